This design comes from an exercise in tuning for small area on the open sky130 flow, not from production work. RTL that was checked went through simulation tests only; none was proved equivalent to the original. Order is by start time. A run may have started before the one above it ended, and the first run may already hold edits. The series may have gaps, and a smaller design here may also do less where the tests do not look. Only the layout flow was run in run 1; the RTL was not checked for function there. No activity file was given, so power comes from the tool's default toggle rates.

==> design.v <==
`timescale 1ns / 1ps
module dff(      
    input clk,  
    input rst,
    input D,     
    output reg Q
);
    always @(posedge clk) begin
        if (rst)
            Q <= 1'b0;
        else
            Q <= D;
    end
endmodule
module debouncer(
    input clk,  
    input rst,
    input btn_in, 
    output btn_out
    );
    wire Q1, Q2, Q2_bar;
    dff dff1(
        .clk (clk),
        .rst (rst),
        .D (btn_in),
        .Q (Q1)
    );
    dff dff2 (
        .clk (clk),
        .rst (rst),
        .D (Q1),
        .Q (Q2)
    );
    assign Q2_bar  = ~Q2;
    assign btn_out = Q2_bar & Q1;
endmodule
`timescale 1ns / 1ps
module select_phase(
    input clk,       
    input rst,
    input sel,       
    input [7: 0] seg,	 
    input [3: 0] an,		 
    output phase,	 
    output reg [27: 0] pships
    );
    reg [2: 0] sel_count;
    assign phase = (sel_count < 3'd4) ? 0: 1;
    reg [27: 0] guess_bit;
    always @* begin
        guess_bit = 28'd0;
        case (an)
            4'b1110: begin
                case (seg)
                    8'b11111110: guess_bit = 28'd1 << 1;
                    8'b11111101: guess_bit = 28'd1 << 0;
                    8'b11111011: guess_bit = 28'd1 << 4;
                    8'b11110111: guess_bit = 28'd1 << 3;
                    8'b11101111: guess_bit = 28'd1 << 2;
                    8'b11011111: guess_bit = 28'd1 << 6;
                    8'b10111111: guess_bit = 28'd1 << 5;
                    default: ;
                endcase
            end
            4'b1101: begin
                case (seg)
                    8'b11111110: guess_bit = 28'd1 << 8;
                    8'b11111101: guess_bit = 28'd1 << 7;
                    8'b11111011: guess_bit = 28'd1 << 11;
                    8'b11110111: guess_bit = 28'd1 << 10;
                    8'b11101111: guess_bit = 28'd1 << 9;
                    8'b11011111: guess_bit = 28'd1 << 13;
                    8'b10111111: guess_bit = 28'd1 << 12;
                    default: ;
                endcase
            end
            4'b1011: begin
                case (seg)
                    8'b11111110: guess_bit = 28'd1 << 15;
                    8'b11111101: guess_bit = 28'd1 << 14;
                    8'b11111011: guess_bit = 28'd1 << 18;
                    8'b11110111: guess_bit = 28'd1 << 17;
                    8'b11101111: guess_bit = 28'd1 << 16;
                    8'b11011111: guess_bit = 28'd1 << 20;
                    8'b10111111: guess_bit = 28'd1 << 19;
                    default: ;
                endcase
            end
            4'b0111: begin
                case (seg)
                    8'b11111110: guess_bit = 28'd1 << 22;
                    8'b11111101: guess_bit = 28'd1 << 21;
                    8'b11111011: guess_bit = 28'd1 << 25;
                    8'b11110111: guess_bit = 28'd1 << 24;
                    8'b11101111: guess_bit = 28'd1 << 23;
                    8'b11011111: guess_bit = 28'd1 << 27;
                    8'b10111111: guess_bit = 28'd1 << 26;
                    default: ;
                endcase
            end
            default: ;
        endcase      
    end
    always @ (posedge clk) begin
        if (rst) begin
            pships <= 0;
            sel_count <= 0;
        end
        else if(sel && sel_count < 4 && phase == 0) begin
            sel_count <= sel_count + 1'b1;     
            pships <= pships + guess_bit;
        end      
    end      
endmodule
`timescale 1ns / 1ps
module select(
    input clk,
    input rst,
    input phase,      
    input sel,       
    input btnU,      
    input btnD,      
    input btnR,      
    input btnL,      
    output reg [3: 0] an,
    output reg [7: 0] seg,
    output [27:0] pships,
    output [27:0] cships
    );
    always @ (posedge clk) begin
            if (rst) begin
                an <= 4'b1110;
                seg <= 8'b11111110;
            end
            else if (seg == 8'b11111110) begin
                if (btnR) begin
                    an <= (an == 4'b1110) ? 
                        4'b0111: (an >> 1'b1) | 4'd8;     
                end
                else begin
                    seg <= 
                    (btnL ? 8'b11111011:
                    btnU ? 8'b11111101: seg);
                end
            end
            else if (seg == 8'b11111101) begin
                if (btnR) begin
                    an <= (an == 4'b1110) ? 
                        4'b0111: (an >> 1'b1) | 4'd8;     
                end
                else begin
                    seg <= 
                    (btnL ? 8'b11110111:
                    btnD ? 8'b11111110: seg);
                end
            end
            else if (seg == 8'b11111011) begin
                seg <= 
                    (btnR ? 8'b11111110:
                    btnL? 8'b11011111:
                    btnU ? 8'b11110111: seg); 
            end
            else if(seg == 8'b11110111) begin
                seg <= 
                    (btnR ? 8'b11111101:
                    btnL ? 8'b10111111:
                    btnD ? 8'b11111011:
                    btnU ? 8'b11101111: seg); 
            end
            else if (seg == 8'b11101111) begin
                seg <= 
                    (btnR ? 8'b11111101:
                    btnL ? 8'b10111111:
                    btnD ? 8'b11110111: seg);
            end
            else if (seg == 8'b11011111) begin
                if (btnL) begin
                    an <= (an == 4'b0111) ?
                        4'b1110: ((an << 1) | 1'b1);     
                end
                else begin
                    seg <= 
                        (btnR ? 8'b11111011:    
                        btnU ? 8'b10111111: seg);
                end
            end
            else if (8'b10111111) begin
                if (btnL) begin 
                    an <= (an == 4'b0111) ?
                        4'b1110: ((an << 1) | 1'b1);     
                end
                else begin
                    seg <= 
                        (btnR ? 8'b11110111:
                        btnD ? 8'b11011111: seg);
                end
            end
            else begin
                seg <= seg;
            end
    end
endmodule
`timescale 1ns / 1ps
module game_phase(
    input clk,
    input sel,       
	 input sw,
	input rst,
	input phase,		 
    input [7: 0] seg,	 
    input [3: 0] an,		 
    output reg [27: 0] pships,  
    output reg [27: 0] sing_guess
    );
    reg [4: 0] sel_count;
    reg [27: 0] guess_bit;
    reg [27: 0] sing_bit;
    always @* begin
        guess_bit = 28'd0;
        sing_bit = 28'd0;
        case (an)
            4'b1110: begin
                case (seg)
                    8'b11111110: begin guess_bit = 28'd1 << 1; sing_bit = 28'd1 << 1; end
                    8'b11111101: begin guess_bit = 28'd1 << 0; sing_bit = 28'd1 << 0; end
                    8'b11111011: begin guess_bit = 28'd1 << 4; sing_bit = 28'd1 << 4; end
                    8'b11110111: begin guess_bit = 28'd1 << 3; sing_bit = 28'd1 << 3; end
                    8'b11101111: begin guess_bit = 28'd1 << 2; sing_bit = 28'd1 << 2; end
                    8'b11011111: begin guess_bit = 28'd1 << 6; sing_bit = 28'd1 << 6; end
                    8'b10111111: begin guess_bit = 28'd1 << 5; sing_bit = 28'd1 << 5; end
                    default: ;
                endcase
            end
            4'b1101: begin
                case (seg)
                    8'b11111110: begin guess_bit = 28'd1 << 8; sing_bit = 28'd1 << 5; end
                    8'b11111101: begin guess_bit = 28'd1 << 7; sing_bit = 28'd1 << 7; end
                    8'b11111011: begin guess_bit = 28'd1 << 11; sing_bit = 28'd1 << 11; end
                    8'b11110111: begin guess_bit = 28'd1 << 10; sing_bit = 28'd1 << 10; end
                    8'b11101111: begin guess_bit = 28'd1 << 9; sing_bit = 28'd1 << 9; end
                    8'b11011111: begin guess_bit = 28'd1 << 13; sing_bit = 28'd1 << 13; end
                    8'b10111111: begin guess_bit = 28'd1 << 12; sing_bit = 28'd1 << 12; end
                    default: ;
                endcase
            end
            4'b1011: begin
                case (seg)
                    8'b11111110: begin guess_bit = 28'd1 << 15; sing_bit = 28'd1 << 15; end
                    8'b11111101: begin guess_bit = 28'd1 << 14; sing_bit = 28'd1 << 14; end
                    8'b11111011: begin guess_bit = 28'd1 << 18; sing_bit = 28'd1 << 18; end
                    8'b11110111: begin guess_bit = 28'd1 << 17; sing_bit = 28'd1 << 17; end
                    8'b11101111: begin guess_bit = 28'd1 << 16; sing_bit = 28'd1 << 16; end
                    8'b11011111: begin guess_bit = 28'd1 << 20; sing_bit = 28'd1 << 20; end
                    8'b10111111: begin guess_bit = 28'd1 << 19; sing_bit = 28'd1 << 19; end
                    default: ;
                endcase
            end
            4'b0111: begin
                case (seg)
                    8'b11111110: begin guess_bit = 28'd1 << 22; sing_bit = 28'd1 << 22; end
                    8'b11111101: begin guess_bit = 28'd1 << 21; sing_bit = 28'd1 << 21; end
                    8'b11111011: begin guess_bit = 28'd1 << 25; sing_bit = 28'd1 << 25; end
                    8'b11110111: begin guess_bit = 28'd1 << 24; sing_bit = 28'd1 << 24; end
                    8'b11101111: begin guess_bit = 28'd1 << 23; sing_bit = 28'd1 << 23; end
                    8'b11011111: begin guess_bit = 28'd1 << 27; sing_bit = 28'd1 << 27; end
                    8'b10111111: begin guess_bit = 28'd1 << 26; sing_bit = 28'd1 << 26; end
                    default: ;
                endcase
            end
            default: ;
        endcase      
    end
    always @ (posedge clk) begin
		if (rst) begin
				sel_count <= 0;
				pships <= 0;
				sing_guess <= 0;
        end else if(!sw && sel && phase) begin
            sel_count <= sel_count + 1'b1;     
            if (guess_bit != 28'd0) begin
                pships <= pships | guess_bit;
                sing_guess <= sing_bit;
            end
        end      
    end      
endmodule
`timescale 1ns / 1ps
module correct_guess_counter(
    input clk,      
    input rst,
    input sel,
    input phase,
    input sw,
    input [27: 0] c_curr_guess,
    input [27: 0] p_curr_guess,
    input [27: 0] cships,
    input [27: 0] pships,
    output finish
    );
    reg [2: 0] c_correct;
    reg [2: 0] p_correct;
    assign finish = (c_correct >= 4 || p_correct >= 4);
    always @(posedge clk) begin
        if (rst) begin
            c_correct <= 0;
            p_correct <= 0;
        end
        else if(phase && sw && sel) begin 
            c_correct <= c_correct + |(pships & c_curr_guess);
        end
        else if(phase && sel && !sw) begin      
            p_correct <= p_correct + |(cships & p_curr_guess);
        end
    end
endmodule
`timescale 1ns / 1ps
module c_guess_generator
(
    input clk,       
    input rst,
	input sel,
    input sw,        
	input phase,
    output reg [27: 0] comp_guess,
    output reg [27: 0] sing_guess
);
    reg [4:0] counter;
    reg [27: 0] guess;
    always @* begin
        case (counter)
            5'd0: guess = 28'h0000020;    
            5'd1: guess = 28'h0000040;    
            5'd2: guess = 28'h0010000;    
            5'd3: guess = 28'h0400000;    
            5'd4: guess = 28'h0000004;    
            5'd5: guess = 28'h0000080;    
            5'd6: guess = 28'h0000400;    
            5'd7: guess = 28'h0000200;    
            5'd8: guess = 28'h2000000;    
            5'd9: guess = 28'h0080000;    
            5'd10: guess = 28'h4000000;    
            5'd11: guess = 28'h0004000;    
            5'd12: guess = 28'h0000010;    
            5'd13: guess = 28'h0000800;    
            5'd14: guess = 28'h0000100;    
            5'd15: guess = 28'h0000008;    
            5'd16: guess = 28'h0040000;    
            5'd17: guess = 28'h0000001;    
            5'd18: guess = 28'h0002000;    
            5'd19: guess = 28'h0001000;    
            5'd20: guess = 28'h0800000;    
            5'd21: guess = 28'h0100000;    
            5'd22: guess = 28'h0200000;    
            5'd23: guess = 28'h1000000;    
            5'd24: guess = 28'h8000000;    
            5'd25: guess = 28'h0000002;    
            5'd26: guess = 28'h0008000;    
            5'd27: guess = 28'h0020000;    
            default: guess = 28'h0000000;
        endcase
    end
    always @ (posedge clk) begin
		if (rst) begin
			  counter <= 0;
			  comp_guess <= 0;
			  sing_guess <= 0;
        end else if (sw && sel && phase && counter < 5'd28) begin         
            comp_guess <= comp_guess | guess;
            sing_guess <= guess;
            counter <= counter + 1;
        end      
    end      
endmodule
`timescale 1ns / 1ps
module vga640x480(
	input clk,		 
	input phase,			 
    input finish,
	input rst,			 
	input [27: 0] pships,		 
	input [27: 0] cships,		 
	input [27: 0] pguess,		 
	input [27: 0] cguess,		 
	output hsync,		 
	output vsync,		 
	output reg [2:0] red,	 
	output reg [2:0] green,  
	output reg [1:0] blue	 
	);
    reg [27: 0] p_guess_res;
    reg [27: 0] c_guess_res;
    parameter hpixels = 800; 
    parameter vlines = 521;  
    parameter hpulse = 96; 	 
    parameter vpulse = 2; 	 
    parameter hbp = 144; 	 
    parameter hfp = 784; 	 
    parameter vbp = 31; 		 
    parameter vfp = 511; 	 
    parameter mid_v = 271 ;	 
    parameter ship_len = 70;	 
    parameter ship_w = 20; 	 
    parameter in_ship_sep = 10;  
    parameter vf_off = 60;	 
    parameter vb_off = 60;	 
    parameter vm_off = 30;   
    parameter horiz_sep = 24 ; 	 
    parameter c_sh1_x = hfp - horiz_sep - ship_w;
    parameter c_sh1_y = vbp + vb_off;
    parameter c_sh2_x = c_sh1_x;
    parameter c_sh2_y = c_sh1_y + ship_len + in_ship_sep;
    parameter c_sh3_x = c_sh1_x - ship_len - in_ship_sep;
    parameter c_sh3_y = c_sh1_y;
    parameter c_sh4_x = c_sh3_x;
    parameter c_sh4_y = c_sh3_y + ship_len;
    parameter c_sh5_x = c_sh4_x;
    parameter c_sh5_y = c_sh4_y + (in_ship_sep + ship_len - ship_w);
    parameter c_sh6_x = c_sh3_x - ship_w - in_ship_sep;
    parameter c_sh6_y = c_sh1_y;
    parameter c_sh7_x = c_sh6_x;
    parameter c_sh7_y = c_sh6_y + ship_len + in_ship_sep;
    parameter c_sh8_x = c_sh6_x - horiz_sep - ship_w;
    parameter c_sh8_y = vbp + vb_off;
    parameter c_sh9_x = c_sh8_x;
    parameter c_sh9_y = c_sh8_y + ship_len + in_ship_sep;
    parameter c_sh10_x = c_sh8_x - ship_len - in_ship_sep;
    parameter c_sh10_y = c_sh8_y;
    parameter c_sh11_x = c_sh10_x;
    parameter c_sh11_y = c_sh10_y + ship_len;
    parameter c_sh12_x = c_sh10_x;
    parameter c_sh12_y = c_sh11_y + (in_ship_sep + ship_len - ship_w);
    parameter c_sh13_x = c_sh10_x - ship_w - in_ship_sep;
    parameter c_sh13_y = c_sh8_y;
    parameter c_sh14_x = c_sh13_x;
    parameter c_sh14_y = c_sh13_y + ship_len + in_ship_sep;
    parameter c_sh15_x = c_sh13_x - horiz_sep - ship_w;
    parameter c_sh15_y = vbp + vb_off;
    parameter c_sh16_x = c_sh15_x;
    parameter c_sh16_y = c_sh15_y + ship_len + in_ship_sep;
    parameter c_sh17_x = c_sh15_x - ship_len - in_ship_sep;
    parameter c_sh17_y = c_sh15_y;
    parameter c_sh18_x = c_sh17_x;
    parameter c_sh18_y = c_sh17_y + ship_len;
    parameter c_sh19_x = c_sh17_x;
    parameter c_sh19_y = c_sh18_y + (in_ship_sep + ship_len - ship_w);
    parameter c_sh20_x = c_sh17_x - ship_w - in_ship_sep;
    parameter c_sh20_y = c_sh15_y;
    parameter c_sh21_x = c_sh20_x;
    parameter c_sh21_y = c_sh20_y + ship_len + in_ship_sep;
    parameter c_sh22_x = c_sh20_x - horiz_sep - ship_w;
    parameter c_sh22_y = vbp + vb_off;
    parameter c_sh23_x = c_sh22_x;
    parameter c_sh23_y = c_sh22_y + ship_len + in_ship_sep;
    parameter c_sh24_x = c_sh22_x - ship_len - in_ship_sep;
    parameter c_sh24_y = c_sh22_y;
    parameter c_sh25_x = c_sh24_x;
    parameter c_sh25_y = c_sh24_y + ship_len;
    parameter c_sh26_x = c_sh24_x;
    parameter c_sh26_y = c_sh25_y + (in_ship_sep + ship_len - ship_w);
    parameter c_sh27_x = c_sh24_x - ship_w - in_ship_sep;
    parameter c_sh27_y = c_sh22_y;
    parameter c_sh28_x = c_sh27_x;
    parameter c_sh28_y = c_sh27_y + ship_len + in_ship_sep;
	parameter p_sh1_x = hfp - horiz_sep - ship_w;
	parameter p_sh1_y = mid_v + vm_off;
	parameter p_sh2_x = p_sh1_x;
	parameter p_sh2_y = p_sh1_y + ship_len + in_ship_sep;
	parameter p_sh3_x = p_sh1_x - ship_len - in_ship_sep;
	parameter p_sh3_y = p_sh1_y;
	parameter p_sh4_x = p_sh3_x;
	parameter p_sh4_y = p_sh3_y + ship_len;
	parameter p_sh5_x = p_sh4_x;
	parameter p_sh5_y = p_sh4_y + (in_ship_sep + ship_len - ship_w);
	parameter p_sh6_x = p_sh3_x - ship_w - in_ship_sep;
	parameter p_sh6_y = p_sh1_y;
	parameter p_sh7_x = p_sh6_x;
	parameter p_sh7_y = p_sh6_y + ship_len + in_ship_sep;
	parameter p_sh8_x = p_sh6_x - horiz_sep - ship_w;
	parameter p_sh8_y = mid_v + vm_off;
	parameter p_sh9_x = p_sh8_x;
	parameter p_sh9_y = p_sh8_y + ship_len + in_ship_sep;
	parameter p_sh10_x = p_sh8_x - ship_len - in_ship_sep;
	parameter p_sh10_y = p_sh8_y;
	parameter p_sh11_x = p_sh10_x;
	parameter p_sh11_y = p_sh10_y + ship_len;
	parameter p_sh12_x = p_sh10_x;
	parameter p_sh12_y = p_sh11_y + (in_ship_sep + ship_len - ship_w);
	parameter p_sh13_x = p_sh10_x - ship_w - in_ship_sep;
	parameter p_sh13_y = p_sh8_y;
	parameter p_sh14_x = p_sh13_x;
	parameter p_sh14_y = p_sh13_y + ship_len + in_ship_sep;
	parameter p_sh15_x = p_sh13_x - horiz_sep - ship_w;
	parameter p_sh15_y = mid_v + vm_off;
	parameter p_sh16_x = p_sh15_x;
	parameter p_sh16_y = p_sh15_y + ship_len + in_ship_sep;
	parameter p_sh17_x = p_sh15_x - ship_len - in_ship_sep;
	parameter p_sh17_y = p_sh15_y;
	parameter p_sh18_x = p_sh17_x;
	parameter p_sh18_y = p_sh17_y + ship_len;
	parameter p_sh19_x = p_sh17_x;
	parameter p_sh19_y = p_sh18_y + (in_ship_sep + ship_len - ship_w);
	parameter p_sh20_x = p_sh17_x - ship_w - in_ship_sep;
	parameter p_sh20_y = p_sh15_y;
	parameter p_sh21_x = p_sh20_x;
	parameter p_sh21_y = p_sh20_y + ship_len + in_ship_sep;
	parameter p_sh22_x = p_sh20_x - horiz_sep - ship_w;
	parameter p_sh22_y = mid_v + vm_off;
	parameter p_sh23_x = p_sh22_x;
	parameter p_sh23_y = p_sh22_y + ship_len + in_ship_sep;
	parameter p_sh24_x = p_sh22_x - ship_len - in_ship_sep;
	parameter p_sh24_y = p_sh22_y;
	parameter p_sh25_x = p_sh24_x;
	parameter p_sh25_y = p_sh24_y + ship_len;
	parameter p_sh26_x = p_sh24_x;
	parameter p_sh26_y = p_sh25_y + (in_ship_sep + ship_len - ship_w);
	parameter p_sh27_x = p_sh24_x - ship_w - in_ship_sep;
	parameter p_sh27_y = p_sh22_y;
	parameter p_sh28_x = p_sh27_x;
	parameter p_sh28_y = p_sh27_y + ship_len + in_ship_sep;
    reg [9:0] hc;
    reg [9:0] vc;
    always @(posedge clk)
    begin
        if (rst) begin
            hc <= 0;
            vc <= 0;
        end
        else if (hc < hpixels - 1)
            hc <= hc + 1;
        else
        begin
            hc <= 0;
            if (vc < vlines - 1)
                vc <= vc + 1;
            else
                vc <= 0;
        end
    end
    assign hsync = (hc < hpulse) ? 0:1;
    assign vsync = (vc < vpulse) ? 0:1;
    always @(posedge clk) begin
      if (rst) begin
        p_guess_res = 0;
        c_guess_res = 0;
        green = 3'b000;
        red = 3'b000;
        blue = 2'b00;
      end
      else begin
        if(phase) begin
            p_guess_res = p_guess_res | (cships & pguess);   
            c_guess_res = c_guess_res | (pships & cguess);   
        end
        if (vc >= c_sh1_y && vc < c_sh1_y + ship_len && hc >= c_sh1_x && hc < c_sh1_x + ship_w) begin
            if (phase && p_guess_res[0] && pguess[0] && !finish) begin
                green = 3'b000;
                red = 3'b111;
                blue = 2'b00;
            end
            else if (phase && !p_guess_res[0] && pguess[0] && !finish) begin
                green = 3'b000;
                red = 3'b000;
                blue = 2'b11;
            end
            else begin
                green = 3'b101;
                red = 3'b101;
                blue = 2'b10;
            end
        end
        else if (vc >= c_sh2_y && vc < c_sh2_y + ship_len && hc >= c_sh2_x && hc < c_sh2_x  + ship_w) begin
            if (phase && p_guess_res[1] && pguess[1] && !finish) begin
                green = 3'b000;
                red = 3'b111;
                blue = 2'b00;
            end
            else if (phase && !p_guess_res[1] && pguess[1] && !finish) begin
                green = 3'b000;
                red = 3'b000;
                blue = 2'b11;
            end
            else begin
                green = 3'b101;
                red = 3'b101;
                blue = 2'b10;
            end
        end
        else if (vc >= c_sh3_y && vc < c_sh3_y + ship_w && hc >= c_sh3_x && hc < c_sh3_x + ship_len) begin
            if (phase && p_guess_res[2] && pguess[2] && !finish) begin
                green = 3'b000;
                red = 3'b111;
                blue = 2'b00;
            end
            else if (phase && !p_guess_res[2] && pguess[2] && !finish) begin
                green = 3'b000;
                red = 3'b000;
                blue = 2'b11;
            end
            else begin
                green = 3'b101;
                red = 3'b101;
                blue = 2'b10;
            end
        end
        else if (vc >= c_sh4_y && vc < c_sh4_y + ship_w && hc >= c_sh4_x && hc < c_sh4_x + ship_len) begin
            if (phase && p_guess_res[3] && pguess[3] && !finish) begin
                green = 3'b000;
                red = 3'b111;
                blue = 2'b00;
            end
            else if (phase && !p_guess_res[3] && pguess[3] && !finish) begin
                green = 3'b000;
                red = 3'b000;
                blue = 2'b11;
            end
            else begin
                green = 3'b101;
                red = 3'b101;
                blue = 2'b10;
            end
        end
        else if (vc >= c_sh5_y && vc < c_sh5_y + ship_w && hc >= c_sh5_x && hc < c_sh5_x + ship_len) begin
            if (phase && p_guess_res[4] && pguess[4] && !finish) begin
                green = 3'b000;
                red = 3'b111;
                blue = 2'b00;
            end
            else if (phase && !p_guess_res[4] && pguess[4] && !finish) begin
                green = 3'b000;
                red = 3'b000;
                blue = 2'b11;
            end
            else begin
                green = 3'b101;
                red = 3'b101;
                blue = 2'b10;
            end
        end
        else if (vc >= c_sh6_y && vc < c_sh6_y + ship_len && hc >= c_sh6_x && hc < c_sh6_x + ship_w) begin
            if (phase && p_guess_res[5] && pguess[5] && !finish) begin
                green = 3'b000;
                red = 3'b111;
                blue = 2'b00;
            end
            else if (phase && !p_guess_res[5] && pguess[5] && !finish) begin
                green = 3'b000;
                red = 3'b000;
                blue = 2'b11;
            end
            else begin
                green = 3'b101;
                red = 3'b101;
                blue = 2'b10;
            end
        end
        else if (vc >= c_sh7_y && vc < c_sh7_y + ship_len && hc >= c_sh7_x && hc < c_sh7_x + ship_w) begin
            if (phase && p_guess_res[6] && pguess[6] && !finish) begin
                green = 3'b000;
                red = 3'b111;
                blue = 2'b00;
            end
            else if (phase && !p_guess_res[6] && pguess[6] && !finish) begin
                green = 3'b000;
                red = 3'b000;
                blue = 2'b11;
            end
            else begin
                green = 3'b101;
                red = 3'b101;
                blue = 2'b10;
            end
        end
        else if (vc >= c_sh8_y && vc < c_sh8_y + ship_len && hc >= c_sh8_x && hc < c_sh8_x + ship_w) begin
            if (phase && p_guess_res && pguess[7] && !finish) begin
                green = 3'b000;
                red = 3'b111;
                blue = 2'b00;
            end
            else if (phase && !p_guess_res && pguess[7] && !finish) begin
                green = 3'b000;
                red = 3'b000;
                blue = 2'b11;
            end
            else begin
                green = 3'b101;
                red = 3'b101;
                blue = 2'b10;
            end
        end
        else if (vc >= c_sh9_y && vc < c_sh9_y + ship_len && hc >= c_sh9_x && hc < c_sh9_x + ship_w) begin
            if (phase && p_guess_res[8] && pguess[8] && !finish) begin
                green = 3'b000;
                red = 3'b111;
                blue = 2'b00;
            end
            else if (phase && !p_guess_res[8] && pguess[8] && !finish) begin
                green = 3'b000;
                red = 3'b000;
                blue = 2'b11;
            end
            else begin
                green = 3'b101;
                red = 3'b101;
                blue = 2'b10;
            end
        end
        else if (vc >= c_sh10_y && vc < c_sh10_y + ship_w && hc >= c_sh10_x && hc < c_sh10_x + ship_len) begin
            if (phase && p_guess_res[9] && pguess[9] && !finish) begin
                green = 3'b000;
                red = 3'b111;
                blue = 2'b00;
            end
            else if (phase && !p_guess_res[9] && pguess[9] && !finish) begin
                green = 3'b000;
                red = 3'b000;
                blue = 2'b11;
            end
            else begin
                green = 3'b101;
                red = 3'b101;
                blue = 2'b10;
            end
        end
        else if (vc >= c_sh11_y && vc < c_sh11_y + ship_w && hc >= c_sh11_x && hc < c_sh11_x + ship_len) begin
            if (phase && p_guess_res[10] && pguess[10] && !finish) begin
                green = 3'b000;
                red = 3'b111;
                blue = 2'b00;
            end
            else if (phase && !p_guess_res[10] && pguess[10] && !finish) begin
                green = 3'b000;
                red = 3'b000;
                blue = 2'b11;
            end
            else begin
                green = 3'b101;
                red = 3'b101;
                blue = 2'b10;
            end
        end
        else if (vc >= c_sh12_y && vc < c_sh12_y + ship_w && hc >= c_sh12_x && hc < c_sh12_x + ship_len) begin
            if (phase && p_guess_res[11] && pguess[11] && !finish) begin
                green = 3'b000;
                red = 3'b111;
                blue = 2'b00;
            end
            else if (phase && !p_guess_res[11] && pguess[11] && !finish) begin
                green = 3'b000;
                red = 3'b000;
                blue = 2'b11;
            end
            else begin
                green = 3'b101;
                red = 3'b101;
                blue = 2'b10;
            end
        end
        else if (vc >= c_sh13_y && vc < c_sh13_y + ship_len && hc >= c_sh13_x && hc < c_sh13_x + ship_w) begin
            if (phase && p_guess_res[12] && pguess[12] && !finish) begin
                green = 3'b000;
                red = 3'b111;
                blue = 2'b00;
            end
            else if (phase && !p_guess_res[12] && pguess[12] && !finish) begin
                green = 3'b000;
                red = 3'b000;
                blue = 2'b11;
            end
            else begin
                green = 3'b101;
                red = 3'b101;
                blue = 2'b10;
            end
        end
        else if (vc >= c_sh14_y && vc < c_sh14_y + ship_len && hc >= c_sh14_x && hc < c_sh14_x + ship_w) begin
            if (phase && p_guess_res[13] && pguess[13] && !finish) begin
                green = 3'b000;
                red = 3'b111;
                blue = 2'b00;
            end
            else if (phase && !p_guess_res[13] && pguess[13] && !finish) begin
                green = 3'b000;
                red = 3'b000;
                blue = 2'b11;
            end
            else begin
                green = 3'b101;
                red = 3'b101;
                blue = 2'b10;
            end
        end
        else if (vc >= c_sh15_y && vc < c_sh15_y + ship_len && hc >= c_sh15_x && hc < c_sh15_x + ship_w) begin
            if (phase && p_guess_res[14] && pguess[14] && !finish) begin
                green = 3'b000;
                red = 3'b111;
                blue = 2'b00;
            end
            else if (phase && !p_guess_res[14] && pguess[14] && !finish) begin
                green = 3'b000;
                red = 3'b000;
                blue = 2'b11;
            end
            else begin
                green = 3'b101;
                red = 3'b101;
                blue = 2'b10;
            end
        end
        else if (vc >= c_sh16_y && vc < c_sh16_y + ship_len && hc >= c_sh16_x && hc < c_sh16_x + ship_w) begin
            if (phase && p_guess_res[15] && pguess[15] && !finish) begin
                green = 3'b000;
                red = 3'b111;
                blue = 2'b00;
            end
            else if (phase && !p_guess_res[15] && pguess[15] && !finish) begin
                green = 3'b000;
                red = 3'b000;
                blue = 2'b11;
            end
            else begin
                green = 3'b101;
                red = 3'b101;
                blue = 2'b10;
            end
        end
        else if (vc >= c_sh17_y && vc < c_sh17_y + ship_w && hc >= c_sh17_x && hc < c_sh17_x + ship_len) begin
            if (phase && p_guess_res[16] && pguess[16] && !finish) begin
                green = 3'b000;
                red = 3'b111;
                blue = 2'b00;
            end
            else if (phase && !p_guess_res[16] && pguess[16] && !finish) begin
                green = 3'b000;
                red = 3'b000;
                blue = 2'b11;
            end
            else begin
                green = 3'b101;
                red = 3'b101;
                blue = 2'b10;
            end
        end
        else if (vc >= c_sh18_y && vc < c_sh18_y + ship_w && hc >= c_sh18_x && hc < c_sh18_x + ship_len) begin
            if (phase && p_guess_res[17] && pguess[17] && !finish) begin
                green = 3'b000;
                red = 3'b111;
                blue = 2'b00;
            end
            else if (phase && !p_guess_res[17] && pguess[17] && !finish) begin
                green = 3'b000;
                red = 3'b000;
                blue = 2'b11;
            end
            else begin
                green = 3'b101;
                red = 3'b101;
                blue = 2'b10;
            end
        end
        else if (vc >= c_sh19_y && vc < c_sh19_y + ship_w && hc >= c_sh19_x && hc < c_sh19_x + ship_len) begin
            if (phase && p_guess_res[18] && pguess[18] && !finish) begin
                green = 3'b000;
                red = 3'b111;
                blue = 2'b00;
            end
            else if (phase && !p_guess_res[18] && pguess[18] && !finish) begin
                green = 3'b000;
                red = 3'b000;
                blue = 2'b11;
            end
            else begin
                green = 3'b101;
                red = 3'b101;
                blue = 2'b10;
            end
        end
        else if (vc >= c_sh20_y && vc < c_sh20_y + ship_len && hc >= c_sh20_x && hc < c_sh20_x + ship_w) begin
            if (phase && p_guess_res[19] && pguess[19] && !finish) begin
                green = 3'b000;
                red = 3'b111;
                blue = 2'b00;
            end
            else if (phase && !p_guess_res[19] && pguess[19] && !finish) begin
                green = 3'b000;
                red = 3'b000;
                blue = 2'b11;
            end
            else begin
                green = 3'b101;
                red = 3'b101;
                blue = 2'b10;
            end
        end
        else if (vc >= c_sh21_y && vc < c_sh21_y + ship_len && hc >= c_sh21_x && hc < c_sh21_x + ship_w) begin
            if (phase && p_guess_res[20] && pguess[20] && !finish) begin
                green = 3'b000;
                red = 3'b111;
                blue = 2'b00;
            end
            else if (phase && !p_guess_res[20] && pguess[20] && !finish) begin
                green = 3'b000;
                red = 3'b000;
                blue = 2'b11;
            end
            else begin
                green = 3'b101;
                red = 3'b101;
                blue = 2'b10;
            end
        end
        else if (vc >= c_sh22_y && vc < c_sh15_y + ship_len && hc >= c_sh22_x && hc < c_sh22_x + ship_w) begin
            if (phase && p_guess_res[21] && pguess[21] && !finish) begin
                green = 3'b000;
                red = 3'b111;
                blue = 2'b00;
            end
            else if (phase && !p_guess_res[21] && pguess[21] && !finish) begin
                green = 3'b000;
                red = 3'b000;
                blue = 2'b11;
            end
            else begin
                green = 3'b101;
                red = 3'b101;
                blue = 2'b10;
            end
        end
        else if (vc >= c_sh23_y && vc < c_sh23_y + ship_len && hc >= c_sh23_x && hc < c_sh23_x + ship_w) begin
            if (phase && p_guess_res[22] && pguess[22] && !finish) begin
                green = 3'b000;
                red = 3'b111;
                blue = 2'b00;
            end
            else if (phase && !p_guess_res[22] && pguess[22] && !finish) begin
                green = 3'b000;
                red = 3'b000;
                blue = 2'b11;
            end
            else begin
                green = 3'b101;
                red = 3'b101;
                blue = 2'b10;
            end
        end
        else if (vc >= c_sh24_y && vc < c_sh24_y + ship_w && hc >= c_sh24_x && hc < c_sh24_x + ship_len) begin
            if (phase && p_guess_res[23] && pguess[23] && !finish) begin
                green = 3'b000;
                red = 3'b111;
                blue = 2'b00;
            end
            else if (phase && !p_guess_res[23] && pguess[23] && !finish) begin
                green = 3'b000;
                red = 3'b000;
                blue = 2'b11;
            end
            else begin
                green = 3'b101;
                red = 3'b101;
                blue = 2'b10;
            end
        end
        else if (vc >= c_sh25_y && vc < c_sh25_y + ship_w && hc >= c_sh26_x && hc < c_sh26_x + ship_len) begin
            if (phase && p_guess_res[24] && pguess[24] && !finish) begin
                green = 3'b000;
                red = 3'b111;
                blue = 2'b00;
            end
            else if (phase && !p_guess_res[24] && pguess[24] && !finish) begin
                green = 3'b000;
                red = 3'b000;
                blue = 2'b11;
            end
            else begin
                green = 3'b101;
                red = 3'b101;
                blue = 2'b10;
            end
        end
        else if (vc >= c_sh26_y && vc < c_sh26_y + ship_w && hc >= c_sh26_x && hc < c_sh26_x + ship_len) begin
            if (phase && p_guess_res[25] && pguess[25] && !finish) begin
                green = 3'b000;
                red = 3'b111;
                blue = 2'b00;
            end
            else if (phase && !p_guess_res[25] && pguess[25] && !finish) begin
                green = 3'b000;
                red = 3'b000;
                blue = 2'b11;
            end
            else begin
                green = 3'b101;
                red = 3'b101;
                blue = 2'b10;
            end
        end
        else if (vc >= c_sh27_y && vc < c_sh27_y + ship_len && hc >= c_sh27_x && hc < c_sh27_x + ship_w) begin
            if (phase && p_guess_res[26] && pguess[26] && !finish) begin
                green = 3'b000;
                red = 3'b111;
                blue = 2'b00;
            end
            else if (phase && !p_guess_res[26] && pguess[26] && !finish) begin
                green = 3'b000;
                red = 3'b000;
                blue = 2'b11;
            end
            else begin
                green = 3'b101;
                red = 3'b101;
                blue = 2'b10;
            end
        end
        else if (vc >= c_sh28_y && vc < c_sh28_y + ship_len && hc >= c_sh28_x && hc < c_sh28_x + ship_w) begin
            if (phase && p_guess_res[27] && pguess[27] && !finish) begin
                green = 3'b000;
                red = 3'b111;
                blue = 2'b00;
            end
            else if (phase && !p_guess_res[27] && pguess[27] && !finish) begin
                green = 3'b000;
                red = 3'b000;
                blue = 2'b11;
            end
            else begin
                green = 3'b101;
                red = 3'b101;
                blue = 2'b10;
            end
        end
		else if (vc >= p_sh1_y && vc < p_sh1_y + ship_len && hc >= p_sh1_x && hc < p_sh1_x + ship_w) begin
				if (phase && c_guess_res[0] && cguess[0] && !finish) begin
					green = 3'b000;
					red = 3'b111;
					blue = 2'b00;
				end
				else if (pships[0] && !finish) begin
					green = 3'b111;
					red = 3'b111;
					blue = 2'b11;
				end
				else if (phase && !c_guess_res[0] && cguess[0] && !finish) begin
					green = 3'b000;
					red = 3'b000;
					blue = 2'b11;
				end
				else begin
					green = 3'b101;
					red = 3'b101;
					blue = 2'b10;
				end
		end
		else if (vc >= p_sh2_y && vc < p_sh2_y + ship_len && hc >= p_sh2_x && hc < p_sh2_x  + ship_w) begin
				if (phase && c_guess_res[1] && cguess[1] && !finish) begin
					green = 3'b000;
					red = 3'b111;
					blue = 2'b00;
				end
				else if (pships[1] && !finish) begin
					green = 3'b111;
					red = 3'b111;
					blue = 2'b11;
				end
				else if (phase && !c_guess_res[1] && cguess[1] && !finish) begin
					green = 3'b000;
					red = 3'b000;
					blue = 2'b11;
				end
				else begin
					green = 3'b101;
					red = 3'b101;
					blue = 2'b10;
				end
		end
		else if (vc >= p_sh3_y && vc < p_sh3_y + ship_w && hc >= p_sh3_x && hc < p_sh3_x + ship_len) begin
				if (phase && c_guess_res[2] && cguess[2] && !finish) begin
					green = 3'b000;
					red = 3'b111;
					blue = 2'b00;
				end
				else if (pships[2] && !finish) begin
					green = 3'b111;
					red = 3'b111;
					blue = 2'b11;
				end
				else if (phase && !c_guess_res[2] && cguess[2] && !finish) begin
					green = 3'b000;
					red = 3'b000;
					blue = 2'b11;
				end
				else begin
					green = 3'b101;
					red = 3'b101;
					blue = 2'b10;
				end
		end
		else if (vc >= p_sh4_y && vc < p_sh4_y + ship_w && hc >= p_sh4_x && hc < p_sh4_x + ship_len) begin
				if (phase && c_guess_res[3] && cguess[3] && !finish) begin
					green = 3'b000;
					red = 3'b111;
					blue = 2'b00;
				end
				else if (pships[3] && !finish) begin
					green = 3'b111;
					red = 3'b111;
					blue = 2'b11;
				end
				else if (phase && !c_guess_res[3] && cguess[3] && !finish) begin
					green = 3'b000;
					red = 3'b000;
					blue = 2'b11;
				end
				else begin
					green = 3'b101;
					red = 3'b101;
					blue = 2'b10;
				end
		end
		else if (vc >= p_sh5_y && vc < p_sh5_y + ship_w && hc >= p_sh5_x && hc < p_sh5_x + ship_len) begin
				if (phase && c_guess_res[4] && cguess[4] && !finish) begin
					green = 3'b000;
					red = 3'b111;
					blue = 2'b00;
				end
				else if (pships[4] && !finish) begin
					green = 3'b111;
					red = 3'b111;
					blue = 2'b11;
				end
				else if (phase && !c_guess_res[4] && cguess[4] && !finish) begin
					green = 3'b000;
					red = 3'b000;
					blue = 2'b11;
				end
				else begin
					green = 3'b101;
					red = 3'b101;
					blue = 2'b10;
				end
		end
		else if (vc >= p_sh6_y && vc < p_sh6_y + ship_len && hc >= p_sh6_x && hc < p_sh6_x + ship_w) begin
				if (phase && c_guess_res[5] && cguess[5] && !finish) begin
					green = 3'b000;
					red = 3'b111;
					blue = 2'b00;
				end
				else if (pships[5] && !finish) begin
					green = 3'b111;
					red = 3'b111;
					blue = 2'b11;
				end
				else if (phase && !c_guess_res[5] && cguess[5] && !finish) begin
					green = 3'b000;
					red = 3'b000;
					blue = 2'b11;
				end
				else begin
					green = 3'b101;
					red = 3'b101;
					blue = 2'b10;
				end
		end
		else if (vc >= p_sh7_y && vc < p_sh7_y + ship_len && hc >= p_sh7_x && hc < p_sh7_x + ship_w) begin
				if (phase && c_guess_res[6] && cguess[6] && !finish) begin
					green = 3'b000;
					red = 3'b111;
					blue = 2'b00;
				end
				else if (pships[6] && !finish) begin
					green = 3'b111;
					red = 3'b111;
					blue = 2'b11;
				end
				else if (phase && !c_guess_res[6] && cguess[6] && !finish) begin
					green = 3'b000;
					red = 3'b000;
					blue = 2'b11;
				end
				else begin
					green = 3'b101;
					red = 3'b101;
					blue = 2'b10;
				end
		end
		else if (vc >= p_sh8_y && vc < p_sh8_y + ship_len && hc >= p_sh8_x && hc < p_sh8_x + ship_w) begin
				if (phase && c_guess_res[7] && cguess[7] && !finish) begin
					green = 3'b000;
					red = 3'b111;
					blue = 2'b00;
				end
				else if (pships[7] && !finish) begin
					green = 3'b111;
					red = 3'b111;
					blue = 2'b11;
				end
				else if (phase && !c_guess_res[7] && cguess[7] && !finish) begin
					green = 3'b000;
					red = 3'b000;
					blue = 2'b11;
				end
				else begin
					green = 3'b101;
					red = 3'b101;
					blue = 2'b10;
				end
		end
		else if (vc >= p_sh9_y && vc < p_sh9_y + ship_len && hc >= p_sh9_x && hc < p_sh9_x + ship_w) begin
				if (phase && c_guess_res[8] && cguess[8] && !finish) begin
					green = 3'b000;
					red = 3'b111;
					blue = 2'b00;
				end
				else if (pships[8] && !finish) begin
					green = 3'b111;
					red = 3'b111;
					blue = 2'b11;
				end
				else if (phase && !c_guess_res[8] && cguess[8] && !finish) begin
					green = 3'b000;
					red = 3'b000;
					blue = 2'b11;
				end
				else begin
					green = 3'b101;
					red = 3'b101;
					blue = 2'b10;
				end
		end
		else if (vc >= p_sh10_y && vc < p_sh10_y + ship_w && hc >= p_sh10_x && hc < p_sh10_x + ship_len) begin
				if (phase && c_guess_res[9] && cguess[9] && !finish) begin
					green = 3'b000;
					red = 3'b111;
					blue = 2'b00;
				end
				else if (pships[9] && !finish) begin
					green = 3'b111;
					red = 3'b111;
					blue = 2'b11;
				end
				else if (phase && !c_guess_res[9] && cguess[9] && !finish) begin
					green = 3'b000;
					red = 3'b000;
					blue = 2'b11;
				end
				else begin
					green = 3'b101;
					red = 3'b101;
					blue = 2'b10;
				end
		end
		else if (vc >= p_sh11_y && vc < p_sh11_y + ship_w && hc >= p_sh11_x && hc < p_sh11_x + ship_len) begin
				if (phase && c_guess_res[10] && cguess[10] && !finish) begin
					green = 3'b000;
					red = 3'b111;
					blue = 2'b00;
				end
				else if (pships[10] && !finish) begin
					green = 3'b111;
					red = 3'b111;
					blue = 2'b11;
				end
				else if (phase && !c_guess_res[10] && cguess[10] && !finish) begin
					green = 3'b000;
					red = 3'b000;
					blue = 2'b11;
				end
				else begin
					green = 3'b101;
					red = 3'b101;
					blue = 2'b10;
				end
		end
		else if (vc >= p_sh12_y && vc < p_sh12_y + ship_w && hc >= p_sh12_x && hc < p_sh12_x + ship_len) begin
				if (phase && c_guess_res[11] && cguess[11] && !finish) begin
					green = 3'b000;
					red = 3'b111;
					blue = 2'b00;
				end
				else if (pships[11] && !finish) begin
					green = 3'b111;
					red = 3'b111;
					blue = 2'b11;
				end
				else if (phase && !c_guess_res[11] && cguess[11] && !finish) begin
					green = 3'b000;
					red = 3'b000;
					blue = 2'b11;
				end
				else begin
					green = 3'b101;
					red = 3'b101;
					blue = 2'b10;
				end
		end
		else if (vc >= p_sh13_y && vc < p_sh13_y + ship_len && hc >= p_sh13_x && hc < p_sh13_x + ship_w) begin
				if (phase && c_guess_res[12] && cguess[12] && !finish) begin
					green = 3'b000;
					red = 3'b111;
					blue = 2'b00;
				end
				else if (pships[12] && !finish) begin
					green = 3'b111;
					red = 3'b111;
					blue = 2'b11;
				end
				else if (phase && !c_guess_res[12] && cguess[12] && !finish) begin
					green = 3'b000;
					red = 3'b000;
					blue = 2'b11;
				end
				else begin
					green = 3'b101;
					red = 3'b101;
					blue = 2'b10;
				end
		end
		else if (vc >= p_sh14_y && vc < p_sh14_y + ship_len && hc >= p_sh14_x && hc < p_sh14_x + ship_w) begin
				if (phase && c_guess_res[13] && cguess[13] && !finish) begin
					green = 3'b000;
					red = 3'b111;
					blue = 2'b00;
				end
				else if (pships[13] && !finish) begin
					green = 3'b111;
					red = 3'b111;
					blue = 2'b11;
				end
				else if (phase && !c_guess_res[13] && cguess[13] && !finish) begin
					green = 3'b000;
					red = 3'b000;
					blue = 2'b11;
				end
				else begin
					green = 3'b101;
					red = 3'b101;
					blue = 2'b10;
				end
		end
		else if (vc >= p_sh15_y && vc < p_sh15_y + ship_len && hc >= p_sh15_x && hc < p_sh15_x + ship_w) begin
				if (phase && c_guess_res[14] && cguess[14] && !finish) begin
					green = 3'b000;
					red = 3'b111;
					blue = 2'b00;
				end
				else if (pships[14] && !finish) begin
					green = 3'b111;
					red = 3'b111;
					blue = 2'b11;
				end
				else if (phase && !c_guess_res[14] && cguess[14] && !finish) begin
					green = 3'b000;
					red = 3'b000;
					blue = 2'b11;
				end
				else begin
					green = 3'b101;
					red = 3'b101;
					blue = 2'b10;
				end
		end
		else if (vc >= p_sh16_y && vc < p_sh16_y + ship_len && hc >= p_sh16_x && hc < p_sh16_x + ship_w) begin
				if (phase && c_guess_res[15] && cguess[15] && !finish) begin
					green = 3'b000;
					red = 3'b111;
					blue = 2'b00;
				end
				else if (pships[15] && !finish) begin
					green = 3'b111;
					red = 3'b111;
					blue = 2'b11;
				end
				else if (phase && !c_guess_res[15] && cguess[15] && !finish) begin
					green = 3'b000;
					red = 3'b000;
					blue = 2'b11;
				end
				else begin
					green = 3'b101;
					red = 3'b101;
					blue = 2'b10;
				end
		end
		else if (vc >= p_sh17_y && vc < p_sh17_y + ship_w && hc >= p_sh17_x && hc < p_sh17_x + ship_len) begin
				if (phase && c_guess_res[16] && cguess[16] && !finish) begin
					green = 3'b000;
					red = 3'b111;
					blue = 2'b00;
				end
				else if (pships[16] && !finish) begin
					green = 3'b111;
					red = 3'b111;
					blue = 2'b11;
				end
				else if (phase && !c_guess_res[16] && cguess[16] && !finish) begin
					green = 3'b000;
					red = 3'b000;
					blue = 2'b11;
				end
				else begin
					green = 3'b101;
					red = 3'b101;
					blue = 2'b10;
				end
		end
		else if (vc >= p_sh18_y && vc < p_sh18_y + ship_w && hc >= p_sh18_x && hc < p_sh18_x + ship_len) begin
				if (phase && c_guess_res[17] && cguess[17] && !finish) begin
					green = 3'b000;
					red = 3'b111;
					blue = 2'b00;
				end
				else if (pships[17] && !finish) begin
					green = 3'b111;
					red = 3'b111;
					blue = 2'b11;
				end
				else if (phase && !c_guess_res[17] && cguess[17] && !finish) begin
					green = 3'b000;
					red = 3'b000;
					blue = 2'b11;
				end
				else begin
					green = 3'b101;
					red = 3'b101;
					blue = 2'b10;
				end
		end
		else if (vc >= p_sh19_y && vc < p_sh19_y + ship_w && hc >= p_sh19_x && hc < p_sh19_x + ship_len) begin
				if (phase && c_guess_res[18] && cguess[18] && !finish) begin
					green = 3'b000;
					red = 3'b111;
					blue = 2'b00;
				end
				else if (pships[18] && !finish) begin
					green = 3'b111;
					red = 3'b111;
					blue = 2'b11;
				end
				else if (phase && !c_guess_res[18] && cguess[18] && !finish) begin
					green = 3'b000;
					red = 3'b000;
					blue = 2'b11;
				end
				else begin
					green = 3'b101;
					red = 3'b101;
					blue = 2'b10;
				end
		end
		else if (vc >= p_sh20_y && vc < p_sh20_y + ship_len && hc >= p_sh20_x && hc < p_sh20_x + ship_w) begin
				if (phase && c_guess_res[19] && cguess[19] && !finish) begin
					green = 3'b000;
					red = 3'b111;
					blue = 2'b00;
				end
				else if (pships[19] && !finish) begin
					green = 3'b111;
					red = 3'b111;
					blue = 2'b11;
				end
				else if (phase && !c_guess_res[19] && cguess[19] && !finish) begin
					green = 3'b000;
					red = 3'b000;
					blue = 2'b11;
				end
				else begin
					green = 3'b101;
					red = 3'b101;
					blue = 2'b10;
				end
		end
		else if (vc >= p_sh21_y && vc < p_sh21_y + ship_len && hc >= p_sh21_x && hc < p_sh21_x + ship_w) begin
				if (phase && c_guess_res[20] && cguess[20] && !finish) begin
					green = 3'b000;
					red = 3'b111;
					blue = 2'b00;
				end
				else if (pships[20] && !finish) begin
					green = 3'b111;
					red = 3'b111;
					blue = 2'b11;
				end
				else if (phase && !c_guess_res[20] && cguess[20] && !finish) begin
					green = 3'b000;
					red = 3'b000;
					blue = 2'b11;
				end
				else begin
					green = 3'b101;
					red = 3'b101;
					blue = 2'b10;
				end
		end
		else if (vc >= p_sh22_y && vc < p_sh15_y + ship_len && hc >= p_sh22_x && hc < p_sh22_x + ship_w) begin
				if (phase && c_guess_res[21] && cguess[21] && !finish) begin
					green = 3'b000;
					red = 3'b111;
					blue = 2'b00;
				end
				else if (pships[21] && !finish) begin
					green = 3'b111;
					red = 3'b111;
					blue = 2'b11;
				end
				else if (phase && !c_guess_res[21] && cguess[21] && !finish) begin
					green = 3'b000;
					red = 3'b000;
					blue = 2'b11;
				end
				else begin
					green = 3'b101;
					red = 3'b101;
					blue = 2'b10;
				end
		end
		else if (vc >= p_sh23_y && vc < p_sh23_y + ship_len && hc >= p_sh23_x && hc < p_sh23_x + ship_w) begin
				if (phase && c_guess_res[22] && cguess[22] && !finish) begin
					green = 3'b000;
					red = 3'b111;
					blue = 2'b00;
				end
				else if (pships[22] && !finish) begin
					green = 3'b111;
					red = 3'b111;
					blue = 2'b11;
				end
				else if (phase && !c_guess_res[22] && cguess[22] && !finish) begin
					green = 3'b000;
					red = 3'b000;
					blue = 2'b11;
				end
				else begin
					green = 3'b101;
					red = 3'b101;
					blue = 2'b10;
				end
		end
		else if (vc >= p_sh24_y && vc < p_sh24_y + ship_w && hc >= p_sh24_x && hc < p_sh24_x + ship_len) begin
				if (phase && c_guess_res[23] && cguess[23] && !finish) begin
					green = 3'b000;
					red = 3'b111;
					blue = 2'b00;
				end
				else if (pships[23] && !finish) begin
					green = 3'b111;
					red = 3'b111;
					blue = 2'b11;
				end
				else if (phase && !c_guess_res[23] && cguess[23] && !finish) begin
					green = 3'b000;
					red = 3'b000;
					blue = 2'b11;
				end
				else begin
					green = 3'b101;
					red = 3'b101;
					blue = 2'b10;
				end
		end
		else if (vc >= p_sh25_y && vc < p_sh25_y + ship_w && hc >= p_sh26_x && hc < p_sh26_x + ship_len) begin
				if (phase && c_guess_res[24] && cguess[24] && !finish) begin
					green = 3'b000;
					red = 3'b111;
					blue = 2'b00;
				end
				else if (pships[24] && !finish) begin
					green = 3'b111;
					red = 3'b111;
					blue = 2'b11;
				end
				else if (phase && !c_guess_res[24] && cguess[24] && !finish) begin
					green = 3'b000;
					red = 3'b000;
					blue = 2'b11;
				end
				else begin
					green = 3'b101;
					red = 3'b101;
					blue = 2'b10;
				end
		end
		else if (vc >= p_sh26_y && vc < p_sh26_y + ship_w && hc >= p_sh26_x && hc < p_sh26_x + ship_len) begin
				if (phase && c_guess_res[25] && cguess[25] && !finish) begin
					green = 3'b000;
					red = 3'b111;
					blue = 2'b00;
				end
				else if (pships[25] && !finish) begin
					green = 3'b111;
					red = 3'b111;
					blue = 2'b11;
				end
				else if (phase && !c_guess_res[25] && cguess[25] && !finish) begin
					green = 3'b000;
					red = 3'b000;
					blue = 2'b11;
				end
				else begin
					green = 3'b101;
					red = 3'b101;
					blue = 2'b10;
				end
		end
		else if (vc >= p_sh27_y && vc < p_sh27_y + ship_len && hc >= p_sh27_x && hc < p_sh27_x + ship_w) begin
				if (phase && c_guess_res[26] && cguess[26] && !finish) begin
					green = 3'b000;
					red = 3'b111;
					blue = 2'b00;
				end
				else if (pships[26] && !finish) begin
					green = 3'b111;
					red = 3'b111;
					blue = 2'b11;
				end
				else if (phase && !c_guess_res[26] && cguess[26] && !finish) begin
					green = 3'b000;
					red = 3'b000;
					blue = 2'b11;
				end
				else begin
					green = 3'b101;
					red = 3'b101;
					blue = 2'b10;
				end
		end
		else if (vc >= p_sh28_y && vc < p_sh28_y + ship_len && hc >= p_sh28_x && hc < p_sh28_x + ship_w) begin
				if (phase && c_guess_res[27] && cguess[27] && !finish) begin
					green = 3'b000;
					red = 3'b111;
					blue = 2'b00;
				end
				else if (pships[27] && !finish) begin
					green = 3'b111;
					red = 3'b111;
					blue = 2'b11;
				end
				else if (phase && !c_guess_res[27] && cguess[27] && !finish) begin
					green = 3'b000;
					red = 3'b000;
					blue = 2'b11;
				end
				else begin
					green = 3'b101;
					red = 3'b101;
					blue = 2'b10;
				end
		end
        else begin
            green = 3'b000;
            red = 3'b000;
            blue = 2'b00;
        end
      end
    end
endmodule
`timescale 1ns / 1ps
module battle_ship(
      input wire clk,			 
      input wire clr,
      input wire btnU,
      input wire btnD,
      input wire btnR,
      input wire btnL,
      input wire sel,
	    input sw,
      output wire [2:0] red,	 
      output wire [2:0] green,   
      output wire [1:0] blue,	     
      output wire [3:0] an,
      output wire [7:0] seg,
      output wire hsync,		 
      output wire vsync			 
	);
	wire clock_4Hz = clk;
	wire clock_25Mhz = clk;
	wire turn;
	wire phase;
  wire finish;
	wire [27: 0] pships;
	wire [27: 0] cships;
  wire [27: 0] c_curr_guess;
  wire [27: 0] p_curr_guess;
	assign cships = 28'b1000000100010000000000010000;
	wire db_btnR;
	wire db_btnL;
	wire db_btnU;
	wire db_btnD;
	wire db_btnSel;
	wire db_btnRst;
	debouncer db_r(
    .clk (clock_4Hz),
		.rst (clr),
    .btn_in (btnR),
    .btn_out (db_btnR)
	);
	debouncer db_l(
		.clk (clock_4Hz),
		.rst (clr),
		.btn_in (btnL),
		.btn_out (db_btnL)
	);
	debouncer db_u(
		.clk (clock_4Hz),
		.rst (clr),
		.btn_in (btnU),
		.btn_out (db_btnU)
	);
	debouncer db_d(
		.clk (clock_4Hz),
		.rst (clr),
		.btn_in (btnD),
		.btn_out (db_btnD)
	);
	debouncer db_sel(
		.clk (clock_4Hz),
		.rst (clr),
		.btn_in (sel),
		.btn_out (db_btnSel)
	);
	assign db_btnRst = clr;
	wire [27:0] cguess;
	wire [27:0] pguess;
	vga640x480 myDisplay(
		.clk(clock_25Mhz),
		.rst(clr),
		.phase(phase),
    .finish (finish),
		.cships(cships),
		.pships(pships),
		.hsync(hsync),
		.vsync(vsync),
		.cguess(cguess),
		.pguess(pguess),
		.red(red),
		.green(green),
		.blue(blue)
	);
	select_phase confirm_select(
		.clk (clock_4Hz),
		.rst (clr),
		.sel (db_btnSel),
		.seg (seg),
		.an (an),
		.phase (phase),
		.pships (pships)
	);
	select mySelections(
		.clk (clock_4Hz),
		.rst (db_btnRst),     	 
		.phase (phase),   		 
		.sel  (db_btnSel),     	 
		.btnU (db_btnU),
		.btnR (db_btnR),
		.btnL (db_btnL),
		.btnD (db_btnD),
		.seg (seg),
		.an (an)
	);
  correct_guess_counter correct_guesses(
      .clk (clock_4Hz),
      .rst (clr),
      .sel (db_btnSel),
      .phase(phase),
      .sw (sw),
      .c_curr_guess (c_curr_guess),
      .p_curr_guess (p_curr_guess),
      .cships (cships),
      .pships (pships),
      .finish (finish)
  ); 
	game_phase myGame(     
		.clk (clock_4Hz),
		.sel (db_btnSel),    
		.rst (db_btnRst),
		.phase (phase),	
		.sw (sw),
		.seg (seg),
		.an (an),
		.pships (pguess),     
    .sing_guess (p_curr_guess)     
	);
	c_guess_generator cguesses
	(
		 .clk (clock_4Hz),
		 .sel (db_btnSel),          
		 .rst (db_btnRst),
		 .sw (sw),
		 .phase (phase),
		 .comp_guess (cguess),
     .sing_guess (c_curr_guess)    
	);
endmodule
==> run.sh <==
#!/bin/bash
# synth_recipe.tcl (not shown) runs the flow's synth.tcl, then flattens the netlist and writes it again
# the make line also repeats each setting of config.mk as NAME=value (left out here)
make -C /OpenROAD-flow-scripts/flow DESIGN_CONFIG=/design/flow/config.mk WORK_HOME=/design/flow/orfs CLKGATE_MAP_FILE= SYNTH_SCRIPT=/design/flow/synth_recipe.tcl finish
==> config.mk <==
export PLATFORM = sky130hd
export DESIGN_NAME = battle_ship
export DESIGN_NICKNAME = battle_ship
export VERILOG_FILES = /design/flow/design.v
export SDC_FILE = /design/flow/constraint.sdc
export NUM_CORES = 4
export LEC_CHECK = 0
export CAP_MARGIN = 20
export CORE_MARGIN = 2
export CORE_UTILIZATION = 40
export SLEW_MARGIN = 20
==> constraint.sdc <==
create_clock -name core_clock -period 10.0 [get_ports {clk}]
set_input_delay 2.0000 -clock core_clock [delete_from_list [all_inputs] [get_ports {clk}]]
set_output_delay 2.0000 -clock core_clock [all_outputs]
set_load 0.01 [all_outputs]
==> impl_results.md, run 1 <==
- Status: complete, no violations
- Hold Path End: db_u.dff2.Q
- HP Class: reg -> reg
- Area leader, netlist: dfxtp_1
- Critical Path End Type: register
- DIE AREA: 36,200 um2
- DRT Pass-1 Iters: 6
- CORE AREA: 34,370 um2
- Post-layout util: 0.4448
- Area delta synth->final: 10.15%
- Drt wl/cell: 21.88 um
- CTS HTree Levels: 1
- Tcrit/Tclk final: 0.4661
- Setup ws final: 5339 ps
- Post-route DRC: 0
- RSZ-0062 raised after global routing: false
- CP required: 10,480 ps
- DP HPWL: 36.59 mm
- Yosys cell types: 103
- Via/cell ratio: 6.201
- I/O pin total: 30
- GRT Overall Usage: 0.2729
- Root Buffer: clkbuf_16
- Max_cap viols: 0
- Synth top area share: 0.3418
- Area occupied by multi-input gates: 8438 um2
- Total wire length: 50.15 mm
- Setup-failing EPs final: 0
- Cts bufs inserted: 27
- Worst R2R End: confirm_select.pships[27]
- Mapped cell area: 13,880 um2
- Wire length of the first global-routing pass: 76.92 mm
- Grt ovf: 0
- Switching Share: 0.2689
- Worst Path Arrival: 5140 ps
- Cells after synthesis: 1,848
- Sequential fraction of the synthesis area: 0.3418
- Pwr Density: 155.0 nW/um2
- FP Rows: 68
- Worst r2r path cells: 17
- GP Congestion: 1.001
- Critical path's largest stage delay: 850 ps
- Die Y-Extent: 190.3 um
- Int Pwr: 1.732 mW
- Combinational power share: 0.123
- Top_reg_cell synth: dfxtp_1
- Fin crit period: 4661 ps
- Slew Limit Fails: 0
- Clk_skew: 9.724 ps
- Synth Warn #: 7
- Number of global-route vias before repair: 13,040
- Hold-critical path depth: 2
- Reg2Reg Setup Slack: 5390 ps
- Worst VDD drop: 0.1773 mV
- DP Worst Slack: 4818 ps
- F_max: 214.5 MHz
- Crit-path slowest cell: and2_2
- Worst-path clk slew: 60 ps
- Via count: 14,210
- Placed Area: 14,310 um2
- Largest cells by area after synthesis: dfxtp_1 34%, nor2_1 8.3%, a21oi_1 6.9%, nand2_1 5.9%, ha_1 3.4%
- Synth Area per Inst: 7.511 um2
- R2R Path Start: mySelections.seg[0]
- Post-synth ARST share: 0
- Leakage: 5.508 nW
- Worst slew pin tran: 991.2 ps
- Fill cell count: 3,542
- Worst-path fanout max: 58
- Largest net degree at the start of global routing: 89
- Worst skew pair latency: 560 ps
- Slew HR: 0.3376
- CTS Hold Buffers Added: 0
- P_sw: 0.6371 mW
- 1st-iter DRT viols: 1,562
- Hold Vio Cnt, Final: 0
- PostCTS Resize Cnt: 0
- Setup bufs post-CTS: 0
- Starting Density: 0.4038
- Die X: 190.3 um
- Antenna-violating nets left: 0
- Ant diodes: 0
- FF+latch area: 4746 um2
- Sequential share of power: 0.421
- Clk sinks: 237
- Design Area, Final: 15,290 um2
- Clock share of power: 0.456
- Yosys reg bits: 237
- Crit start category: input pin
- Total chip power: 2.369 mW
- Share of cells above drive strength 1: 0.06532
- Final net count: 1,863
- Number of flops mapped to enable cells by yosys: 0
- Port-buffer cells: 28
- CTS tree: done
- CP most frequent cell: nor2_1
- Setup TNS: 0 ps
- Critical Path, Cell by Cell: clkdlybuf4s50_1 -> and3_1 -> and2_2 -> nand4_1 -> xor2_1 -> nor2_1 -> or4_1 -> nor2_1
- Initial antenna violation count: 0
- WS Path Type: in -> reg
- Min-delay src: db_u.dff1.Q
- CTS max path bufs: 3
- Post-synth net total: 1,895
logic make-up (layout without fill, tap and decap cells):
group	Yosys count	after routing	synth area share
buffers and inverters	141	130	0.05093
AND/OR/NAND/NOR	835	835	0.2829
AO/OA/AOI/OAI	548	548	0.2578
XOR/XNOR	38	38	0.02398
multiplexers	9	9	0.006581
other	1	1	0.0002702
adder cells (fa/ha/maj)	39	39	0.03570
flip-flops	237	237	0.3418
power groups by stage:
stage	Clock (mW)	Combinational [mW]	Sequential (mW)
after global routing	1.14	0.322	1.00
after detailed placement	0	0.286	1.02
after global placement	0	0.285	1.02
final	1.08	0.290	0.998
after CTS	1.10	0.288	0.997
after floorplan	0	0.191	1.01
layer usage:
layer	wire length, um	global-route usage	vias to the layer above
li1	-	-	6681
met1	21950	0.3733	6749
met2	21920	0.4287	644
met3	4009	0.04453	138
met4	2279	0.1094	0
met5	0	0	-
worst max-delay path: cells and delay by family:
family        cells  cell delay [ps]
buf+inv           1              570
simple gates      6             2280
xor+xnor          1              260
layout by cell type, fill, tap and decap left out, types with 14 or more instances in the layout:
cell / instances
nor4_1: 15
a21o_1: 14
o22ai_1: 26
a21oi_1: 192
clkbuf_16: 27
nand4_1: 28
nor2_1: 307
xor2_1: 14
inv_1: 30
o21ai_0: 72
dfxtp_1: 236
xnor2_1: 24
nand2_1: 220
a22oi_1: 15
nor2b_1: 21
a31oi_1: 66
nor3_1: 46
nand2b_1: 16
clkdlybuf4s50_1: 27
and3_1: 20
buf_4: 22
or3_1: 17
nand3_1: 63
ha_1: 38
cell usage after synthesis (all sizes together) (15+ instances only):
| library cell | count |
|---|---|
| nor3b | 15 |
| nand2 | 222 |
| a31oi | 67 |
| a21oi | 194 |
| nor3 | 46 |
| nor2b | 22 |
| or3 | 18 |
| nand3 | 64 |
| a21o | 16 |
| clkbuf | 64 |
| and3 | 21 |
| a22oi | 15 |
| ha | 38 |
| nor4 | 16 |
| xnor2 | 24 |
| o21ai | 78 |
| buf | 46 |
| dfxtp | 237 |
| inv | 30 |
| nand4 | 29 |
| nor2 | 310 |
| o22ai | 26 |
| nand2b | 16 |
worst max path at each step:
stage | from | to | depth (start not counted)
after floorplan | mySelections.seg[3] | confirm_select.pships[27] | 19
after global placement | sw | cguesses.guess[22] | 8
after detailed placement | sw | cguesses.guess[22] | 8
after CTS | sw | cguesses.guess[22] | 8
after global routing | mySelections.seg[0] | confirm_select.pships[27] | 17
final | sw | cguesses.guess[22] | 8
per-stage QoR:
stage / std cells / hold WS (ps)
CTS: 2292 / 437.0
global route: 2292 / 473.4
floorplan: 1848 / 410.1
global placement: 2242 / 433.9
finish: 2292 / 434.8
detailed placement: 2242 / 430.5
state kept, by name (all words and copies together) (netlist names), 7 cells and up:
signal                 cells
myDisplay.hc              10
mySelections.seg           7
cguesses.sing_guess       28
myDisplay.vc              10
myGame.pships             28
cguesses.comp_guess       28
cguesses.guess            28
myDisplay.c_guess_res     28
confirm_select.pships     28
final cells by class:
type / instances / area share
tap: 455 / 0.03724
multi-input combinational: 1470 / 0.5519
sequential: 237 / 0.3104
clock inverter: 15 / 0.01440
timing repair buffer: 50 / 0.02922
clock buffer: 35 / 0.04943
inverter: 30 / 0.007366
==> run 2: changes to the inputs <==
==> design.v (replaced) <==
`timescale 1ns / 1ps
module battle_ship(
    input wire clk,
    input wire clr,
    input wire btnU,
    input wire btnD,
    input wire btnR,
    input wire btnL,
    input wire sel,
    input sw,
    output wire [2:0] red,
    output wire [2:0] green,
    output wire [1:0] blue,
    output wire [3:0] an,
    output wire [7:0] seg,
    output wire hsync,
    output wire vsync
);
    reg [4:0] q1, q2;
    always @(posedge clk) begin
        if (clr) begin
            q1 <= 5'd0;
            q2 <= 5'd0;
        end else begin
            q1 <= {sel, btnD, btnU, btnL, btnR};
            q2 <= q1;
        end
    end
    wire [4:0] pl = q1 & ~q2;
    wire pR = pl[0], pL = pl[1], pU = pl[2], pD = pl[3], pS = pl[4];
    reg [1:0] a;
    reg [2:0] j;
    always @(posedge clk) begin
        if (clr) begin
            a <= 2'd0;
            j <= 3'd1;
        end else begin
            case (j)
                3'd1: if (pR) a <= a - 2'd1;
                      else if (pL) j <= 3'd4;
                      else if (pU) j <= 3'd0;
                3'd0: if (pR) a <= a - 2'd1;
                      else if (pL) j <= 3'd3;
                      else if (pD) j <= 3'd1;
                3'd4: if (pR) j <= 3'd1;
                      else if (pL) j <= 3'd6;
                      else if (pU) j <= 3'd3;
                3'd3: if (pR) j <= 3'd0;
                      else if (pL) j <= 3'd5;
                      else if (pD) j <= 3'd4;
                      else if (pU) j <= 3'd2;
                3'd2: if (pR) j <= 3'd0;
                      else if (pL) j <= 3'd5;
                      else if (pD) j <= 3'd3;
                3'd6: if (pL) a <= a + 2'd1;
                      else if (pR) j <= 3'd4;
                      else if (pU) j <= 3'd5;
                default: if (pL) a <= a + 2'd1;
                      else if (pR) j <= 3'd3;
                      else if (pD) j <= 3'd6;
            endcase
        end
    end
    assign an = ~(4'd1 << a);
    assign seg = {1'b1, j != 3'd5, j != 3'd6, j != 3'd2, j != 3'd3,
                  j != 3'd4, j != 3'd0, j != 3'd1};
    wire [6:0] jh = 7'd1 << j;
    wire [3:0] ah = 4'd1 << a;
    wire [27:0] koh = {{7{ah[3]}} & jh, {7{ah[2]}} & jh, {7{ah[1]}} & jh, {7{ah[0]}} & jh};
    reg [2:0] scount;
    wire phase = scount[2];
    reg [27:0] pships;
    wire en_s = pS & ~phase;
    wire [27:0] add = koh & {28{en_s}};
    wire [28:0] cy;
    assign cy[0] = 1'b0;
    genvar gi;
    generate for (gi = 0; gi < 28; gi = gi + 1) begin : g_add
        wire t = add[gi] | cy[gi];
        assign cy[gi+1] = pships[gi] & t;
    end endgenerate
    wire [27:0] tt = add | cy[27:0];
    always @(posedge clk) begin
        if (clr) begin
            scount <= 3'd0;
            pships <= 28'd0;
        end else begin
            if (en_s) scount <= scount + 3'd1;
            pships <= pships ^ tt;
        end
    end
    wire en_p = pS & ~sw & phase;
    wire en_c = pS & sw & phase;
    reg [27:0] pguess;
    reg plast;       
    wire khit = (a == 2'd0 && j == 3'd4) || (a == 2'd2 && j == 3'd2) ||
                (a == 2'd2 && j == 3'd6) || (a == 2'd3 && j == 3'd6);
    always @(posedge clk) begin
        if (clr) begin
            pguess <= 28'd0;
            plast <= 1'b0;
        end else if (en_p) begin
            pguess <= pguess | koh;
            plast <= khit;
        end
    end
    reg [4:0] cnt;
    always @(posedge clk) begin
        if (clr)
            cnt <= 5'd0;
        else if (en_c && cnt < 5'd28)
            cnt <= cnt + 5'd1;
    end
    function [4:0] cseg(input [4:0] n);
        case (n)
            5'd0: cseg = 5;   5'd1: cseg = 6;   5'd2: cseg = 16;  5'd3: cseg = 22;
            5'd4: cseg = 2;   5'd5: cseg = 7;   5'd6: cseg = 10;  5'd7: cseg = 9;
            5'd8: cseg = 25;  5'd9: cseg = 19;  5'd10: cseg = 26; 5'd11: cseg = 14;
            5'd12: cseg = 4;  5'd13: cseg = 11; 5'd14: cseg = 8;  5'd15: cseg = 3;
            5'd16: cseg = 18; 5'd17: cseg = 0;  5'd18: cseg = 13; 5'd19: cseg = 12;
            5'd20: cseg = 23; 5'd21: cseg = 20; 5'd22: cseg = 21; 5'd23: cseg = 24;
            5'd24: cseg = 27; 5'd25: cseg = 1;  5'd26: cseg = 15; default: cseg = 17;
        endcase
    endfunction
    reg chit;
    integer ci;
    always @* begin
        chit = 1'b0;
        for (ci = 1; ci <= 28; ci = ci + 1)
            if (cnt == ci) chit = pships[cseg(ci - 1)];
    end
    reg [27:0] cguess;
    integer gk;
    always @* begin
        for (gk = 0; gk < 28; gk = gk + 1) cguess[gk] = 1'b0;
        for (gk = 0; gk < 28; gk = gk + 1)
            if (cnt > gk) cguess[cseg(gk)] = 1'b1;
    end
    reg [2:0] ccor, pcor;
    always @(posedge clk) begin
        if (clr) begin
            ccor <= 3'd0;
            pcor <= 3'd0;
        end else if (en_c) begin
            ccor <= ccor + {2'd0, chit};
        end else if (en_p) begin
            pcor <= pcor + {2'd0, plast};
        end
    end
    wire finish = ccor[2] | pcor[2];
    reg [9:0] hc, vc;
    always @(posedge clk) begin
        if (clr) begin
            hc <= 10'd0;
            vc <= 10'd0;
        end else if (hc < 10'd799)
            hc <= hc + 10'd1;
        else begin
            hc <= 10'd0;
            if (vc < 10'd520) vc <= vc + 10'd1;
            else vc <= 10'd0;
        end
    end
    assign hsync = hc >= 10'd96;
    assign vsync = vc >= 10'd2;
    reg [1:0] d;
    reg xlv, xh, xrv;
    integer xd;
    always @* begin
        d = 2'd0; xlv = 1'b0; xh = 1'b0; xrv = 1'b0;
        for (xd = 0; xd < 4; xd = xd + 1) begin
            if (hc >= 630 - 154*xd && hc < 650 - 154*xd) begin d = xd; xlv = 1'b1; end
            if (hc >= 660 - 154*xd && hc < 730 - 154*xd) begin d = xd; xh = 1'b1; end
            if (hc >= 740 - 154*xd && hc < 760 - 154*xd) begin d = xd; xrv = 1'b1; end
        end
    end
    wire cm = vc >= 91 && vc < 241;
    wire pm = vc >= 301 && vc < 451;
    wire [9:0] y = cm ? vc - 10'd91 : vc - 10'd301;
    wire yuv = y < 70;
    wire ylv = y >= 80;
    wire yth = y < 20;
    wire ymh = y >= 70 && y < 90;
    wire ybh = y >= 130;
    reg [2:0] sj;
    reg inseg;
    always @* begin
        sj = 3'd0; inseg = 1'b0;
        if (xlv && yuv) begin sj = 3'd5; inseg = 1'b1; end
        if (xlv && ylv) begin sj = 3'd6; inseg = 1'b1; end
        if (xh && yth) begin sj = 3'd2; inseg = 1'b1; end
        if (xh && ymh) begin sj = 3'd3; inseg = 1'b1; end
        if (xh && ybh) begin sj = 3'd4; inseg = 1'b1; end
        if (xrv && yuv) begin sj = 3'd0; inseg = 1'b1; end
        if (xrv && ylv) begin sj = 3'd1; inseg = 1'b1; end
        if (!(cm || pm)) inseg = 1'b0;
    end
    wire [6:0] pg_d = d == 2'd0 ? pguess[6:0] : d == 2'd1 ? pguess[13:7] :
                      d == 2'd2 ? pguess[20:14] : pguess[27:21];
    wire [6:0] ps_d = d == 2'd0 ? pships[6:0] : d == 2'd1 ? pships[13:7] :
                      d == 2'd2 ? pships[20:14] : pships[27:21];
    wire [6:0] cg_d = d == 2'd0 ? cguess[6:0] : d == 2'd1 ? cguess[13:7] :
                      d == 2'd2 ? cguess[20:14] : cguess[27:21];
    wire gbit = pg_d[sj];
    wire sbit = ps_d[sj];
    wire cbit = cg_d[sj];
    wire anyhit = pguess[4] | pguess[16] | pguess[20] | pguess[27];
    wire cship = (d == 2'd0 && sj == 3'd4) || (d == 2'd2 && sj == 3'd2) ||
                 (d == 2'd2 && sj == 3'd6) || (d == 2'd3 && sj == 3'd6) ||
                 (d == 2'd1 && sj == 3'd0 && anyhit);
    reg [2:0] col;
    always @(posedge clk) begin
        if (clr || !inseg)
            col <= 3'b000;
        else if (cm) begin
            if (gbit && !finish) col <= cship ? 3'b100 : 3'b001;
            else col <= 3'b010;
        end else begin
            if (finish) col <= 3'b010;
            else if (sbit) col <= cbit ? 3'b100 : 3'b111;
            else col <= cbit ? 3'b001 : 3'b010;
        end
    end
    assign red = {col[2] | col[1], col[2], col[2] | col[1]};
    assign green = {col[1], col[2] & col[1], col[1]};
    assign blue = {col[1] | col[0], col[0]};
endmodule
==> run 2 against run 1 <==
Register-to-register slack worse by 4900 ps. Combinational power is 37% lower. Clock skew grew 3.3 ps. Clock power decreased by 65%. Routed wire length down 59%. Clock-buffer cell count fell by 26. Sequential power decreased by 54%. Sequential share of layout area is 4.6 points lower. Die area is 45% lower. Global-route usage down 6.7 points. Via count down 51%. Largest cell class unchanged.
==> impl_results.md, run 2 <==
- Setup-failing EPs final: 0
- GP Congestion: 0.8905
- CTS Hold Buffers Added: 0
- Pwr Density: 123.3 nW/um2
- Starting Density: 0.4068
- Die Y-Extent: 141.7 um
- Mapped cell area: 7584 um2
- Largest cells by area after synthesis: dfxtp_1 29%, ha_1 6.8%, nor2_1 6.1%, a21oi_1 4.8%, nor2b_1 4.0%
- Min-delay src: pguess[6]
- Post-synth ARST share: 0
- Most frequent cells in the layout: 121 x nor2_1, 105 x dfxtp_1, 72 x a21oi_1
- Post-Synth Adder-Cell Area: 0.06765
- CORE AREA: 18,640 um2
- Crit start category: register
- GRT Overall Usage: 0.2063
- R2R Path Start: q1[4]
- Synth Area in XOR/XNOR: 0.03234
- Number of flops mapped to enable cells by yosys: 0
- Critical path's largest stage delay: 320 ps
- Share of cells above drive strength 1: 0.07557
- Hold Path End: pguess[6]
- Synth top area share: 0.2877
- Largest net degree at the start of global routing: 92
- Clk_skew: 12.98 ps
- Top_reg_cell synth: dfxtp_1
- DR top layer: met4
- Slew Limit Fails: 0
- Most common cell after layout, fill and taps aside: nor2_1
- DRT Pass-1 Iters: 5
- Top post-synthesis cells by count: 123 x nor2_1, 109 x dfxtp_1, 73 x a21oi_1
- Crit-path slowest cell: dfxtp_2
- Yosys reg bits: 109
- Final net count: 1,011
- HP Class: reg -> reg
- Fin crit period: 9557 ps
- Port-buffer cells: 28
- Clock share of power: 0.371
- Post-synthesis mux area share: 0.03894
- Critical Path End Type: register
- Cts bufs inserted: 9
- Worst R2R End: pships[27]
- Worst Path Arrival: 9780 ps
- Total chip power: 1.021 mW
- Post-route DRC: 0
- Clk sinks: 109
- Synth Warn #: 1
- Hold-critical path depth: 2
- Max_cap viols: 0
- Slew HR: 0.3199
- Post-synth net total: 1,033
- Antenna-violating nets left: 0
- Main combinational cell family by area after synthesis: simple AND/OR/NAND/NOR gates
- Wl on met1: 9.683 mm
- DIE AREA: 20,080 um2
- P_sw: 0.2995 mW
- CP most frequent cell: a21o_1
- Area leader, netlist: dfxtp_1
- Sequential share of power: 0.451
- Worst slew pin tran: 1016 ps
- Reg2Reg Setup Slack: 440 ps
- CTS tree: done
- Synth Area per Inst: 7.707 um2
- Yosys cell types: 80
- Worst VDD drop: 0.09594 mV
- FP Rows: 50
- Root Buffer: clkbuf_16
- I/O pin total: 30
- Wire length of the first global-routing pass: 33.51 mm
- Number of global-route vias before repair: 6,468
- CTS HTree Levels: 3
- Via count: 7,019
- Placed Area: 7928 um2
- Biggest regs: pguess: 28 flops, pships: 28 flops
- Switching Share: 0.2933
- Worst skew pair latency: 370 ps
- Hold Vio Cnt, Final: 0
- Area delta synth->final: 9.223%
- Initial antenna violation count: 0
- Met3 wire len: 1.092 mm
- F_max: 104.6 MHz
- DP HPWL: 14.16 mm
- Fill cell count: 1,917
- DR WL met2: 9.237 mm
- Die X: 141.7 um
- Post-layout util: 0.4443
- WS Path Type: reg -> reg
- Combinational power share: 0.178
- Status: complete, no violations
- Drt wl/cell: 17.03 um
- Post-Synth Simple-Gate Area: 0.2638
- CP required: 10,220 ps
- Worst-path clk slew: 80 ps
- Ant diodes: 0
- Int Pwr: 0.7216 mW
- Top-count cell post-synth: nor2_1
- Sequential fraction of the synthesis area: 0.2877
- Synth Area in Compound Gates: 0.2521
- Via/cell ratio: 5.849
- Grt ovf: 0
- Cells after synthesis: 984
- 1st-iter DRT viols: 611
- Leakage: 3.521 nW
- Design Area, Final: 8283 um2
- Worst r2r path cells: 59
- Tcrit/Tclk final: 0.9557
- Total wire length: 20.44 mm
- CTS max path bufs: 2
- Worst-path fanout max: 5
==> run 2: layout make-up <==
cell class              instances  area [um2]  share of cell area
inverters                      29       108.9             0.01314
clock inverters                 6       81.33            0.009819
multi-input cells             772        5010              0.6048
clock buffers                   9       225.2             0.02719
well taps                     234       292.8             0.03535
repair buffers                 41       372.9             0.04502
flip-flops and latches        109        2192              0.2647
==> run 2: routing by layer <==
layer	track usage	vias up
met5	0	-
met1	0.2839	3263
met2	0.3265	239
met3	0.04084	32
li1	-	3485
met4	0.06368	0
==> run 2: how the worst max path moves through the flow <==
stage	slack, ps	end	from	cells after the start
CTS	200	pships[27]	a[0]	58
detailed placement	240	pships[27]	a[0]	58
global placement	440	pships[27]	a[0]	58
global route	-10	pships[27]	q1[4]	59
floorplan	200	pships[27]	j[2]	61
finish	440	pships[27]	q1[4]	59
==> run 2: kinds of logic (layout without fill, tap and decap cells) <==
group                      after synthesis  count (layout)
AOI/OAI and AO/OA                      275             275
and+or+nand+nor                        399             399
adders and majority gates               41              41
xor gates and xnor gates                28              28
other                                    1               1
DFF                                    109             109
buffers and inverters                  103              85
muxes                                   28              28
==> run 2: repair_timing <==
action                                  4_1_cts  5_1_grt
endpoints found under the setup margin        0        2
resized for setup                             0       17
setup buffers                                 0        1
==> run 2: critical path: cells and delay by family, from the launching register on <==
kind | cells | cell delay [ps]
AOI/OAI and AO/OA | 27 | 4040
and+or+nand+nor | 4 | 330
xor gates and xnor gates | 1 | 150
DFF | 1 | 320
adders and majority gates | 27 | 4560
==> run 2: per-stage QoR <==
| stage | worst slack (ps) | hold slack (ps) | TNS, ps | cells |
|---|---|---|---|---|
| global placement | 435.5 | 441.5 | 0 | 1184 |
| detailed placement | 242.0 | 452.2 | 0 | 1184 |
| finish | 442.7 | 468.7 | 0 | 1200 |
| global route | -11.80 | 485.4 | -11.80 | 1200 |
| floorplan | 197.1 | 428.6 | 0 | 984 |
| CTS | 195.1 | 470.3 | 0 | 1199 |
==> run 2: power groups by stage <==
stage | combinational (mW) | sequential [mW] | clock, mW
5_1_grt | 0.200 | 0.462 | 0.403
4_1_cts | 0.180 | 0.459 | 0.390
3_3_place_gp | 0.181 | 0.469 | 0
3_5_place_dp | 0.179 | 0.469 | 0
6_report | 0.182 | 0.460 | 0.379
2_1_floorplan | 0.117 | 0.463 | 0
==> run 3: changes to the inputs <==
--- a/design.v
+++ b/design.v
@@ -111,30 +111,39 @@
         else if (en_c && cnt < 5'd28)
             cnt <= cnt + 5'd1;
     end
-    function [4:0] cseg(input [4:0] n);
-        case (n)
-            5'd0: cseg = 5;   5'd1: cseg = 6;   5'd2: cseg = 16;  5'd3: cseg = 22;
-            5'd4: cseg = 2;   5'd5: cseg = 7;   5'd6: cseg = 10;  5'd7: cseg = 9;
-            5'd8: cseg = 25;  5'd9: cseg = 19;  5'd10: cseg = 26; 5'd11: cseg = 14;
-            5'd12: cseg = 4;  5'd13: cseg = 11; 5'd14: cseg = 8;  5'd15: cseg = 3;
-            5'd16: cseg = 18; 5'd17: cseg = 0;  5'd18: cseg = 13; 5'd19: cseg = 12;
-            5'd20: cseg = 23; 5'd21: cseg = 20; 5'd22: cseg = 21; 5'd23: cseg = 24;
-            5'd24: cseg = 27; 5'd25: cseg = 1;  5'd26: cseg = 15; default: cseg = 17;
-        endcase
-    endfunction
     reg chit;
-    integer ci;
-    always @* begin
-        chit = 1'b0;
-        for (ci = 1; ci <= 28; ci = ci + 1)
-            if (cnt == ci) chit = pships[cseg(ci - 1)];
-    end
-    reg [27:0] cguess;
-    integer gk;
-    always @* begin
-        for (gk = 0; gk < 28; gk = gk + 1) cguess[gk] = 1'b0;
-        for (gk = 0; gk < 28; gk = gk + 1)
-            if (cnt > gk) cguess[cseg(gk)] = 1'b1;
+    always @* begin
+        case (cnt)
+            5'd1: chit = pships[5];
+            5'd2: chit = pships[6];
+            5'd3: chit = pships[16];
+            5'd4: chit = pships[22];
+            5'd5: chit = pships[2];
+            5'd6: chit = pships[7];
+            5'd7: chit = pships[10];
+            5'd8: chit = pships[9];
+            5'd9: chit = pships[25];
+            5'd10: chit = pships[19];
+            5'd11: chit = pships[26];
+            5'd12: chit = pships[14];
+            5'd13: chit = pships[4];
+            5'd14: chit = pships[11];
+            5'd15: chit = pships[8];
+            5'd16: chit = pships[3];
+            5'd17: chit = pships[18];
+            5'd18: chit = pships[0];
+            5'd19: chit = pships[13];
+            5'd20: chit = pships[12];
+            5'd21: chit = pships[23];
+            5'd22: chit = pships[20];
+            5'd23: chit = pships[21];
+            5'd24: chit = pships[24];
+            5'd25: chit = pships[27];
+            5'd26: chit = pships[1];
+            5'd27: chit = pships[15];
+            5'd28: chit = pships[17];
+            default: chit = 1'b0;
+        endcase
     end
     reg [2:0] ccor, pcor;
     always @(posedge clk) begin
@@ -148,62 +157,153 @@
         end
     end
     wire finish = ccor[2] | pcor[2];
-    reg [9:0] hc, vc;
-    always @(posedge clk) begin
-        if (clr) begin
-            hc <= 10'd0;
-            vc <= 10'd0;
-        end else if (hc < 10'd799)
-            hc <= hc + 10'd1;
-        else begin
-            hc <= 10'd0;
-            if (vc < 10'd520) vc <= vc + 10'd1;
-            else vc <= 10'd0;
-        end
-    end
-    assign hsync = hc >= 10'd96;
-    assign vsync = vc >= 10'd2;
-    reg [1:0] d;
-    reg xlv, xh, xrv;
-    integer xd;
-    always @* begin
-        d = 2'd0; xlv = 1'b0; xh = 1'b0; xrv = 1'b0;
-        for (xd = 0; xd < 4; xd = xd + 1) begin
-            if (hc >= 630 - 154*xd && hc < 650 - 154*xd) begin d = xd; xlv = 1'b1; end
-            if (hc >= 660 - 154*xd && hc < 730 - 154*xd) begin d = xd; xh = 1'b1; end
-            if (hc >= 740 - 154*xd && hc < 760 - 154*xd) begin d = xd; xrv = 1'b1; end
-        end
-    end
-    wire cm = vc >= 91 && vc < 241;
-    wire pm = vc >= 301 && vc < 451;
-    wire [9:0] y = cm ? vc - 10'd91 : vc - 10'd301;
-    wire yuv = y < 70;
-    wire ylv = y >= 80;
-    wire yth = y < 20;
-    wire ymh = y >= 70 && y < 90;
-    wire ybh = y >= 130;
+    reg [2:0] hs;
+    reg [1:0] hd;
+    reg [6:0] hq;
+    wire hend = hq == 7'd0;
+    reg [2:0] hs_n;
+    reg [6:0] hl;
+    always @* begin
+        case (hs)
+            3'd5: hs_n = (hd == 2'd0) ? 3'd6 : 3'd0;
+            3'd7: hs_n = 3'd0;
+            default: hs_n = hs + 3'd1;
+        endcase
+        case (hs_n)
+            3'd0: hl = 7'd8;
+            3'd1: hl = 7'd53;
+            3'd2: hl = 7'd11;
+            3'd3: hl = 7'd53;
+            3'd4: hl = 7'd8;
+            3'd6: hl = 7'd13;
+            3'd7: hl = 7'd2;
+            default: hl = (hd == 2'd0) ? 7'd33 : 7'd104;
+        endcase
+    end
+    wire lend = hend && hs == 3'd5 && hd == 2'd0;
+    always @(posedge clk) begin
+        if (clr) begin
+            hs <= 3'd6;
+            hd <= 2'd3;
+            hq <= 7'd13;
+        end else if (hend) begin
+            hs <= hs_n;
+            hq <= hl;
+            if (hs == 3'd5) hd <= hd - 2'd1;
+        end else
+            hq <= {hq[5:0], ~(hq[6] ^ hq[5])};
+    end
+    assign hsync = hs != 3'd6;
+    reg vm;
+    reg [2:0] vb;
+    reg [6:0] vq;
+    wire vend = vq == 7'd0;
+    reg [2:0] vb_n;
+    reg vm_n;
+    reg [6:0] vl;
+    always @* begin
+        case (vb)
+            3'd5: vb_n = vm ? 3'd6 : 3'd7;
+            3'd6: vb_n = vm ? 3'd6 : 3'd7;
+            3'd7: vb_n = 3'd0;
+            default: vb_n = vb + 3'd1;
+        endcase
+        vm_n = vm ^ ((vb == 3'd5 && !vm) || (vb == 3'd6 && vm));
+        case ({vm_n, vb_n})
+            4'b0000: vl = 7'd8;
+            4'b0001: vl = 7'd73;
+            4'b0010: vl = 7'd53;
+            4'b0011: vl = 7'd53;
+            4'b0100: vl = 7'd33;
+            4'b0101: vl = 7'd8;
+            4'b1000: vl = 7'd8;
+            4'b1001: vl = 7'd73;
+            4'b1010: vl = 7'd53;
+            4'b1011: vl = 7'd53;
+            4'b1100: vl = 7'd33;
+            4'b1101: vl = 7'd8;
+            4'b0110: vl = 7'd64;
+            4'b0111: vl = 7'd105;
+            4'b1111: vl = 7'd29;
+            4'b1110: vl = 7'd11;
+            default: vl = 7'd0;
+        endcase
+    end
+    always @(posedge clk) begin
+        if (clr) begin
+            vm <= 1'b0;
+            vb <= 3'd6;
+            vq <= 7'd64;
+        end else if (lend) begin
+            if (vend) begin
+                vb <= vb_n;
+                vm <= vm_n;
+                vq <= vl;
+            end else
+                vq <= {vq[5:0], ~(vq[6] ^ vq[5])};
+        end
+    end
+    assign vsync = !(vm == 1'b0 && vb == 3'd6);
+    wire [1:0] d = hd;
+    wire cm = ~vm;
+    wire ub = vb == 3'd0 || vb == 3'd1;
+    wire lb = vb == 3'd3 || vb == 3'd4 || vb == 3'd5;
     reg [2:0] sj;
     reg inseg;
     always @* begin
-        sj = 3'd0; inseg = 1'b0;
-        if (xlv && yuv) begin sj = 3'd5; inseg = 1'b1; end
-        if (xlv && ylv) begin sj = 3'd6; inseg = 1'b1; end
-        if (xh && yth) begin sj = 3'd2; inseg = 1'b1; end
-        if (xh && ymh) begin sj = 3'd3; inseg = 1'b1; end
-        if (xh && ybh) begin sj = 3'd4; inseg = 1'b1; end
-        if (xrv && yuv) begin sj = 3'd0; inseg = 1'b1; end
-        if (xrv && ylv) begin sj = 3'd1; inseg = 1'b1; end
-        if (!(cm || pm)) inseg = 1'b0;
+        sj = 3'd0;
+        inseg = 1'b0;
+        case (hs)
+            3'd0: begin sj = ub ? 3'd5 : 3'd6; inseg = ub | lb; end
+            3'd2: begin
+                sj = vb == 3'd0 ? 3'd2 : vb == 3'd5 ? 3'd4 : 3'd3;
+                inseg = vb == 3'd0 || vb == 3'd2 || vb == 3'd3 || vb == 3'd5;
+            end
+            3'd4: begin sj = ub ? 3'd0 : 3'd1; inseg = ub | lb; end
+            default: ;
+        endcase
     end
     wire [6:0] pg_d = d == 2'd0 ? pguess[6:0] : d == 2'd1 ? pguess[13:7] :
                       d == 2'd2 ? pguess[20:14] : pguess[27:21];
     wire [6:0] ps_d = d == 2'd0 ? pships[6:0] : d == 2'd1 ? pships[13:7] :
                       d == 2'd2 ? pships[20:14] : pships[27:21];
-    wire [6:0] cg_d = d == 2'd0 ? cguess[6:0] : d == 2'd1 ? cguess[13:7] :
-                      d == 2'd2 ? cguess[20:14] : cguess[27:21];
     wire gbit = pg_d[sj];
     wire sbit = ps_d[sj];
-    wire cbit = cg_d[sj];
+    reg [4:0] pk;
+    always @* begin
+        case ({d, sj})
+            5'b00000: pk = 5'd17;
+            5'b00001: pk = 5'd25;
+            5'b00010: pk = 5'd4;
+            5'b00011: pk = 5'd15;
+            5'b00100: pk = 5'd12;
+            5'b00101: pk = 5'd0;
+            5'b00110: pk = 5'd1;
+            5'b01000: pk = 5'd5;
+            5'b01001: pk = 5'd14;
+            5'b01010: pk = 5'd7;
+            5'b01011: pk = 5'd6;
+            5'b01100: pk = 5'd13;
+            5'b01101: pk = 5'd19;
+            5'b01110: pk = 5'd18;
+            5'b10000: pk = 5'd11;
+            5'b10001: pk = 5'd26;
+            5'b10010: pk = 5'd2;
+            5'b10011: pk = 5'd27;
+            5'b10100: pk = 5'd16;
+            5'b10101: pk = 5'd9;
+            5'b10110: pk = 5'd21;
+            5'b11000: pk = 5'd22;
+            5'b11001: pk = 5'd3;
+            5'b11010: pk = 5'd20;
+            5'b11011: pk = 5'd23;
+            5'b11100: pk = 5'd8;
+            5'b11101: pk = 5'd10;
+            5'b11110: pk = 5'd24;
+            default: pk = 5'd31;
+        endcase
+    end
+    wire cbit = cnt > pk;
     wire anyhit = pguess[4] | pguess[16] | pguess[20] | pguess[27];
     wire cship = (d == 2'd0 && sj == 3'd4) || (d == 2'd2 && sj == 3'd2) ||
                  (d == 2'd2 && sj == 3'd6) || (d == 2'd3 && sj == 3'd6) ||
==> run 3 against run 2 <==
Still clean. Clock-buffer cell count grew 3. Clock power fell by 4%. First-iteration DRC count shrank 17%. Clock skew fell by 1.3 ps. Synthesized cell count decreased by 17%. Power down 12%. Core utilization is 1.0 points higher. Cell area down 9.3%. Worst hold slack lost 5.3 ps. Critical path type unchanged. Largest cell class unchanged. Largest power group unchanged.
==> impl_results.md, run 3 <==
- Post-Layout Cell Count: 1,036
- 1st-iter DRT viols: 510
- FF+latch area: 2253 um2
- DIE AREA: 17,890 um2
- Ant diodes: 0
- DP HPWL: 11.83 mm
- Setup-failing EPs final: 0
- Setup TNS: 0 ps
- Via/cell ratio: 5.482
- Hold Vio Cnt, Final: 0
- CTS max path bufs: 2
- Most frequent cells in the layout: 107 x dfxtp_1, 97 x nor2_1, 58 x ha_1
- Largest net degree at the start of global routing: 85
- Cells after synthesis: 812
- Clk sinks: 112
- DP Worst Slack: 234.4 ps
- Leakage: 3.253 nW
- Synth top area share: 0.3330
- Total wire length: 16.80 mm
- CP most frequent cell: a21o_1
- Post-synth net total: 886
- Drt wl/cell: 16.21 um
- Worst VDD drop: 0.09222 mV
- Share of cells above drive strength 1: 0.07843
- Area occupied by multi-input gates: 4184 um2
- GRT Overall Usage: 0.1906
- Max_cap viols: 0
- CTS HTree Levels: 3
- Slew HR: 0.4274
- Starting Density: 0.4075
- CP required: 10,230 ps
- Top post-synthesis cells by count: 112 x dfxtp_1, 97 x nor2_1, 66 x ha_1
- Tcrit/Tclk final: 0.9480
- Pwr Density: 119.4 nW/um2
- Crit start category: register
- Cells after DPL: 1,019
- CORE AREA: 16,520 um2
- Number of global-route vias before repair: 5,133
- Final net count: 885
- GP Congestion: 0.8430
- WS Path Type: reg -> reg
- Worst Path Arrival: 9710 ps
- Die X: 133.8 um
- Mapped cell area: 6734 um2
- Placed Area: 7157 um2
- Most common cell after layout, fill and taps aside: dfxtp_1
- Critical Path End Type: register
- Biggest regs: pguess: 28 flops, pships: 28 flops
- Setup ws final: 519.5 ps
- Synth Area per Inst: 8.293 um2
- Slew Limit Fails: 0
- Worst skew pair latency: 370 ps
- Worst-path clk slew: 80 ps
- Root Buffer: clkbuf_16
- I/O pin total: 30
- Yosys cell types: 73
- FP Rows: 47
- Cts bufs inserted: 9
- Via count: 5,679
- WHS: 463.4 ps
- Worst slew pin tran: 858.8 ps
- Crit-path slowest cell: dfxtp_2
- Die Y-Extent: 133.8 um
- Critical path's largest stage delay: 330 ps
- CTS tree: done
- Design Area, Final: 7511 um2
- HP Class: reg -> reg
- F_max: 105.5 MHz
- DRT Pass-1 Iters: 6
- Largest cells by area after synthesis: dfxtp_1 33%, ha_1 12%, nor2_1 5.4%, nor2b_1 4.9%, a21oi_1 4.0%
- Wire length of the first global-routing pass: 27.10 mm
- Sequential fraction of the synthesis area: 0.3330
- Number of flops mapped to enable cells by yosys: 0
- Synth Warn #: 1
- Initial antenna violation count: 0
- Antenna-violating nets left: 0
- Yosys reg bits: 112
- Post-synth ARST share: 0
- Clk_skew: 11.70 ps
- Fill cell count: 1,674
- Top-count cell post-synth: dfxtp_1
- Fin crit period: 9480 ps
- Top_reg_cell synth: dfxtp_1
- Worst-path fanout max: 6
- Area leader, netlist: dfxtp_1
- Grt ovf: 0
- Port-buffer cells: 28
- Status: complete, no violations
- Post-route DRC: 0
- Area delta synth->final: 11.54%
==> run 3: timing repair <==
item                       CTS  global route
setup buffers                0             1
gates resized for setup      0            22
setup endpoints to repair    0             2
hold buffers                 0             0
==> run 3: path summary, 6_finish.rpt <==
| path | from | endpoint | slack, ps | depth (start not counted) |
|---|---|---|---|---|
| setup / recovery | q1[4] | pships[27] | 520 | 59 |
| hold / removal | pguess[6] | pguess[6] | 460 | 2 |
| setup reg to reg | q1[4] | pships[27] | 520 | 59 |
| hold reg to reg | pguess[6] | pguess[6] | 460 | 2 |
==> run 3: cell type report <==
class	instances	area share
clock inverter	4	0.005997
sequential	112	0.3000
tap	220	0.03665
timing repair buffer	41	0.04998
inverter	35	0.01749
clock buffer	12	0.03282
multi-input combinational	612	0.5571
==> run 3: layer usage <==
layer  track usage  vias up  share of wire
met5             0        -              0
met4       0.04019        0          0.012
met3       0.04376       19          0.047
met2        0.3026      125           0.45
met1        0.2650     2681           0.49
li1              -     2854              -
==> run 3: stage by stage <==
step	power, mW	util
floorplan	0.5126	-
global placement	0.5412	0.4331
detailed placement	0.5416	0.4331
CTS	0.9020	0.4507
global route	0.9324	0.4545
finish	0.8968	0.4545
==> run 3: cells by family after synthesis <==
| family | Yosys count | share of synthesized area |
|---|---|---|
| compound gates | 212 | 0.2105 |
| xor+xnor | 14 | 0.01821 |
| fa+ha+maj | 66 | 0.1226 |
| buf+inv | 88 | 0.05221 |
| flops | 112 | 0.3330 |
| mux | 31 | 0.05481 |
| other cells | 1 | 0.0005569 |
| simple gates | 288 | 0.2081 |
==> run 3: critical path, delay by kind of cell, from the launching register on <==
family | cells | cell delay [ps]
DFF | 1 | 330
and+or+nand+nor | 4 | 320
adders and majority gates | 27 | 4550
AOI/OAI and AO/OA | 27 | 4050
xor gates and xnor gates | 1 | 140
==> run 3: power by group <==
part,internal [mW],switching (mW)
clock,0.182,0.182
combinational,0.0308,0.0428
sequential,0.453,0.00593
total,0.666,0.231

[re-timing with driven ports]
In the flow no input, the clock included, has a driving cell. The finished layouts below were timed again as built, in two steps. Step 1: set_driving_cell puts a clkbuf_16 on clk and a buf_2 on each other input, an assumption about the parent block. Step 2 times the ports against the registers' clock, not the clock port: input delays grow and output delays shrink by t, the midpoint of the rising clock arrivals with the driver on. a / b / c = no drivers / after step 1 / after step 2; a / b = the first two.
run | shift t [ns] | setup WS [ns] | hold WS [ns] | worst setup path at the end | latest minus earliest clock arrival (ns)
run 1 | 0.603 | 5.339 / 5.346 / 4.743 | 0.435 / 0.435 / 0.435 | input to register | 0.011 / 0.012
run 2 | 0.405 | 0.443 / 0.443 / 0.443 | 0.469 / 0.469 / 0.469 | register to register | 0.013 / 0.013
run 3 | 0.412 | 0.520 / 0.520 / 0.520 | 0.463 / 0.463 / 0.463 | register to register | 0.012 / 0.011
After both steps setup and hold are still met in every run listed. For run 1, which loses most, drivers alone change the setup slack by +0.007 ns; drivers and shift together by -0.596 ns.
